From an optimization exercise on the open Yosys and OpenROAD flow, aimed at small area, a short achievable clock period and few clock cycles; shortcuts taken in it are not production practice.
RTL that was checked went through simulation tests only; none was proved equivalent to the original.
The runs stand in the order in which they began. Some may have run side by side, so a run need not build on the results above it, and the first need not be the original design.
Not every run is shown, and edits may drop behaviour that the tests do not exercise.
The RTL of runs 5 and 6 was laid out without a check of its function.
The clock port is modelled as an ideal driver; clocking choices that lean on that would not hold on a real chip.
Power figures rest on the tool's default switching activity, not on a simulated workload.

$ cat run.sh
#!/bin/bash
# synth_recipe.tcl (not shown) runs the flow's synth.tcl, then flattens the netlist and writes it again
# the make line also repeats each setting of config.mk as NAME=value (left out here)
make -C /OpenROAD-flow-scripts/flow DESIGN_CONFIG=/design/flow/config.mk WORK_HOME=/design/flow/orfs CLKGATE_MAP_FILE= SYNTH_SCRIPT=/design/flow/synth_recipe.tcl finish
$ cat config.mk
export PLATFORM = sky130hd
export DESIGN_NAME = router_top
export DESIGN_NICKNAME = router_top
export VERILOG_FILES = /design/flow/design.v
export SDC_FILE = /design/flow/constraint.sdc
export NUM_CORES = 4
export LEC_CHECK = 0
export CAP_MARGIN = 20
export CORE_MARGIN = 2
export CORE_UTILIZATION = 40
export SLEW_MARGIN = 20
$ cat constraint.sdc
create_clock -name core_clock -period 5.0 [get_ports {clock}]
set_input_delay 1.0000 -clock core_clock [delete_from_list [all_inputs] [get_ports {clock}]]
set_output_delay 1.0000 -clock core_clock [all_outputs]
set_load 0.01 [all_outputs]
$ cat design.v
`timescale 1ns / 1ps
module fifo(
clk,rst,wr_en,sft_rst,lfd_state,rd_en,data_in,data_out,full,empty
    );
    input clk,rst,wr_en,rd_en,sft_rst,lfd_state;
    input [7:0]data_in;
    output reg full,empty;
    output reg [7:0]data_out;
    reg [4:0]rd_ptr,wr_ptr;
    reg [5:0]count;
    reg temp;
    reg [8:0]mem[15:0];
    reg [4:0] increment;
    integer i;
    always @(posedge clk)
    begin
    if(!rst)
    temp<=0;
    else
    temp<=lfd_state;
    end
    always @(posedge clk)
    begin
    if(!rst||sft_rst) begin
    wr_ptr<=0;
    rd_ptr<=0;end
    else begin
    if(wr_en&&!full)
    wr_ptr<=wr_ptr+1;
    if(rd_en&&!empty)
    rd_ptr<=rd_ptr+1;
    end
    end
    always @(posedge clk)
    begin
    if(!rst||sft_rst)increment<=0;
    else if(wr_en&&!full&&!(rd_en&&!empty))increment<=increment+1;
    else if(rd_en&&!empty&&!(wr_en&&!full))increment<=increment-1;
    else increment<=increment;
    end
    always@(increment)
    begin
    empty<=(increment==5'd0)?1'b1:1'b0;
    full<=(increment==5'd16)?1'b1:1'b0;
    end
    always @(posedge clk)
    begin
    if(!rst||sft_rst)
    for( i=0;i<16;i=i+1)
    mem[i]<=0;
    if(wr_en&&!full)
    begin
    mem[wr_ptr[3:0]][7:0]<=data_in;
    mem[wr_ptr[3:0]][8]<=temp;
    end
    end
    always@(posedge clk)
    begin
    if(!rst)
    data_out<=8'd0;
    else if(sft_rst)
    data_out<=8'd0;
    else if(rd_en &&!empty)
    data_out<=mem[rd_ptr[3:0]][7:0];
    else data_out<=data_out;
    end
    always @(posedge clk)
    begin
    if(rd_en&& !empty)
    begin
    if(mem[rd_ptr[3:0]][8])count<=mem[rd_ptr[3:0]][7:2]+1'b1;
    else if(count!=0)count<=count-1;
    end
    else
    count<=count;
    end
endmodule
`timescale 1ns / 1ps
module fsm(clk,rst,pkt_valid,busy,parity_done,data_in,soft_reset0,soft_reset1,soft_reset2,low_packet_valid,fifo_empty_0,fifo_empty_1,fifo_empty_2,
detect_addr,lfd_state,laf_state,full_state,write_enb_reg,rst_int_reg,ld_state,fifo_full   );
input clk,rst,pkt_valid,parity_done,soft_reset0,soft_reset1,soft_reset2,low_packet_valid,fifo_empty_0,fifo_empty_1,fifo_empty_2,fifo_full;
input [1:0]data_in;
output busy,detect_addr,lfd_state,laf_state,full_state,write_enb_reg,rst_int_reg,ld_state ;
reg [1:0]temp;
parameter decode_address=3'b000,load_first_data=3'b001,load_data=3'b010,fifo_full_state=3'b011,load_after_full=3'b100,
load_parity=3'b101,check_parity_error=3'b110,wait_till_empty=3'b111;
reg [2:0]p_s,n_s;
always @(posedge clk)
begin
if(!rst)
temp<=0;
else if(detect_addr)
temp<=data_in;
else
temp<=temp;
end
always @(posedge clk)
begin
if(!rst)
p_s<=decode_address;
else if((soft_reset0&&temp==0)||(soft_reset1&&temp==1)||(soft_reset2&&temp==2))
p_s<=decode_address;
else
p_s<=n_s;
end
always @(*)
begin
case(p_s)
decode_address:
begin
 if((pkt_valid&&(data_in[1:0]==0)&&fifo_empty_0)||(pkt_valid&&(data_in[1:0]==1)&&fifo_empty_1)||(pkt_valid&&(data_in[1:0]==2)&&fifo_empty_2))
 n_s<=load_first_data;
 else if((pkt_valid&&(data_in[1:0]==0)&&!fifo_empty_0)||(pkt_valid&&(data_in[1:0]==1)&&!fifo_empty_1)||(pkt_valid&&(data_in[1:0]==2)&&!fifo_empty_2))
 n_s<=wait_till_empty;
 else
 n_s<=decode_address;
end
load_first_data:
 n_s<=load_data;
load_data:
begin
if(fifo_full)
n_s<=fifo_full_state;
else if(!fifo_full&&!pkt_valid)
n_s<=load_parity;
else
n_s<=load_data;
end
fifo_full_state:
if(!fifo_full)
n_s<=load_after_full;
else
n_s<=fifo_full_state;
load_after_full:
begin
if(!parity_done&&!low_packet_valid)
n_s<=load_data;
else if(!parity_done&&low_packet_valid)
n_s<=load_parity;
else if(parity_done)
n_s<=decode_address;
else
n_s<=load_after_full;
end
load_parity:
if(!fifo_full)
n_s<=check_parity_error;
else
n_s<=load_parity;
check_parity_error:
if(!fifo_full)
n_s<=decode_address;
else 
n_s<=check_parity_error;
wait_till_empty:
begin
if((fifo_empty_0&&(temp==0))||(fifo_empty_1&&(temp==1))||(fifo_empty_2&&(temp==2)))
n_s<=load_first_data;
else
n_s<=wait_till_empty;
end
default :n_s<=decode_address;
endcase
end
assign busy=((p_s==load_first_data)||(p_s==fifo_full_state)||(p_s==load_after_full)||(p_s==load_parity)||(p_s==check_parity_error)
||(p_s==wait_till_empty))?1'b1:1'b0;
assign detect_addr=(p_s==decode_address)?1'b1:1'b0;
assign ld_state=(p_s==load_data)?1'b1:1'b0;
assign laf_state=(p_s==load_after_full)?1'b1:1'b0;
assign full_state=(p_s==fifo_full_state)?1'b1:1'b0;
assign write_enb_reg=((p_s==load_data)||(p_s==load_after_full)||(p_s==load_parity))?1'b1:1'b0;
assign rst_int_reg=(p_s==check_parity_error)?1'b1:1'b0;
assign lfd_state=(p_s==load_first_data)?1'b1:1'b0;
endmodule
`timescale 1ns / 1ps
module router_register( clk,rst,pkt_valid,data_in,fifo_full,rst_int_reg,detect_addr,ld_state,laf_state,full_state,lfd_state,parity_done,
low_packet_valid,err,dout);
input clk,rst,pkt_valid,fifo_full,detect_addr,rst_int_reg,ld_state,laf_state,full_state,lfd_state;
input [7:0] data_in;
output reg err;
output reg parity_done,low_packet_valid;
output reg [7:0] dout;
reg [7:0] hld_header,fifo_full_byte,internal_parity,pkt_parity;
always @(posedge clk)
begin
if(!rst ||rst_int_reg)
low_packet_valid<=0;
else if (!pkt_valid &&(ld_state))
low_packet_valid<=1;
else low_packet_valid<=low_packet_valid;
end
always @(posedge clk)
if(pkt_valid&&detect_addr)
hld_header<=data_in;
always@(posedge clk)
if(fifo_full &&ld_state)
fifo_full_byte<=data_in;
always@(posedge clk)
begin
if(!rst||detect_addr)
parity_done<=0;
else if(!pkt_valid &&!fifo_full&&ld_state)
parity_done<=1;
else if(low_packet_valid && laf_state&&!parity_done)
parity_done<=1;
else 
parity_done<=parity_done;
end
always @(posedge clk) begin
if(!rst)
dout<=8'd0;
else if(ld_state&&!fifo_full)
dout<=data_in;
else if(lfd_state)
dout<=hld_header;
else if(laf_state)
dout<=fifo_full_byte;
end
always @(posedge clk)
begin
if(!rst)
err<=0;
else if (parity_done)
begin
 if (internal_parity==pkt_parity)
err<=0;
else
err<=1;
end
else
err<=0;
end
always@(posedge clk)
begin
if(!rst)
pkt_parity<=8'd0;
else if(!pkt_valid && ld_state&& !fifo_full)
pkt_parity<=data_in;
else if(laf_state&&!parity_done&&low_packet_valid)
pkt_parity<=fifo_full_byte;
else
pkt_parity<=pkt_parity;
end
always @(posedge clk)
begin
if(!rst||detect_addr)
internal_parity<=0;
else if(lfd_state)
internal_parity<=internal_parity^hld_header;
else if(ld_state &&!full_state && pkt_valid)
internal_parity<=internal_parity^data_in;
else
internal_parity<=internal_parity;
end
endmodule
`timescale 1ns / 1ps
module router_synchronizer(input detect_addr,write_enb_reg,clock,resetn,read_enb_0,read_enb_1,read_enb_2, full_0,full_1,full_2,empty_0,empty_1,empty_2,
 input [1:0]data_in,
output vld_out_0,vld_out_1,vld_out_2,output reg fifo_full,soft_reset_0,soft_reset_1,soft_reset_2,output reg [2:0]write_en );
reg [4:0]count_0,count_1,count_2;
reg [1:0] temp;
 always@(posedge clock)
 begin
 if(!resetn)
 temp<=2'b00;
 else if(detect_addr)
 temp<=data_in;
 else
 temp<=temp;
 end
 always @(*)
 begin
 case(temp)
 2'b00:fifo_full=full_0;
 2'b01:fifo_full=full_1;
 2'b10:fifo_full=full_2;
 default:fifo_full=1'b0;
 endcase
 end
 always @(*)
 begin
 if(write_enb_reg)
 case(temp)
 2'b00:write_en=3'b001;
 2'b01:write_en=3'b010;
 2'b10:write_en=3'b100;
 default:write_en=0;
 endcase
 else
 write_en=0;
 end
 assign vld_out_0=(!empty_0)?1'b1:1'b0;
  assign vld_out_1=(!empty_1)?1'b1:1'b0;
   assign vld_out_2=(!empty_2)?1'b1:1'b0;
   always @(posedge clock)
      begin
      if(!resetn)
      begin
      soft_reset_0<=1'b0;
      count_0<=5'b0; end
      else if(vld_out_0&&!read_enb_0)begin
      if(count_0==5'b11110)begin
         soft_reset_0<=1'b1;
         count_0<=0;end
         else begin
      count_0<=count_0+1;
      soft_reset_0<=0;end
      end
      else begin
      count_0<=0;
      soft_reset_0<=0;end
      end
   always @(posedge clock)
      begin
      if(!resetn)
      begin
      soft_reset_1<=1'b0;
      count_1<=5'b0; end
      else if(vld_out_1&&!read_enb_1)begin
      if(count_1==5'b11110)begin
         soft_reset_1<=1'b1;
         count_1<=0;end
         else begin
      count_1<=count_1+1;
      soft_reset_1<=0;end
      end
      else begin
      count_1<=0;
      soft_reset_1<=0;end
      end
   always @(posedge clock)
      begin
      if(!resetn)
      begin
      soft_reset_2<=1'b0;
      count_2<=5'b0; end
      else if(vld_out_2&&!read_enb_2)begin
      if(count_2==5'b11110)begin
         soft_reset_2<=1'b1;
         count_2<=0;end
         else begin
      count_2<=count_2+1;
      soft_reset_2<=0;end
      end
      else begin
      count_2<=0;
      soft_reset_2<=0;end
      end
endmodule
`timescale 1ns / 1ps
module router_top(clock,resetn,pkt_valid,read_enb_0,read_enb_1,read_enb_2,data_in,
				    busy,err,vld_out_0,vld_out_1,vld_out_2,data_out_0,data_out_1,data_out_2);
  input [7:0]data_in;
  input pkt_valid,clock,resetn,read_enb_0,read_enb_1,read_enb_2;
  output [7:0]data_out_0,data_out_1,data_out_2;
  output vld_out_0,vld_out_1,vld_out_2,err,busy;
	wire soft_reset_0,full_0,empty_0,soft_reset_1,full_1,empty_1,soft_reset_2,full_2,empty_2,
         fifo_full,detect_add,ld_state,laf_state,full_state,lfd_state,rst_int_reg,
         parity_done,low_packet_valid,write_enb_reg;
	wire [2:0]write_enb;
	wire [7:0]d_in;
	 fifo fifo_0(
   clock,resetn,write_enb[0],soft_reset_0,lfd_state,read_enb_0,d_in,data_out_0,full_0,empty_0
       );
		 fifo fifo_1(
         clock,resetn,write_enb[1],soft_reset_1,lfd_state,read_enb_1,d_in,data_out_1,full_1,empty_1
             );		   
	 fifo fifo_2(
               clock,resetn,write_enb[2],soft_reset_2,lfd_state,read_enb_2,d_in,data_out_2,full_2,empty_2
                   );
    router_register register( clock,resetn,pkt_valid,data_in,fifo_full,rst_int_reg,detect_add,ld_state,laf_state,full_state,lfd_state,parity_done,
    low_packet_valid,err,d_in);			  
  router_synchronizer sync_block( detect_add,write_enb_reg,clock,resetn,read_enb_0,read_enb_1,read_enb_2, full_0,full_1,full_2,empty_0,empty_1,empty_2,    
    data_in[1:0],
  vld_out_0,vld_out_1,vld_out_2, fifo_full,soft_reset_0,soft_reset_1,soft_reset_2 ,write_enb );
  fsm fsm_1(clock,resetn,pkt_valid,busy,parity_done,data_in[1:0],soft_reset_0,soft_reset_1,soft_reset_2,low_packet_valid,empty_0,empty_1,empty_2,
    detect_add,lfd_state,laf_state,full_state,write_enb_reg,rst_int_reg,ld_state,fifo_full   );  
endmodule
==> results of run 1 <==
-- where the power goes --
group	internal [uW]	total (uW)	switching, uW	leakage (uW)
Combinational	1290	2820	1530	0.00365
Clock	2340	4040	1700	0.000876
Sequential	4970	5680	713	0.00504
-- layout make-up --
class	count	area, sq um	share of cell area (%)
clock buffer	72	1560	5.87
clock inverter	30	238	0.898
inverter	25	93.8	0.354
multi-input combinational	1077	8780	33.1
sequential	513	14300	54.0
tap	773	967	3.65
timing repair buffer	58	553	2.09
-- synth_stat cells, drive strengths merged, types with 15 or more instances --
cell and instances:
and2 388, xor2 41, nor2b 15, or2 49, clkbuf 83, inv 22, edfxtp 400, ha 33
a21oi 56, mux4 120, dfxtp 113, nand2 112, buf 29, nor3 21, nor2 108
-- layout by cell type (no fill, tap or decap), types with 13 or more instances in the layout --
| cell | Yosys | layout |
|---|---|---|
| xor2_1 | 41 | 41 |
| dfxtp_1 | 113 | 102 |
| ha_1 | 33 | 33 |
| nor2b_1 | 15 | 15 |
| or2_2 | 49 | 49 |
| nand2_1 | 100 | 100 |
| xnor2_1 | 13 | 13 |
| nor2_1 | 96 | 96 |
| clkdlybuf4s50_1 | 0 | 42 |
| clkbuf_16 | 0 | 59 |
| and2_1 | 388 | 388 |
| mux4_2 | 120 | 120 |
| edfxtp_1 | 400 | 400 |
| mux2i_1 | 13 | 13 |
| a21oi_1 | 56 | 56 |
| buf_4 | 6 | 15 |
| inv_1 | 22 | 22 |
| clkinv_2 | 0 | 14 |
-- registers in the layout, summed over array words and instances, names as in the netlist, 5 cells and up --
name and flops:
fifo_0.mem 128, fifo_1.mem 128, fifo_2.mem 128, fifo_0.data_out 8, fifo_1.data_out 8, fifo_2.data_out 8, register.dout 8, register.fifo_full_byte 8
register.hld_header 8, register.internal_parity 8, register.pkt_parity 8, fifo_0.increment 5, fifo_1.increment 5, fifo_2.increment 5, sync_block.count_0 5, sync_block.count_1 5
sync_block.count_2 5
-- critical path, delay by kind of cell --
family                     cells  cell delay, ps
and+or+nand+nor                4             930
buffers and inverters          3            1070
AOI/OAI and AO/OA              2             370
adders and majority gates      2             650
xor gates and xnor gates       1             140
-- metal layers --
metal	vias to the layer above	GRT usage (%)	wire, um
li1	6169	-	-
met1	6642	24.7	24100
met2	279	28.1	24200
met3	91	3.35	2620
met4	0	5.76	1570
met5	-	0	0
-- per-stage QoR --
stage	setup slack [ps]	hold WS (ps)	instance area, sq um	instances	power [uW]
6_report	1290	459	26500	2548	12500
5_1_grt	1010	481	26500	2548	13200
4_1_cts	1320	462	26500	2547	12700
3_5_place_dp	674	453	24700	2445	8610
3_3_place_gp	747	443	24700	2445	8550
2_1_floorplan	1960	430	23600	1727	7480
-- cell families (layout without fill, tap and decap cells) --
| logic type | after synthesis | after routing |
|---|---|---|
| buffers and inverters | 137 | 185 |
| AOI/OAI and AO/OA | 108 | 108 |
| DFF | 513 | 513 |
| xor gates and xnor gates | 54 | 54 |
| and+or+nand+nor | 746 | 746 |
| adders and majority gates | 36 | 36 |
| muxes | 133 | 133 |
-- worst max path at each step --
stage,from,cells past startpoint,end,slack [ps]
4_1_cts,read_enb_1,12,fifo_1.increment[4],1320
3_3_place_gp,read_enb_1,12,fifo_1.increment[4],750
2_1_floorplan,read_enb_2,11,fifo_2.increment[4],1960
5_1_grt,fifo_2.increment[0],14,fifo_2.increment[4],1010
3_5_place_dp,read_enb_1,12,fifo_1.increment[4],670
6_report,read_enb_1,12,fifo_1.increment[4],1290
==> results.rst, run 1 <==
.. list-table::
   :header-rows: 1

   * - Metric
     - Value
   * - Result of the run
     - no timing/DRC/antenna violations
   * - Hold Path Origin
     - fifo_0.data_out[3]
   * - Synth Net Count
     - between 1,500 and 2,000
   * - Kind of start point of the critical path
     - input pin
   * - Clock Skews
     - between 10 and 15 ps
   * - Average size of a mapped cell
     - 13.7 sq um
   * - Routed wire length per instance
     - between 20 and 25 um
   * - Unrepaired setup endpoints after global routing
     - no
   * - Leakage power
     - 0.00957 uW
   * - Die Span Y
     - between 200 and 250 um
   * - Crit path required time
     - approximately 5500 ps
   * - Post-Route Utilization
     - a little under half
   * - Later-pin clock latency in the skew report
     - 600 ps
   * - Worst-case register-to-register setup slack
     - ~1400 ps
   * - Fraction of final layout cells sized beyond drive strength 1
     - a little under a fifth
   * - Critical R2R Capture
     - fifo_2.increment[4]
   * - Fraction of the yosys area taken by sequential cells
     - between 60 and 70%
   * - Clock tree buffer depth
     - 3
   * - Mux contribution to synthesized area
     - about an eighth
   * - Power density relative to cell area
     - 474 mW/mm^2
   * - Series of cell instances along the critical path
     - clkdlybuf4s50_1 -> and2_1 -> clkinv_1 -> ha_1 -> inv_1 -> ha_1 -> nor2b_1 -> o21a_1 -> or3_1 -> a21oi_1 -> xnor2_1 -> nor2_1
   * - Quantity of hold-fixing buffers added after cts
     - 0
   * - Final critical-path share of the clock period
     - roughly 74%
   * - Commonest register cell after synthesis
     - edfxtp_1
   * - Antenna violations before repair
     - 0
   * - Post-Synthesis Cell Area
     - 0.0236 sq mm
   * - Count of unresolved DRC violations after routing
     - 0
   * - Setup TNS
     - 0 ps
   * - Reg clk slew, reported paths
     - about 60 ps
   * - N_diodes
     - 0
   * - Starting utilization of the core area
     - between 40% and 50%
   * - Element type at the critical path end
     - flop
   * - Width of the chip
     - 247 um
   * - Share of flip-flops with an asynchronous set or reset after synthesis
     - 0%
   * - 1st-pass router iterations
     - 5
   * - Area leader, netlist
     - edfxtp_1
   * - Number of H-tree levels
     - 2
   * - Synthesis-stage register bit count
     - 513
   * - Layout overhead on the synthesized area
     - 12.2%
   * - Number of flops mapped to enable cells by yosys
     - 400
   * - Logic depth of the worst register-to-register path
     - 14
   * - Global Route Usage Sum
     - ~18%
   * - Routed via count
     - between 10,000 and 15,000
   * - Number of library cell types mapped by synthesis
     - between 50 and 60
   * - Final count of negative-setup-slack endpoints
     - 0
   * - Routability cong.
     - a little under 0.8
   * - Clock Root Buffer
     - clkbuf_16
   * - Startpoint-to-endpoint class of the critical path
     - input pin to flop
   * - Vias in the first global route
     - about 13,000
   * - Post-Synthesis Cells
     - between 1,500 and 2,000
   * - # nets final
     - between 1,500 and 2,000
   * - Number of rows created at floorplan
     - between 80 and 90
   * - Number of ports placed on the die boundary
     - 43
   * - Overall die area
     - slightly above 0.06 sq mm
   * - YS warnings
     - 4
   * - Overflow after GRT
     - 0
   * - Cell type with the highest occurrence count on the critical path
     - ha_1
   * - Number of resized instances in the post-cts repair step
     - 0
   * - Biggest area contributors in the synthesized netlist
     - edfxtp_1, mux4_2, and2_1, dfxtp_1, ha_1
   * - # Max-Cap Violations
     - 0
   * - Number of buffers inserted during clock tree synthesis
     - 55
   * - Ratio of routed vias to standard cells
     - roughly 5.2
   * - Startpoint of the worst-slack reg-to-reg timing path
     - fifo_2.increment[0]
   * - Maximum fanout encountered on the critical timing path
     - 13
   * - Drt initial violations
     - 938
   * - Instance count along the most critical hold path
     - 2
   * - Hpwl dp
     - between 30 and 40 mm
   * - Relative slew slack
     - approximately two fifths
   * - Setup Buffers After CTS
     - 0
   * - Delay of the slowest critical-path stage
     - 490 ps
   * - Largest family of logic cells by synthesized area
     - simple AND/OR/NAND/NOR gates
   * - Simple-gate portion of the synthesized area
     - between 10% and 20%
   * - Arrival time at the worst endpoint
     - around 4200 ps
   * - Wire length of the first global-routing pass
     - around 82 mm
   * - FMAX
     - around 270 MHz
   * - Std-Cell Core Area
     - 0.0587 sq mm
   * - Synthesized-area fraction occupied by ao, oa, aoi and oai cells
     - approximately 3%
   * - Slew of the pin with the lowest slew margin
     - between 800 and 900 ps
   * - Slowest-stage cell, CP
     - clkdlybuf4s50_1
   * - Number of sinks handled by clock tree synthesis
     - 513
   * - Post-Synth Adder-Cell Area
     - about 2%
   * - Input/output buffers
     - 42
   * - Slew Viols, Final
     - 0
   * - Final-layout fill cell count
     - approximately 5,000
   * - Worst hold path class
     - flop to flop
   * - Final antenna-violating net count
     - 0
   * - CTS tree
     - built
   * - Proportion of netlist area held by the largest area contributor
     - between 50 and 60%
   * - Pin count of the biggest net entering global routing
     - 50
   * - Endpoint of the worst hold path
     - fifo_0.data_out[3]
   * - Total length of routed wires
     - 52.5 mm
   * - Shortest clock period the worst path allows after layout
     - roughly 3700 ps
   * - Post-Synth XOR/XNOR Area
     - between 2 and 2.5%
   * - Worst IR Drop VDD
     - roughly 0.3 mV
   * - Endpoints failing hold
     - 0
Testbench counts, summed over its fixed seeds: cycles 31,359.
==> run 2, diff against run 1 <==
==> design.v (replaced) <==
`timescale 1ns / 1ps
module fifo(
  input clk,
  input rst_n,
  input [7:0] din,
  input wr,
  input rd_enb,
  output vld,
  output full_next,
  output [7:0] dout
);
  reg c1, c2;           
  reg wp, rp;           
  reg [7:0] m0, m1;
  wire rd = rd_enb & c1;
  always @(posedge clk) begin
    if (!c2 && !wp) m0 <= din;
    if (!c2 && wp) m1 <= din;
  end
  always @(posedge clk)
    if (!rst_n) begin
      c1 <= 1'b0; c2 <= 1'b0; wp <= 1'b0; rp <= 1'b0;
    end else begin
      if (wr) wp <= ~wp;
      if (rd) rp <= ~rp;
      c1 <= wr | c2 | (c1 & ~rd);
      c2 <= ~rd & (c2 | (c1 & wr));
    end
  assign full_next = ~rd & (c2 | (c1 & wr));
  assign vld = c1;
  assign dout = rp ? m0 : m1;
endmodule
`timescale 1ns / 1ps
module router_top(clock,resetn,pkt_valid,read_enb_0,read_enb_1,read_enb_2,data_in,
                  busy,err,vld_out_0,vld_out_1,vld_out_2,data_out_0,data_out_1,data_out_2);
  input [7:0] data_in;
  input pkt_valid,clock,resetn,read_enb_0,read_enb_1,read_enb_2;
  output [7:0] data_out_0,data_out_1,data_out_2;
  output vld_out_0,vld_out_1,vld_out_2,err,busy;
  reg busy_q, in_pkt, pe, err_q;
  reg [1:0] addr;
  reg [7:0] par;
  wire take = ~busy_q & (in_pkt | pkt_valid);
  wire [1:0] tgt = in_pkt ? addr : data_in[1:0];
  wire [2:0] wr = {take & (tgt == 2'd2), take & (tgt == 2'd1), take & (tgt == 2'd0)};
  wire [2:0] full_next;
  wire in_pkt_next = take ? pkt_valid : in_pkt;
  fifo fifo_0(clock, resetn, data_in, wr[0], read_enb_0, vld_out_0, full_next[0], data_out_0);
  fifo fifo_1(clock, resetn, data_in, wr[1], read_enb_1, vld_out_1, full_next[1], data_out_1);
  fifo fifo_2(clock, resetn, data_in, wr[2], read_enb_2, vld_out_2, full_next[2], data_out_2);
  always @(posedge clock)
    if (!resetn) begin
      busy_q <= 1'b0; in_pkt <= 1'b0; pe <= 1'b0; err_q <= 1'b0;
    end else begin
      in_pkt <= in_pkt_next;
      busy_q <= in_pkt_next ? full_next[tgt] : |full_next;
      pe <= take & in_pkt & ~pkt_valid;         
      err_q <= pe & (|par);
    end
  always @(posedge clock) begin
    addr <= tgt;
    if (!in_pkt) par <= data_in;
    else if (!busy_q) par <= par ^ data_in;
  end
  assign busy = busy_q;
  assign err = err_q;
endmodule
==> results.rst, run 2 <==
.. list-table::
   :header-rows: 1

   * - Metric
     - Value
   * - Number of H-tree levels
     - 3
   * - Pin count of the biggest net entering global routing
     - 22
   * - Reg clk slew, reported paths
     - 70 ps
   * - Element type at the critical path end
     - primary output
   * - Post-layout power
     - ~1400 uW
   * - YS warnings
     - 2
   * - Setup Buffers After CTS
     - 0
   * - Crit path required time
     - ~4000 ps
   * - Count of unresolved DRC violations after routing
     - 0
   * - Later-pin clock latency in the skew report
     - between 300 and 400 ps
   * - Overflow after GRT
     - 0
   * - Routed wire length per instance
     - between 10 and 15 um
   * - Unrepaired setup endpoints after global routing
     - no
   * - FMAX
     - between 300 and 400 MHz
   * - N_diodes
     - 0
   * - Final critical-path share of the clock period
     - between 50% and 60%
   * - Commonest register cell after synthesis
     - edfxtp_1
   * - Post-Synthesis Cell Area
     - 0.00289 sq mm
   * - Number of buffers inserted during clock tree synthesis
     - 9
   * - Wire length of the first global-routing pass
     - between 7 and 8 mm
   * - Global Route Usage Sum
     - between 10% and 20%
   * - CTS tree
     - built
   * - Vias in the first global route
     - 1,614
   * - Final antenna-violating net count
     - 0
   * - Worst IR Drop VDD
     - ~0.17 mV
   * - Kind of start point of the critical path
     - flop
   * - Beginning of the critical path
     - fifo_0.rp
   * - Endpoints failing hold
     - 0
   * - Average size of a mapped cell
     - about 15 sq um
   * - Post-Synthesis Cells
     - ~190
   * - Clock tree buffer depth
     - 2
   * - Area leader, netlist
     - edfxtp_1
   * - Routed via count
     - 1,630
   * - Power density relative to cell area
     - between 300 and 400 mW/mm^2
   * - # nets final
     - 249
   * - Logic depth of the worst register-to-register path
     - 4
   * - Width of the chip
     - between 80 and 90 um
   * - Critical R2R Capture
     - busy_q
   * - Input/output buffers
     - 42
   * - Leakage power
     - about 0.0013 uW
   * - Ratio of routed vias to standard cells
     - approximately 4.8
   * - Startpoint of the worst-slack reg-to-reg timing path
     - in_pkt
   * - Number of rows created at floorplan
     - 31
   * - Number of library cell types mapped by synthesis
     - 36
   * - Starting utilization of the core area
     - approximately two fifths
   * - Fraction of final layout cells sized beyond drive strength 1
     - between 10% and 20%
   * - Biggest area contributors in the synthesized netlist
     - edfxtp_1, dfxtp_1, mux2_2, xnor2_1, nand2_1
   * - Std-Cell Core Area
     - 0.00714 sq mm
   * - WHS
     - about 420 ps
   * - Number of resized instances in the post-cts repair step
     - 0
   * - Fraction of the yosys area taken by sequential cells
     - ~71%
   * - Slew of the pin with the lowest slew margin
     - about 880 ps
   * - Clock Skews
     - ~5.3 ps
   * - Total length of routed wires
     - roughly 5.0 mm
   * - Setup TNS
     - 0 ps
   * - Slew Viols, Final
     - 0
   * - Most frequent cells in the layout
     - edfxtp_1, clkdlybuf4s50_1, mux2_2, dfxtp_1, nand2_1
   * - Drt initial violations
     - 73
   * - Antenna violations before repair
     - 0
   * - Routability cong.
     - just under 0.8
   * - Quantity of hold-fixing buffers added after cts
     - 0
   * - Number of sinks handled by clock tree synthesis
     - 74
   * - Startpoint-to-endpoint class of the critical path
     - flop to primary output
   * - Most common cell after layout, fill and taps aside
     - edfxtp_1
   * - Result of the run
     - no timing/DRC/antenna violations
   * - Top-count cell post-synth
     - edfxtp_1
   * - Number of flops mapped to enable cells by yosys
     - 56
   * - Proportion of netlist area held by the largest area contributor
     - slightly below 60%
   * - Relative slew slack
     - between 40 and 50%
   * - Synth Net Count
     - between 200 and 250
   * - 1st-pass router iterations
     - 4
   * - Worst-case register-to-register setup slack
     - just over 3000 ps
   * - Clock Root Buffer
     - clkbuf_8
   * - Shortest clock period the worst path allows after layout
     - between 2000 and 3000 ps
   * - Final count of negative-setup-slack endpoints
     - 0
   * - Leading post-synthesis cells by instance count
     - edfxtp_1, mux2_2, dfxtp_1
   * - Hpwl dp
     - between 3 and 4 mm
   * - Number of ports placed on the die boundary
     - 43
   * - Synthesis-stage register bit count
     - 74
   * - Overall die area
     - ~0.0079 sq mm
   * - Layout overhead on the synthesized area
     - 26.2%
   * - # Max-Cap Violations
     - 0
   * - Die Span Y
     - about 90 um
   * - Setup crit end
     - data_out_0[1]
   * - Maximum fanout encountered on the critical timing path
     - 9
   * - Share of flip-flops with an asynchronous set or reset after synthesis
     - 0%
   * - Arrival time at the worst endpoint
     - 1850 ps
   * - Worst hold path class
     - flop to flop
run 2: changes by cell type after synthesis, sizes merged, moves of 95 or more:
cell    before  now
and2       388    8
edfxtp     400   56
mux4       120    0
nor2       108    6
nand2      112   16
dfxtp      113   18
run 2: stage by stage:
step / area [sq um] / utilization, % / std cells / setup WS, ps
floorplan: 2890 / - / 189 / 2910
global placement: 3410 / 47.8 / 323 / 2070
detailed placement: 3410 / 47.8 / 323 / 2040
CTS: 3650 / 51.2 / 339 / 2100
global route: 3650 / 51.2 / 339 / 2050
finish: 3650 / 51.2 / 339 / 2150
run 2: worst max-delay path, cell delays in order, from the launching register on:
cell	delay, ps
dfxtp_1	620
mux2_2	410
clkdlybuf4s50_1	490
run 2: worst min-delay path by stage:
| stage | startpoint | depth (start not counted) | to |
|---|---|---|---|
| after floorplan | pe | 2 | err_q |
| after global placement | pe | 2 | err_q |
| after detailed placement | pe | 2 | err_q |
| after CTS | pe | 2 | err_q |
| after global routing | pe | 2 | err_q |
| final | pe | 2 | err_q |
run 2: report_power, final:
part	switching (uW)	total [uW]	leakage, uW	internal, uW
combinational	62.1	132	0.000461	70.3
sequential	22.0	738	0.000701	716
clock	208	550	0.000124	342
total	292	1420	0.00129	1130
run 2: layout make-up:
| cell class | count | area [sq um] |
|---|---|---|
| inverter | 2 | 7.51 |
| timing repair buffer | 42 | 420 |
| tap | 99 | 124 |
| clock buffer | 10 | 138 |
| clock inverter | 6 | 104 |
| multi-input combinational | 106 | 816 |
| sequential | 74 | 2040 |
| fill | 650 | 3490 |
run 2: cell families (layout without fill, tap and decap cells):
logic type | Yosys count | after routing | share of synthesized area (%)
flops | 74 | 74 | 70.6
simple gates | 50 | 50 | 9.21
mux | 25 | 25 | 9.68
compound gates | 17 | 17 | 5.06
xor+xnor | 14 | 14 | 4.24
buf+inv | 9 | 60 | 1.25
run 2: per-layer routing:
metal | wire, um | share of wire, % | GRT usage (%)
met1 | 2240 | 45 | 18.2
met2 | 2300 | 46 | 21.4
met3 | 311 | 6.2 | 3.51
met4 | 144 | 2.9 | 9.50
met5 | 0 | 0 | 0
Testbench counts for the RTL of run 2, summed over its fixed seeds: cycles 28,230.
==> run 3, diff against run 2 <==
--- a/config.mk
+++ b/config.mk
@@ -10,2 +10,3 @@
 export CORE_UTILIZATION = 40
+export SETUP_SLACK_MARGIN = 3.0
 export SLEW_MARGIN = 20
==> results.rst, run 3 <==
.. list-table::
   :header-rows: 1

   * - Metric
     - Value
   * - Result of the run
     - no timing/DRC/antenna violations
   * - Routability cong.
     - 0.798
   * - Beginning of the critical path
     - fifo_0.rp
   * - CTS tree
     - built
   * - Hold Path Origin
     - pe
   * - Number of ports placed on the die boundary
     - 43
   * - Clock Root Buffer
     - clkbuf_8
   * - Drt initial violations
     - 83
   * - Most frequent cells in the layout
     - edfxtp_1, buf_6, mux2_4, nand2_1
   * - Later-pin clock latency in the skew report
     - ~340 ps
   * - Setup TNS
     - 0 ps
   * - Clock tree buffer depth
     - 2
   * - Die Span Y
     - ~89 um
   * - Logic depth of the worst register-to-register path
     - 4
   * - Endpoint of the worst hold path
     - err_q
   * - Clock Skews
     - roughly 5.8 ps
   * - Worst IR Drop VDD
     - roughly 0.14 mV
   * - Vias in the first global route
     - approximately 1,700
   * - # Max-Cap Violations
     - 0
   * - Biggest area contributors in the synthesized netlist
     - edfxtp_1, dfxtp_1, mux2_2, xnor2_1, nand2_1
   * - # nets final
     - about 270
   * - Number of buffers inserted during clock tree synthesis
     - 9
   * - Global Route Usage Sum
     - 15.0%
   * - Number of flops mapped to enable cells by yosys
     - 56
   * - Worst hold path class
     - flop to flop
   * - Relative slew slack
     - 44.9%
   * - Quantity of hold-fixing buffers added after cts
     - 0
   * - Synth Net Count
     - slightly above 200
   * - Worst-case register-to-register setup slack
     - between 3000 and 4000 ps
   * - Number of rows created at floorplan
     - 31
   * - Number of library cell types mapped by synthesis
     - 36
   * - 1st-pass router iterations
     - 4
   * - Startpoint-to-endpoint class of the critical path
     - flop to primary output
   * - Instance count along the most critical hold path
     - 2
   * - Final antenna-violating net count
     - 0
   * - Synthesis-stage register bit count
     - 74
   * - Share of flip-flops with an asynchronous set or reset after synthesis
     - 0%
   * - Total length of routed wires
     - between 5 and 6 mm
   * - Number of sinks handled by clock tree synthesis
     - 74
   * - Antenna violations before repair
     - 0
   * - Global-route layer with the greatest usage
     - met2
   * - Starting utilization of the core area
     - about two fifths
   * - Fraction of met3 tracks used by global routing
     - ~4.8%
   * - Multi-input combinational cell area
     - around 920 sq um
   * - Arrival time at the worst endpoint
     - 1270 ps
   * - Proportion of netlist area held by the largest area contributor
     - about three fifths
   * - Pin count of the biggest net entering global routing
     - 22
   * - Power density relative to cell area
     - 341 mW/mm^2
   * - Std-Cell Core Area
     - ~0.007 sq mm
   * - Post-Synthesis Cell Area
     - between 0.002 and 0.003 sq mm
   * - Post-Route Utilization
     - ~55%
   * - YS warnings
     - 2
   * - Area used by sequential logic in the layout
     - around 0.0021 sq mm
   * - Maximum fanout encountered on the critical timing path
     - 5
   * - Top-count cell post-synth
     - edfxtp_1
   * - Hpwl dp
     - around 3.4 mm
   * - Leakage power
     - roughly 0.0015 uW
   * - Slew of the pin with the lowest slew margin
     - approximately 820 ps
   * - Wire length of the first global-routing pass
     - 8.48 mm
   * - Fraction of final layout cells sized beyond drive strength 1
     - a little under two fifths
   * - Shortest clock period the worst path allows after layout
     - about 2300 ps
   * - Width of the chip
     - between 80 and 90 um
   * - Overall die area
     - 0.00793 sq mm
   * - Routed via count
     - around 1,700
   * - Global-route track usage on met1
     - a little under a fifth
   * - Kind of start point of the critical path
     - flop
   * - Layout overhead on the synthesized area
     - 34.5%
   * - Fraction of the yosys area taken by sequential cells
     - between 70% and 80%
   * - FMAX
     - about 440 MHz
   * - Post-Synthesis Cells
     - approximately 190
   * - Leading post-synthesis cells by instance count
     - edfxtp_1, mux2_2, dfxtp_1
   * - Count of unresolved DRC violations after routing
     - 0
   * - Area leader, netlist
     - edfxtp_1
   * - Endpoints failing hold
     - 0
   * - Final count of negative-setup-slack endpoints
     - 0
   * - Unrepaired setup endpoints after global routing
     - yes
   * - Reg clk slew, reported paths
     - 70 ps
   * - Ratio of routed vias to standard cells
     - around 4.7
   * - Critical R2R Capture
     - busy_q
   * - Final critical-path share of the clock period
     - ~45%
   * - Startpoint of the worst-slack reg-to-reg timing path
     - in_pkt
   * - N_diodes
     - 0
   * - Most common cell after layout, fill and taps aside
     - edfxtp_1
   * - Commonest register cell after synthesis
     - edfxtp_1
   * - Overflow after GRT
     - 0
   * - Input/output buffers
     - 42
   * - Number of H-tree levels
     - 3
   * - M2 GR Usage
     - between 20% and 30%
   * - Routed wire length per instance
     - about 15 um
   * - Crit path required time
     - around 4000 ps
   * - Average size of a mapped cell
     - roughly 15 sq um
   * - Element type at the critical path end
     - primary output
   * - Slew Viols, Final
     - 0
   * - Final-layout fill cell count
     - between 600 and 700
-- run 3: cell types whose count changed in the layout (fill, tap and decap cells not counted), moves of 3 or more --
cell             before  now
mux2_2               24    0
clkdlybuf4s50_1      42    8
dfxtp_1              18   12
buf_4                 0   12
buf_12                0    3
dfxtp_4               0    3
clkbuf_1              0    3
dlygate4sd2_1         0    3
mux2_4                0   24
dfxtp_2               0    3
buf_6                 0   27
-- run 3: layout make-up --
cell class	instances	area share [%]
repair buffers	58	15.6
inverters	2	0.193
well taps	99	3.18
flip-flops and latches	74	52.8
clock inverters	4	1.09
multi-input cells	106	23.7
clock buffers	12	3.47
-- run 3: timing repair --
action / 4_1_cts / 5_1_grt
setup buffers: 11 / 5
resized for setup: 181 / 13
pin swaps: 0 / 5
endpoints found under the setup margin: 38 / 27
-- run 3: worst max-delay path by stage --
stage,endpoint,slack [ps]
final,data_out_0[1],2730
after global routing,data_out_0[1],2690
after CTS,data_out_0[1],2710
after detailed placement,busy_q,2030
after global placement,busy_q,2090
after floorplan,busy_q,2930
-- run 3: metal layers --
| layer | up-vias | share of wire (%) |
|---|---|---|
| met5 | - | 0 |
| met4 | 0 | 2.2 |
| met3 | 9 | 4.7 |
| met2 | 46 | 48 |
| met1 | 814 | 45 |
| li1 | 815 | - |
-- run 3: cells by family (layout without fill, tap and decap cells) --
group                     Yosys count  after routing  synth area share, %
xor gates and xnor gates           14             14                 4.24
DFF                                74             74                 70.6
muxes                              25             25                 9.68
buffers and inverters               9             76                 1.25
AOI/OAI and AO/OA                  17             17                 5.06
and+or+nand+nor                    50             50                 9.21
-- run 3: worst max-delay path, cell delays in order (launching register included) --
cell	delay (ps)
dfxtp_4	360
buf_12	140
mux2_4	310
buf_6	120
-- run 3: where the power goes --
group | leakage, uW | total (uW) | internal, uW | switching (uW)
Sequential | 0.000705 | 737 | 715 | 21.1
Clock | 0.0000894 | 429 | 227 | 202
Combinational | 0.000723 | 163 | 90.8 | 72.6
-- run 3: per-stage QoR --
| step | std cells | total power, uW | cell area, sq um | worst slack [ps] | hold slack, ps |
|---|---|---|---|---|---|
| 2_1_floorplan | 189 | 816 | 2890 | 2930 | 397 |
| 3_3_place_gp | 323 | 883 | 3410 | 2090 | 431 |
| 3_5_place_dp | 323 | 886 | 3410 | 2030 | 423 |
| 4_1_cts | 350 | 1340 | 3840 | 2710 | 439 |
| 5_1_grt | 355 | 1390 | 3890 | 2690 | 487 |
| 6_report | 355 | 1330 | 3890 | 2730 | 436 |
==> run 4, diff against run 3 <==
--- a/config.mk
+++ b/config.mk
@@ -9,3 +9,5 @@
 export CORE_MARGIN = 2
-export CORE_UTILIZATION = 40
+export CORE_UTILIZATION = 60
+export CTS_CLUSTER_DIAMETER = 100
+export CTS_CLUSTER_SIZE = 40
 export SETUP_SLACK_MARGIN = 3.0
==> results.rst, run 4 <==
.. list-table::
   :header-rows: 1

   * - Metric
     - Value
   * - Ratio of routed vias to standard cells
     - roughly 5.6
   * - Number of H-tree levels
     - 3
   * - Proportion of netlist area held by the largest area contributor
     - between 50% and 60%
   * - Delay of the slowest critical-path stage
     - 380 ps
   * - Number of library cell types mapped by synthesis
     - 36
   * - Fraction of the yosys area taken by sequential cells
     - 70.6%
   * - Std-Cell Core Area
     - ~0.0047 sq mm
   * - Commonest register cell after synthesis
     - edfxtp_1
   * - Vias in the first global route
     - ~1,800
   * - Fraction of final layout cells sized beyond drive strength 1
     - around two fifths
   * - Critical R2R Capture
     - busy_q
   * - Startpoint-to-endpoint class of the critical path
     - flop to primary output
   * - Leading post-synthesis cells by instance count
     - edfxtp_1, mux2_2, dfxtp_1
   * - # nets final
     - ~270
   * - Share of flip-flops with an asynchronous set or reset after synthesis
     - 0%
   * - Overall die area
     - around 0.0054 sq mm
   * - Post-Synthesis Cells
     - 189
   * - Slew Viols, Final
     - 0
   * - Slew of the pin with the lowest slew margin
     - 772 ps
   * - Series of cell instances along the critical path
     - buf_6 -> mux2_4 -> buf_6
   * - FMAX
     - approximately 440 MHz
   * - Routed wire length per instance
     - 18.9 um
   * - Number of flops mapped to enable cells by yosys
     - 56
   * - Final critical-path share of the clock period
     - 45.3%
   * - Most common cell after layout, fill and taps aside
     - edfxtp_1
   * - Worst hold path class
     - flop to flop
   * - Clock Skews
     - about 8.0 ps
   * - Routed via count
     - 1,760
   * - Clock Root Buffer
     - clkbuf_8
   * - Arrival time at the worst endpoint
     - roughly 1300 ps
   * - Post-Synthesis Cell Area
     - 0.00289 sq mm
   * - Pin count of the biggest net entering global routing
     - 22
   * - Clock tree buffer depth
     - 2
   * - Number of sinks handled by clock tree synthesis
     - 74
   * - Mux contribution to synthesized area
     - about a tenth
   * - Beginning of the critical path
     - fifo_0.rp
   * - Global Route Usage Sum
     - between 20% and 30%
   * - Synthesized-area fraction occupied by ao, oa, aoi and oai cells
     - under 10%
   * - 1st-pass router iterations
     - 4
   * - Cell type with the highest occurrence count on the critical path
     - buf_6
   * - Number of ports placed on the die boundary
     - 43
   * - Largest family of logic cells by synthesized area
     - multiplexers
   * - Kind of start point of the critical path
     - flop
   * - Layout overhead on the synthesized area
     - 37.4%
   * - Setup TNS
     - 0 ps
   * - Antenna violations before repair
     - 0
   * - Average size of a mapped cell
     - approximately 15 sq um
   * - # Max-Cap Violations
     - 0
   * - Top-count cell post-synth
     - edfxtp_1
   * - Starting utilization of the core area
     - 61.7%
   * - Slowest-stage cell, CP
     - dfxtp_4
   * - Worst IR Drop VDD
     - 0.273 mV
   * - Synth Net Count
     - 203
   * - Final-layout fill cell count
     - around 220
   * - Maximum fanout encountered on the critical timing path
     - 4
   * - Number of rows created at floorplan
     - 25
   * - Synthesis-stage register bit count
     - 74
   * - Overflow after GRT
     - 0
   * - N_diodes
     - 0
   * - Later-pin clock latency in the skew report
     - around 340 ps
   * - Reg clk slew, reported paths
     - 80 ps
   * - Result of the run
     - no timing/DRC/antenna violations
   * - Drt initial violations
     - between 100 and 150
   * - Most frequent cells in the layout
     - edfxtp_1, buf_6, mux2_4, nand2_1, buf_4
   * - Wire length of the first global-routing pass
     - slightly below 9 mm
   * - Shortest clock period the worst path allows after layout
     - around 2300 ps
   * - Instance count along the most critical hold path
     - 2
   * - Final count of negative-setup-slack endpoints
     - 0
   * - Crit path required time
     - 4000 ps
   * - Biggest area contributors in the synthesized netlist
     - edfxtp_1, dfxtp_1, mux2_2, xnor2_1, nand2_1
   * - Worst-case register-to-register setup slack
     - around 3300 ps
   * - Total length of routed wires
     - approximately 5.9 mm
   * - Endpoints failing hold
     - 0
   * - Count of unresolved DRC violations after routing
     - 0
   * - Die Span Y
     - about 73 um
   * - Width of the chip
     - ~73 um
   * - Routability cong.
     - around 0.77
   * - Relative slew slack
     - 48.4%
   * - Unrepaired setup endpoints after global routing
     - yes
   * - Element type at the critical path end
     - primary output
   * - Final antenna-violating net count
     - 0
   * - CTS tree
     - built
   * - Simple-gate portion of the synthesized area
     - ~9%
   * - YS warnings
     - 2
   * - Post-Route Utilization
     - about 85%
   * - Area leader, netlist
     - edfxtp_1
   * - Logic depth of the worst register-to-register path
     - 4
   * - Number of buffers inserted during clock tree synthesis
     - 9
   * - Post-Synth XOR/XNOR Area
     - between 4 and 5%
   * - Input/output buffers
     - 42
   * - Leakage power
     - around 0.0016 uW
   * - Post-Synth Adder-Cell Area
     - 0%
   * - Setup crit end
     - data_out_0[2]
   * - Hpwl dp
     - 3.51 mm
   * - Power density relative to cell area
     - roughly 370 mW/mm^2
   * - Startpoint of the worst-slack reg-to-reg timing path
     - in_pkt
run 4: cell counts after synthesis:
No cell type changed its count.
run 4: worst min-delay path by stage:
| stage | start | endpoint | slack (ps) |
|---|---|---|---|
| 3_5_place_dp | pe | err_q | 420 |
| 3_3_place_gp | pe | err_q | 420 |
| 5_1_grt | pe | err_q | 470 |
| 4_1_cts | pe | err_q | 430 |
| 2_1_floorplan | pe | err_q | 400 |
| 6_report | pe | err_q | 430 |
run 4: critical path, delay by kind of cell, from the launching register on:
family | cells | cell delay (ps)
buffers and inverters | 2 | 250
muxes | 1 | 300
DFF | 1 | 380
run 4: metrics by stage:
| step | std cells | hold slack (ps) | instance area, sq um | setup WS [ps] | power [uW] |
|---|---|---|---|---|---|
| 2_1_floorplan | 189 | 397 | 2890 | 2930 | 816 |
| 3_3_place_gp | 278 | 418 | 3350 | 2170 | 879 |
| 3_5_place_dp | 278 | 420 | 3350 | 2080 | 887 |
| 4_1_cts | 306 | 426 | 3880 | 2730 | 1460 |
| 5_1_grt | 314 | 470 | 3980 | 2700 | 1510 |
| 6_report | 314 | 428 | 3980 | 2740 | 1460 |
run 4: timing repair:
action | 4_1_cts | 5_1_grt
pin swaps | 3 | 7
gates resized for setup | 186 | 14
buffers inserted | 12 | 8
setup endpoints to repair | 38 | 28
hold buffers | 0 | 0
run 4: cells by family (layout without fill, tap and decap cells):
family | after synthesis | after routing
multiplexers | 25 | 25
XOR/XNOR | 14 | 14
buffers and inverters | 9 | 80
AO/OA/AOI/OAI | 17 | 17
AND/OR/NAND/NOR | 50 | 50
flip-flops | 74 | 74
run 4: layout make-up:
class	count	area, sq um	area share (%)
Tap cell	54	67.6	1.70
Sequential cell	74	2060	51.7
Clock inverter	4	70.1	1.76
Multi-Input combinational cell	106	935	23.5
Clock buffer	12	178	4.47
Inverter	2	7.51	0.189
Timing Repair Buffer	62	662	16.6
run 4: power by group:
group	total, uW	internal, uW	switching [uW]
combinational	172	95.4	76.4
sequential	740	716	24.3
clock	553	340	212
total	1460	1150	313
run 4: layer usage:
metal	global-route usage [%]	wire length [um]
met2	39.6	3080
met5	0	0
met3	3.98	252
met4	10.1	82
met1	29.2	2530
==> run 5, diff against run 4 <==
--- a/design.v
+++ b/design.v
@@ -8,12 +8,12 @@
   output vld,
-  output full_next,
+  output c1_q,
+  output c2_q,
   output [7:0] dout
 );
-  reg c1, c2;           
-  reg wp, rp;           
-  reg [7:0] m0, m1;
+  reg c1, c2, b;
+  reg [7:0] ra, rb;
   wire rd = rd_enb & c1;
   always @(posedge clk) begin
-    if (!c2 && !wp) m0 <= din;
-    if (!c2 && wp) m1 <= din;
+    if (b) ra <= rb;
+    if (!c2) rb <= din;
   end
@@ -21,12 +21,12 @@
     if (!rst_n) begin
-      c1 <= 1'b0; c2 <= 1'b0; wp <= 1'b0; rp <= 1'b0;
+      c1 <= 1'b0; c2 <= 1'b0; b <= 1'b0;
     end else begin
-      if (wr) wp <= ~wp;
-      if (rd) rp <= ~rp;
       c1 <= wr | c2 | (c1 & ~rd);
       c2 <= ~rd & (c2 | (c1 & wr));
+      b <= (wr & (~c1 | rd)) | (c2 & rd);
     end
-  assign full_next = ~rd & (c2 | (c1 & wr));
   assign vld = c1;
-  assign dout = rp ? m0 : m1;
+  assign c1_q = c1;
+  assign c2_q = c2;
+  assign dout = ra;
 endmodule
@@ -45,7 +45,20 @@
   wire [2:0] wr = {take & (tgt == 2'd2), take & (tgt == 2'd1), take & (tgt == 2'd0)};
-  wire [2:0] full_next;
-  wire in_pkt_next = take ? pkt_valid : in_pkt;
-  fifo fifo_0(clock, resetn, data_in, wr[0], read_enb_0, vld_out_0, full_next[0], data_out_0);
-  fifo fifo_1(clock, resetn, data_in, wr[1], read_enb_1, vld_out_1, full_next[1], data_out_1);
-  fifo fifo_2(clock, resetn, data_in, wr[2], read_enb_2, vld_out_2, full_next[2], data_out_2);
+  wire [2:0] c1, c2;
+  wire [2:0] rdq = {read_enb_2, read_enb_1, read_enb_0};
+  fifo fifo_0(clock, resetn, data_in, wr[0], read_enb_0, vld_out_0, c1[0], c2[0], data_out_0);
+  fifo fifo_1(clock, resetn, data_in, wr[1], read_enb_1, vld_out_1, c1[1], c2[1], data_out_1);
+  fifo fifo_2(clock, resetn, data_in, wr[2], read_enb_2, vld_out_2, c1[2], c2[2], data_out_2);
+  wire [2:0] p = c1 & ~rdq;
+  wire [2:0] q = c2 & ~rdq;
+  wire any_q = |q;
+  reg busy_n;
+  always @(*)
+    if (in_pkt) begin
+      if (busy_q) busy_n = q[addr];
+      else if (pkt_valid) busy_n = p[addr];
+      else busy_n = any_q | p[addr];
+    end else begin
+      if (!busy_q && pkt_valid) busy_n = p[data_in[1:0]];
+      else busy_n = any_q;
+    end
   always @(posedge clock)
@@ -54,4 +67,4 @@
     end else begin
-      in_pkt <= in_pkt_next;
-      busy_q <= in_pkt_next ? full_next[tgt] : |full_next;
+      in_pkt <= take ? pkt_valid : in_pkt;
+      busy_q <= busy_n;
       pe <= take & in_pkt & ~pkt_valid;         
--- a/config.mk
+++ b/config.mk
@@ -9,5 +9,3 @@
 export CORE_MARGIN = 2
-export CORE_UTILIZATION = 60
-export CTS_CLUSTER_DIAMETER = 100
-export CTS_CLUSTER_SIZE = 40
+export CORE_UTILIZATION = 40
 export SETUP_SLACK_MARGIN = 3.0
==> results.rst, run 5 <==
.. list-table::
   :header-rows: 1

   * - Metric
     - Value
   * - Result of the run
     - no timing/DRC/antenna violations
   * - Number of rows created at floorplan
     - 28
   * - Slowest-stage cell, CP
     - dfxtp_4
   * - Number of flops mapped to enable cells by yosys
     - 56
   * - YS warnings
     - 2
   * - Fraction of final layout cells sized beyond drive strength 1
     - 18.8%
   * - Internal Dissipation
     - around 1000 uW
   * - Unrepaired setup endpoints after global routing
     - yes
   * - Final critical-path share of the clock period
     - between 30% and 40%
   * - Clock Skews
     - just under 8 ps
   * - Delay of the slowest critical-path stage
     - 390 ps
   * - Largest delay share family, worst path
     - flip-flops
   * - Post-Route Utilization
     - a little under three fifths
   * - Overflow after GRT
     - 0
   * - Shortest clock period the worst path allows after layout
     - about 2000 ps
   * - Number of sinks handled by clock tree synthesis
     - 71
   * - Drt initial violations
     - slightly above 90
   * - Number of buffer and inverter stages on the critical path
     - 1
   * - Count of unresolved DRC violations after routing
     - 0
   * - Final non-filler cell total
     - 288
   * - Number of library cell types mapped by synthesis
     - 27
   * - Area used by sequential logic in the layout
     - between 0.0015 and 0.002 sq mm
   * - Hpwl dp
     - approximately 3.0 mm
   * - Average size of a mapped cell
     - between 15 and 20 sq um
   * - Fraction of the yosys area taken by sequential cells
     - about four fifths
   * - Starting utilization of the core area
     - around two fifths
   * - Multi-input combinational cell area
     - 546 sq um
   * - Switching power share of the total
     - 19.7%
   * - Wire length of the first global-routing pass
     - ~6.7 mm
   * - Reported net switching power
     - roughly 260 uW
   * - Series of cell instances along the critical path
     - dlygate4sd2_1
   * - Leakage power
     - between 0.001 and 0.0015 uW
   * - WHS
     - roughly 420 ps
   * - Crit path required time
     - roughly 4000 ps
   * - Slew of the pin with the lowest slew margin
     - around 630 ps
   * - # Max-Cap Violations
     - 0
   * - Routed via count
     - 1,404
   * - Ratio of routed vias to standard cells
     - 4.88
   * - Worst hold path class
     - flop to flop
   * - Number of H-tree levels
     - 3
   * - Startpoint-to-endpoint class of the critical path
     - flop to primary output
   * - Crit path setup slack, layout
     - ~3000 ps
   * - Slew Viols, Final
     - 0
   * - DP Cell Count
     - ~270
   * - Combinational share of power
     - under 10%
   * - Most common cell after layout, fill and taps aside
     - edfxtp_1
   * - Element type at the critical path end
     - primary output
   * - Number of buffers inserted during clock tree synthesis
     - 9
   * - N_diodes
     - 0
   * - Biggest area contributors in the synthesized netlist
     - edfxtp_1, dfxtp_1, xnor2_1, nand2_1, a21oi_1
   * - Leading post-synthesis cells by instance count
     - edfxtp_1, nand2_1, dfxtp_1
   * - Most frequent cells in the layout
     - edfxtp_1, clkdlybuf4s15_1, nand2_1, dfxtp_1
   * - Power density relative to cell area
     - slightly below 400 mW/mm^2
   * - Maximum fanout encountered on the critical timing path
     - 8
   * - Later-pin clock latency in the skew report
     - roughly 330 ps
   * - Clock tree buffer depth
     - 2
   * - Input/output buffers
     - 42
   * - Vias in the first global route
     - 1,389
   * - Arrival time at the worst endpoint
     - roughly 980 ps
   * - Routability cong.
     - around 0.91
   * - Endpoints failing hold
     - 0
   * - Final-layout fill cell count
     - between 400 and 500
   * - Layout overhead on the synthesized area
     - 31.6%
   * - Total length of routed wires
     - around 4.2 mm
   * - Worst slack after detailed placement
     - 2350 ps
   * - 1st-pass router iterations
     - 4
   * - Part of the power in the clock network
     - between 40% and 50%
   * - Overall die area
     - 0.00697 sq mm
   * - Commonest register cell after synthesis
     - edfxtp_1
   * - Final count of negative-setup-slack endpoints
     - 0
   * - # nets final
     - about 220
   * - Post-Synthesis Cells
     - about 160
   * - Proportion of netlist area held by the largest area contributor
     - between 60% and 70%
   * - Die Span Y
     - approximately 84 um
   * - Antenna violations before repair
     - 0
   * - FMAX
     - about 500 MHz
   * - Worst-case register-to-register setup slack
     - 3200 ps
   * - Setup TNS
     - 0 ps
   * - CTS tree
     - built
   * - Kind of start point of the critical path
     - flop
   * - Top-count cell post-synth
     - edfxtp_1
   * - Area leader, netlist
     - edfxtp_1
   * - Routed wire length per instance
     - 14.6 um
   * - Global Route Usage Sum
     - between 10% and 20%
   * - Pin count of the biggest net entering global routing
     - 17
   * - Synth Net Count
     - about 170
   * - Power share of the sequential group
     - between 50% and 60%
   * - Relative slew slack
     - 58.1%
   * - Share of flip-flops with an asynchronous set or reset after synthesis
     - 0%
   * - Number of ports placed on the die boundary
     - 43
   * - Worst IR Drop VDD
     - 0.231 mV
   * - Synthesis-stage register bit count
     - a little over 70
   * - Final antenna-violating net count
     - 0
   * - Post-Synthesis Cell Area
     - ~0.0025 sq mm
   * - Width of the chip
     - roughly 84 um
   * - Std-Cell Core Area
     - roughly 0.0060 sq mm
   * - Clock Root Buffer
     - clkbuf_8
   * - Reg clk slew, reported paths
     - about 60 ps
run 5: changes by cell type after synthesis, sizes merged, moves of 3 or more:
cell,delta
dfxtp,-3
nor3b,+3
inv,+3
a21oi,+5
mux2,-23
xor2,-3
and2,-8
xnor2,-3
run 5: logic make-up (layout without fill, tap and decap cells):
logic type	after synthesis	in the layout	synth area share [%]
flip-flops	71	71	78.4
buffers and inverters	9	67	1.63
AND/OR/NAND/NOR	42	42	9.80
XOR/XNOR	8	8	2.77
multiplexers	4	4	1.63
AO/OA/AOI/OAI	21	21	5.79
run 5: timing repair:
action	CTS	global route
pin swaps	0	3
setup buffers	0	5
gates resized for setup	48	29
endpoints found under the setup margin	39	27
hold buffers	0	0
run 5: path summary, 6_finish.rpt:
kind,start,endpoint,cells past startpoint
max reg2reg,in_pkt,fifo_2.b,5
min reg2reg,fifo_0.rb[6],fifo_0.ra[6],0
max,busy_q,busy,1
min,fifo_0.rb[6],fifo_0.ra[6],0
run 5: metrics by stage:
step	total power [uW]	instance area, sq um
after CTS	1300	3260
after global placement	778	3020
after global routing	1350	3330
final	1300	3330
after detailed placement	783	3020
after floorplan	741	2530
run 5: area by class of cell:
class,instances,share of cell area (%)
Clock buffer,9,3.72
Clock inverter,6,3.31
Inverter,5,0.564
Multi-Input combinational cell,75,16.4
Sequential cell,71,59.8
Tap cell,75,2.82
Timing Repair Buffer,47,13.4
run 5: layer usage:
layer | up-vias | GRT usage (%) | wire length (um)
li1 | 674 | - | -
met1 | 671 | 14.7 | 1710
met2 | 48 | 21.3 | 2190
met3 | 11 | 3.36 | 218
met4 | 0 | 7.04 | 88
met5 | - | 0 | 0
run 5: power groups by stage:
stage | Combinational, uW | Clock [uW] | Sequential, uW
finish | 80.7 | 524 | 695
CTS | 73.8 | 534 | 696
floorplan | 38.3 | 0 | 703
global route | 87.0 | 565 | 699
global placement | 73.0 | 0 | 705
detailed placement | 75.3 | 0 | 708
==> run 6, diff against run 5 <==
--- a/config.mk
+++ b/config.mk
@@ -10,3 +10,3 @@
 export CORE_UTILIZATION = 40
-export SETUP_SLACK_MARGIN = 3.0
+export SETUP_SLACK_MARGIN = 3.3
 export SLEW_MARGIN = 20
==> results.rst, run 6 <==
.. list-table::
   :header-rows: 1

   * - Metric
     - Value
   * - Drt initial violations
     - 84
   * - Maximum fanout encountered on the critical timing path
     - 1
   * - CTS tree
     - built
   * - Routed wire length per instance
     - about 15 um
   * - Number of library cell types mapped by synthesis
     - 27
   * - Std-Cell Core Area
     - about 0.0060 sq mm
   * - Average size of a mapped cell
     - between 15 and 20 sq um
   * - Crit path setup slack, layout
     - about 3100 ps
   * - Final count of negative-setup-slack endpoints
     - 0
   * - Setup TNS
     - 0 ps
   * - Final critical-path share of the clock period
     - a little under two fifths
   * - Worst IR Drop VDD
     - approximately 0.19 mV
   * - Most frequent cells in the layout
     - edfxtp_1, buf_2, nand2_1, dfxtp_1, buf_4
   * - Shortest clock period the worst path allows after layout
     - approximately 1900 ps
   * - Antenna violations before repair
     - 0
   * - Element type at the critical path end
     - primary output
   * - Vias in the first global route
     - between 1,000 and 1,500
   * - Largest delay share family, worst path
     - flip-flops
   * - Routability cong.
     - approximately 0.81
   * - Hpwl dp
     - 3.01 mm
   * - Layout overhead on the synthesized area
     - 29.7%
   * - Most common cell after layout, fill and taps aside
     - edfxtp_1
   * - Number of H-tree levels
     - 3
   * - Post-Synthesis Cells
     - about 160
   * - Series of cell instances along the critical path
     - buf_2
   * - Worst slack after detailed placement
     - about 2400 ps
   * - Count of unresolved DRC violations after routing
     - 0
   * - Synthesis-stage register bit count
     - 71
   * - Slew Viols, Final
     - 0
   * - Share of flip-flops with an asynchronous set or reset after synthesis
     - 0%
   * - Clock tree buffer depth
     - 2
   * - Clock Root Buffer
     - clkbuf_8
   * - Width of the chip
     - 83.5 um
   * - Beginning of the critical path
     - fifo_2.ra[1]
   * - FMAX
     - 539 MHz
   * - Endpoints failing hold
     - 0
   * - WHS
     - between 400 and 500 ps
   * - Post-Synthesis Cell Area
     - roughly 0.0025 sq mm
   * - Final-layout fill cell count
     - ~500
   * - Unrepaired setup endpoints after global routing
     - yes
   * - Starting utilization of the core area
     - around two fifths
   * - Clock Skews
     - 8.53 ps
   * - Number of rows created at floorplan
     - 28
   * - Crit path required time
     - ~4000 ps
   * - N_diodes
     - 0
   * - Worst hold path class
     - flop to flop
   * - Overall die area
     - between 0.006 and 0.007 sq mm
   * - Total length of routed wires
     - around 4.5 mm
   * - 1st-pass router iterations
     - 4
   * - Number of buffers inserted during clock tree synthesis
     - 9
   * - Input/output buffers
     - 42
   * - Die Span Y
     - 83.5 um
   * - Slew of the pin with the lowest slew margin
     - approximately 410 ps
   * - Leading post-synthesis cells by instance count
     - edfxtp_1, nand2_1, dfxtp_1
   * - Fraction of the yosys area taken by sequential cells
     - between 70 and 80%
   * - Number of flops mapped to enable cells by yosys
     - 56
   * - Number of ports placed on the die boundary
     - between 40 and 50
   * - Routed via count
     - 1,444
   * - Reg clk slew, reported paths
     - about 70 ps
   * - Slowest-stage cell, CP
     - edfxtp_1
   * - Ratio of routed vias to standard cells
     - approximately 5
   * - Global Route Usage Sum
     - about 14%
   * - # Max-Cap Violations
     - 0
   * - Overflow after GRT
     - 0
   * - Pin count of the biggest net entering global routing
     - 17
   * - Top-count cell post-synth
     - edfxtp_1
   * - Later-pin clock latency in the skew report
     - 330 ps
   * - Arrival time at the worst endpoint
     - about 860 ps
   * - Result of the run
     - no timing/DRC/antenna violations
   * - Final antenna-violating net count
     - 0
   * - Area leader, netlist
     - edfxtp_1
   * - Biggest area contributors in the synthesized netlist
     - edfxtp_1, dfxtp_1, xnor2_1, nand2_1, a21oi_1
   * - # nets final
     - 229
   * - Fraction of final layout cells sized beyond drive strength 1
     - between 30% and 40%
   * - Delay of the slowest critical-path stage
     - roughly 380 ps
   * - Number of sinks handled by clock tree synthesis
     - slightly above 70
   * - Leakage power
     - ~0.0012 uW
   * - Startpoint of the worst-slack reg-to-reg timing path
     - in_pkt
   * - Kind of start point of the critical path
     - flop
   * - Power density relative to cell area
     - between 300 and 400 mW/mm^2
   * - Startpoint-to-endpoint class of the critical path
     - flop to primary output
   * - Hold Path Origin
     - fifo_2.rb[6]
   * - Wire length of the first global-routing pass
     - 7.50 mm
   * - Commonest register cell after synthesis
     - edfxtp_1
   * - Proportion of netlist area held by the largest area contributor
     - about 67%
   * - Relative slew slack
     - approximately 73%
   * - Number of buffer and inverter stages on the critical path
     - 1
   * - Synth Net Count
     - 169
   * - YS warnings
     - 2
## run 6: cell counts after synthesis
Identical to the previous run, type by type.
## run 6: logic make-up (layout without fill, tap and decap cells)
| kind of cell | after synthesis | in the layout | synth area share (%) |
|---|---|---|---|
| AND/OR/NAND/NOR | 42 | 42 | 9.80 |
| XOR/XNOR | 8 | 8 | 2.77 |
| AO/OA/AOI/OAI | 21 | 21 | 5.79 |
| multiplexers | 4 | 4 | 1.63 |
| buffers and inverters | 9 | 74 | 1.63 |
| flip-flops | 71 | 71 | 78.4 |
## run 6: area by class of cell
type | count | area (sq um) | area share, %
clock buffer | 9 | 124 | 3.78
clock inverter | 7 | 87.6 | 2.67
inverter | 5 | 18.8 | 0.572
multi-input combinational | 75 | 583 | 17.8
sequential | 71 | 1990 | 60.7
tap | 75 | 93.8 | 2.86
timing repair buffer | 53 | 383 | 11.7
## run 6: metal layers
layer | GRT usage (%) | share of wire (%) | vias up
met5 | 0 | 0 | -
met4 | 4.40 | 1.3 | 0
li1 | - | - | 692
met1 | 17.2 | 43 | 708
met3 | 6.03 | 6.4 | 6
met2 | 22.9 | 49 | 38
## run 6: worst paths after layout
path                   endpoint  slack (ps)  depth (start not counted)
setup / recovery  data_out_2[1]        3140                          1
hold / removal     fifo_2.ra[6]         420                          0
setup reg to reg       fifo_0.b        3390                          6
hold reg to reg    fifo_2.ra[6]         420                          0
## run 6: repair_timing
action | in CTS | in global routing
hold buffers | 0 | 0
endpoints found under the setup margin | 44 | 39
buffers inserted | 8 | 3
pin swaps | 7 | 8
resized for setup | 161 | 16
## run 6: per-stage QoR
| stage | std cells | utilization (%) | power, uW | area [sq um] |
|---|---|---|---|---|
| 6_report | 295 | 54.4 | 1260 | 3280 |
| 5_1_grt | 295 | 54.4 | 1310 | 3280 |
| 4_1_cts | 292 | 53.8 | 1270 | 3240 |
| 3_5_place_dp | 268 | 50.4 | 786 | 3040 |
| 3_3_place_gp | 268 | 50.4 | 783 | 3040 |
| 2_1_floorplan | 155 | - | 744 | 2540 |
## run 6: power breakdown
part           internal [uW]  switching (uW)  leakage (uW)
Clock                    276             199      0.000102
Combinational           48.2            43.7      0.000418
Sequential               673            20.7      0.000681
Total                    998             263       0.00120
==> run 7, diff against run 6 <==
==> design.v (replaced) <==
`timescale 1ns / 1ps
module fifo(
  input clk,
  input rst_n,
  input [7:0] r,
  input own,            
  input vld_next,
  input rd_enb,
  output a_q,           
  output vld,
  output [7:0] dout
);
  reg a, v;
  reg [7:0] ra;
  wire rd = rd_enb & v;
  always @(posedge clk)
    if (own & ~a) ra <= r;
  always @(posedge clk)
    if (!rst_n) begin
      a <= 1'b0; v <= 1'b0;
    end else begin
      a <= v & ~rd_enb;
      v <= vld_next;
    end
  assign a_q = a;
  assign vld = v;
  assign dout = ra;
endmodule
`timescale 1ns / 1ps
module router_top(clock,resetn,pkt_valid,read_enb_0,read_enb_1,read_enb_2,data_in,
                  busy,err,vld_out_0,vld_out_1,vld_out_2,data_out_0,data_out_1,data_out_2);
  input [7:0] data_in;
  input pkt_valid,clock,resetn,read_enb_0,read_enb_1,read_enb_2;
  output [7:0] data_out_0,data_out_1,data_out_2;
  output vld_out_0,vld_out_1,vld_out_2,err,busy;
  reg busy_q, in_pkt, pe, err_q, rv;
  reg [1:0] addr;       
  reg [7:0] r, par;
  wire [2:0] a, vld;
  wire [2:0] rdq = {read_enb_2, read_enb_1, read_enb_0};
  wire [2:0] own = {rv & (addr == 2'd2), rv & (addr == 2'd1), rv & (addr == 2'd0)};
  wire a_o = a[addr];                       
  wire stuck = rv & a_o;
  wire take = ~busy_q & (in_pkt | pkt_valid);
  wire [1:0] tgt = in_pkt ? addr : data_in[1:0];
  wire [2:0] hit = {tgt == 2'd2, tgt == 2'd1, tgt == 2'd0};
  wire [2:0] keep = vld & ~rdq;             
  wire [2:0] vld_next = keep | (take ? hit : (own & a));
  fifo fifo_0(clock, resetn, r, own[0], vld_next[0], read_enb_0, a[0], vld_out_0, data_out_0);
  fifo fifo_1(clock, resetn, r, own[1], vld_next[1], read_enb_1, a[1], vld_out_1, data_out_1);
  fifo fifo_2(clock, resetn, r, own[2], vld_next[2], read_enb_2, a[2], vld_out_2, data_out_2);
  assign vld = {vld_out_2, vld_out_1, vld_out_0};
  always @(posedge clock)
    if (!resetn) begin
      busy_q <= 1'b0; in_pkt <= 1'b0; pe <= 1'b0; err_q <= 1'b0; rv <= 1'b0;
    end else begin
      in_pkt <= take ? pkt_valid : in_pkt;
      rv <= take | stuck;
      busy_q <= take ? keep[tgt] : (stuck & ~rdq[addr]);
      pe <= take & in_pkt & ~pkt_valid;         
      err_q <= pe & (|par);
    end
  always @(posedge clock) begin
    if (take) addr <= tgt;
    if (!stuck) r <= data_in;
    if (!in_pkt) par <= data_in;
    else if (!busy_q) par <= par ^ data_in;
  end
  assign busy = busy_q;
  assign err = err_q;
endmodule
==> results.rst, run 7 <==
.. list-table::
   :header-rows: 1

   * - Metric
     - Value
   * - Overflow after GRT
     - 0
   * - Worst hold path class
     - flop to flop
   * - Number of sinks handled by clock tree synthesis
     - 53
   * - Number of rows created at floorplan
     - 25
   * - # nets final
     - roughly 190
   * - Number of flops mapped to enable cells by yosys
     - 42
   * - Endpoints failing hold
     - 0
   * - Layout overhead on the synthesized area
     - 29.9%
   * - Setup TNS
     - 0 ps
   * - Most frequent cells in the layout
     - edfxtp_1, buf_2, nand2_1, buf_4
   * - Total length of routed wires
     - 3.58 mm
   * - Number of H-tree levels
     - 2
   * - Delay of the slowest critical-path stage
     - about 390 ps
   * - Clock tree buffer depth
     - 2
   * - 1st-pass router iterations
     - 4
   * - Post-layout instance area
     - between 0.002 and 0.003 sq mm
   * - Share of flip-flops with an asynchronous set or reset after synthesis
     - 0%
   * - Post-Synthesis Cell Area
     - between 0.0015 and 0.002 sq mm
   * - Worst IR Drop VDD
     - between 0.1 and 0.15 mV
   * - Maximum fanout encountered on the critical timing path
     - 1
   * - Quantity of hold-fixing buffers added after cts
     - 0
   * - Post-Synthesis Cells
     - between 100 and 150
   * - Final antenna-violating net count
     - 0
   * - Synth Net Count
     - roughly 140
   * - Kind of start point of the critical path
     - flop
   * - Final critical-path share of the clock period
     - between 30% and 40%
   * - Startpoint of the worst-slack reg-to-reg timing path
     - addr[0]
   * - Later-pin clock latency in the skew report
     - between 300 and 400 ps
   * - Element type at the critical path end
     - primary output
   * - Crit path setup slack, layout
     - between 3000 and 4000 ps
   * - Leading post-synthesis cells by instance count
     - edfxtp_1, dfxtp_1, nand2_1
   * - Result of the run
     - no timing/DRC/antenna violations
   * - M2 GR Usage
     - a little over a fifth
   * - Leakage power
     - approximately 0.00095 uW
   * - Routability cong.
     - a little under 0.9
   * - Critical R2R Capture
     - r[2]
   * - Power density relative to cell area
     - roughly 330 mW/mm^2
   * - Routed via count
     - around 1,200
   * - Reg clk slew, reported paths
     - around 100 ps
   * - CTS tree
     - built
   * - Vias in the first global route
     - about 1,100
   * - Commonest register cell after synthesis
     - edfxtp_1
   * - Final-layout fill cell count
     - about 400
   * - Number of ports placed on the die boundary
     - 43
   * - Largest delay share family, worst path
     - flip-flops
   * - Top-count cell post-synth
     - edfxtp_1
   * - Startpoint-to-endpoint class of the critical path
     - flop to primary output
   * - Area used by sequential logic in the layout
     - between 0.001 and 0.0015 sq mm
   * - Unrepaired setup endpoints after global routing
     - yes
   * - Arrival time at the worst endpoint
     - 850 ps
   * - Die Span Y
     - between 70 and 80 um
   * - Slew Viols, Final
     - 0
   * - YS warnings
     - 2
   * - Std-Cell Core Area
     - 0.00472 sq mm
   * - Endpoint of the worst hold path
     - err_q
   * - Relative slew slack
     - slightly below 60%
   * - Series of cell instances along the critical path
     - buf_2
   * - Wire length of the first global-routing pass
     - 5.64 mm
   * - Slew of the pin with the lowest slew margin
     - roughly 610 ps
   * - Average size of a mapped cell
     - 15.8 sq um
   * - Synthesis-stage register bit count
     - 53
   * - Area of placed instances
     - 0.00247 sq mm
   * - Hold Path Origin
     - pe
   * - Global-route track usage on met1
     - 18.8%
   * - Ratio of routed vias to standard cells
     - approximately 4.7
   * - Most common cell after layout, fill and taps aside
     - edfxtp_1
   * - Clock Root Buffer
     - clkbuf_8
   * - Count of unresolved DRC violations after routing
     - 0
   * - Pin count of the biggest net entering global routing
     - 19
   * - Clock Skews
     - 10.1 ps
   * - Hpwl dp
     - 2.53 mm
   * - Slowest-stage cell, CP
     - edfxtp_1
   * - Number of buffer and inverter stages on the critical path
     - 1
   * - Area leader, netlist
     - edfxtp_1
   * - Proportion of netlist area held by the largest area contributor
     - ~64%
   * - N_diodes
     - 0
   * - Routed wire length per instance
     - between 10 and 15 um
   * - Overall die area
     - approximately 0.0055 sq mm
   * - Fraction of met3 tracks used by global routing
     - 4.88%
   * - Drt initial violations
     - 69
   * - Shortest clock period the worst path allows after layout
     - around 1900 ps
   * - Multi-input combinational cell area
     - 509 sq um
   * - Biggest area contributors in the synthesized netlist
     - edfxtp_1, dfxtp_1, xnor2_1, nand2_1, a21oi_1
   * - Fraction of final layout cells sized beyond drive strength 1
     - around two fifths
   * - Final count of negative-setup-slack endpoints
     - 0
   * - Fraction of the yosys area taken by sequential cells
     - 75.5%
   * - Global Route Usage Sum
     - approximately 14%
   * - Instance count along the most critical hold path
     - 2
   * - Worst slack after detailed placement
     - approximately 2600 ps
   * - # Max-Cap Violations
     - 0
   * - Global-route layer with the greatest usage
     - met2
   * - Input/output buffers
     - 42
   * - FMAX
     - ~540 MHz
   * - Antenna violations before repair
     - 0
   * - Crit path required time
     - 4000 ps
   * - Number of buffers inserted during clock tree synthesis
     - 5
   * - Starting utilization of the core area
     - between 40 and 50%
   * - Width of the chip
     - around 74 um
   * - Worst-case register-to-register setup slack
     - between 3000 and 4000 ps
   * - WHS
     - about 420 ps
   * - Logic depth of the worst register-to-register path
     - 3
   * - Number of library cell types mapped by synthesis
     - 31
## run 7: routing by layer
layer / part of all wire [%] / up-vias
li1: - / 572
met1: 46 / 546
met2: 45 / 38
met3: 6.5 / 7
met4: 2.1 / 0
met5: 0 / -
## run 7: layout make-up
class                   count  share of cell area [%]
flip-flops and latches     53                    58.4
clock inverters             3                   0.982
clock buffers               5                    2.70
multi-input cells          64                    20.0
inverters                   5                   0.736
repair buffers             51                    13.9
well taps                  67                    3.29
## run 7: through the flow
step	std cells	utilization [%]	power, uW
after floorplan	124	-	555
after global placement	231	52.2	591
after detailed placement	231	52.2	593
after CTS	245	53.3	838
after global routing	248	54.0	869
final	248	54.0	834
## run 7: repair_timing
item / 4_1_cts / 5_1_grt
pin swaps: 3 / 0
setup endpoints to repair: 62 / 48
resized for setup: 143 / 8
setup buffers: 6 / 3
hold endpoints to repair: 0 / 0
## run 7: cells by family after synthesis
family	after synthesis	synth area share (%)
compound gates	14	6.00
xor+xnor	8	3.57
buf+inv	7	1.40
flops	53	75.5
mux	4	2.10
simple gates	38	11.4
## run 7: worst max path at each step
stage / startpoint / end / slack, ps / depth (start not counted)
after floorplan: data_in[0] / busy_q / 3150 / 5
after global placement: data_in[0] / busy_q / 2560 / 6
after detailed placement: data_in[0] / busy_q / 2560 / 6
after CTS: fifo_1.ra[4] / data_out_1[4] / 3130 / 1
after global routing: fifo_1.ra[4] / data_out_1[4] / 3100 / 1
final: fifo_1.ra[6] / data_out_1[6] / 3150 / 1
## run 7: power by group
| group | switching, uW | total, uW | internal (uW) |
|---|---|---|---|
| clock network | 146 | 248 | 101 |
| logic | 33.2 | 69.5 | 36.4 |
| registers | 16.3 | 517 | 500 |
Testbench counts for the RTL of run 7, summed over its fixed seeds: cycles 28,230.
==> run 8, diff against run 7 <==
--- a/config.mk
+++ b/config.mk
@@ -10,3 +10,3 @@
 export CORE_UTILIZATION = 40
-export SETUP_SLACK_MARGIN = 3.3
+export SETUP_SLACK_MARGIN = 3.5
 export SLEW_MARGIN = 20
==> results.rst, run 8 <==
.. list-table::
   :header-rows: 1

   * - Metric
     - Value
   * - Result of the run
     - no timing/DRC/antenna violations
   * - Number of ports placed on the die boundary
     - 43
   * - Proportion of netlist area held by the largest area contributor
     - 64.3%
   * - Leakage power
     - around 0.0010 uW
   * - Input/output buffers
     - 42
   * - Area leader, netlist
     - edfxtp_1
   * - Global Route Usage Sum
     - 15.3%
   * - Final count of negative-setup-slack endpoints
     - 0
   * - Unrepaired setup endpoints after global routing
     - yes
   * - Arrival time at the worst endpoint
     - between 800 and 900 ps
   * - Final antenna-violating net count
     - 0
   * - Post-Synthesis Cells
     - about 120
   * - Hold Path Origin
     - pe
   * - Slowest-stage cell, CP
     - edfxtp_1
   * - Number of flops mapped to enable cells by yosys
     - 42
   * - Power density relative to cell area
     - between 300 and 400 mW/mm^2
   * - Commonest register cell after synthesis
     - edfxtp_1
   * - Area of placed instances
     - 0.00249 sq mm
   * - Shortest clock period the worst path allows after layout
     - 1840 ps
   * - Post-Synthesis Cell Area
     - approximately 0.0020 sq mm
   * - # nets final
     - between 200 and 250
   * - Most common cell after layout, fill and taps aside
     - edfxtp_1
   * - Slew Viols, Final
     - 0
   * - Hpwl dp
     - 2.53 mm
   * - Final critical-path share of the clock period
     - a little under two fifths
   * - Std-Cell Core Area
     - around 0.0047 sq mm
   * - Startpoint of the worst-slack reg-to-reg timing path
     - addr[1]
   * - Overall die area
     - between 0.005 and 0.006 sq mm
   * - Starting utilization of the core area
     - 41.5%
   * - Count of unresolved DRC violations after routing
     - 0
   * - Post-Synth XOR/XNOR Area
     - under 10%
   * - Wire length of the first global-routing pass
     - ~6 mm
   * - Maximum fanout encountered on the critical timing path
     - 1
   * - Simple-gate portion of the synthesized area
     - between 10% and 20%
   * - Routed via count
     - 1,253
   * - Mux contribution to synthesized area
     - 2.10%
   * - Clock Skews
     - between 5 and 6 ps
   * - Largest delay share family, worst path
     - flip-flops
   * - Die Span Y
     - between 70 and 80 um
   * - Leading post-synthesis cells by instance count
     - edfxtp_1, dfxtp_1, nand2_1
   * - Routability cong.
     - about 0.88
   * - Startpoint-to-endpoint class of the critical path
     - flop to primary output
   * - Fraction of final layout cells sized beyond drive strength 1
     - a little under half
   * - Layout overhead on the synthesized area
     - 39.3%
   * - Beginning of the critical path
     - fifo_0.ra[7]
   * - CTS tree
     - built
   * - Synthesis-stage register bit count
     - between 50 and 60
   * - Worst hold path class
     - flop to flop
   * - Final non-filler cell total
     - 260
   * - Drt initial violations
     - 42
   * - Kind of start point of the critical path
     - flop
   * - Biggest area contributors in the synthesized netlist
     - edfxtp_1, dfxtp_1, xnor2_1, nand2_1, a21oi_1
   * - Number of H-tree levels
     - 2
   * - Relative slew slack
     - 70.5%
   * - Setup TNS
     - 0 ps
   * - Synthesized-area fraction occupied by ao, oa, aoi and oai cells
     - under 10%
   * - Later-pin clock latency in the skew report
     - ~310 ps
   * - N_diodes
     - 0
   * - Pin count of the biggest net entering global routing
     - 19
   * - Quantity of hold-fixing buffers added after cts
     - 0
   * - FMAX
     - 542 MHz
   * - Crit path required time
     - approximately 4000 ps
   * - Endpoints failing hold
     - 0
   * - Antenna violations before repair
     - 0
   * - Number of sinks handled by clock tree synthesis
     - 53
   * - Element type at the critical path end
     - primary output
   * - Reg clk slew, reported paths
     - 100 ps
   * - Post-layout instance area
     - 0.00273 sq mm
   * - Clock tree buffer depth
     - 2
   * - Total length of routed wires
     - 4.04 mm
   * - Number of buffers inserted during clock tree synthesis
     - 5
   * - Post-Synth Adder-Cell Area
     - 0%
   * - Number of library cell types mapped by synthesis
     - 31
   * - DP Cell Count
     - 231
   * - Slew of the pin with the lowest slew margin
     - between 400 and 500 ps
   * - YS warnings
     - 2
   * - Share of flip-flops with an asynchronous set or reset after synthesis
     - 0%
   * - Delay of the slowest critical-path stage
     - between 300 and 400 ps
   * - Number of buffer and inverter stages on the critical path
     - 1
   * - Worst-case register-to-register setup slack
     - 3330 ps
   * - Most frequent cells in the layout
     - edfxtp_1, buf_2, buf_4, nand2_1, buf_6
   * - Worst IR Drop VDD
     - approximately 0.13 mV
   * - Overflow after GRT
     - 0
   * - 1st-pass router iterations
     - 4
   * - Clock Root Buffer
     - clkbuf_8
   * - Largest family of logic cells by synthesized area
     - simple AND/OR/NAND/NOR gates
   * - Series of cell instances along the critical path
     - buf_2
   * - Vias in the first global route
     - 1,227
   * - Ratio of routed vias to standard cells
     - 4.82
   * - Width of the chip
     - roughly 74 um
   * - Average size of a mapped cell
     - 15.8 sq um
   * - Post-Route Utilization
     - a little under 60%
   * - Number of rows created at floorplan
     - 25
   * - Fraction of the yosys area taken by sequential cells
     - 75.5%
   * - Synth Net Count
     - ~140
   * - Top-count cell post-synth
     - edfxtp_1
   * - Routed wire length per instance
     - around 16 um
   * - # Max-Cap Violations
     - 0
run 8: cell counts after synthesis:
No cell type changed its count.
run 8: cell type report:
| class | instances | area, sq um |
|---|---|---|
| fillers | 390 | 1990 |
| flip-flops and latches | 53 | 1490 |
| multi-input cells | 64 | 569 |
| repair buffers | 63 | 474 |
| well taps | 67 | 83.8 |
| clock buffers | 5 | 68.8 |
| clock inverters | 3 | 25.0 |
| inverters | 5 | 21.3 |
run 8: logic make-up after synthesis:
family,Yosys count
compound gates,14
xor+xnor,8
buf+inv,7
flops,53
mux,4
simple gates,38
run 8: what timing repair did:
action,CTS,global route
buffers inserted,14,7
gates resized for setup,161,22
endpoints found under the setup margin,85,51
hold endpoints to repair,0,0
pin swaps,10,6
gates cloned,0,0
run 8: final timing paths:
check,to,cells after the start
worst max-delay path,data_out_0[7],1
worst min register to register,err_q,2
worst max register to register,r[7],3
worst min-delay path,err_q,2
run 8: per-layer routing:
metal  vias to the layer above  track usage (%)  wire, um
met1                       602             20.5      1870
met4                         0             7.07        76
met3                         8             3.12       215
met5                         -                0         0
li1                        597                -         -
met2                        46             24.0      1880
run 8: stage by stage:
stage	total power (uW)	hold slack, ps	setup slack (ps)
finish	860	425	3160
global route	884	486	3110
CTS	846	433	3140
detailed placement	595	415	2480
global placement	593	421	2530
floorplan	557	397	3200
run 8: report_power, final:
group	total [uW]	internal [uW]	switching, uW
sequential	516	500	16.0
combinational	88.4	47.1	41.3
clock	255	102	153
==> run 9, diff against run 8 <==
==> design.v (replaced) <==
`timescale 1ns / 1ps
module fifo(
  input clk,
  input rst_n,
  input [7:0] r,
  input load,
  input vld_next,
  output vld,
  output [7:0] dout
);
  reg v;
  reg [7:0] ra;
  always @(posedge clk)
    if (load) ra <= r;
  always @(posedge clk)
    if (!rst_n) v <= 1'b0;
    else v <= vld_next;
  assign vld = v;
  assign dout = ra;
endmodule
`timescale 1ns / 1ps
module router_top(clock,resetn,pkt_valid,read_enb_0,read_enb_1,read_enb_2,data_in,
                  busy,err,vld_out_0,vld_out_1,vld_out_2,data_out_0,data_out_1,data_out_2);
  input [7:0] data_in;
  input pkt_valid,clock,resetn,read_enb_0,read_enb_1,read_enb_2;
  output [7:0] data_out_0,data_out_1,data_out_2;
  output vld_out_0,vld_out_1,vld_out_2,err,busy;
  reg busy_q, in_pkt, err_q, rv;
  reg [1:0] addr;       
  reg [7:0] r, par;
  wire [2:0] vld = {vld_out_2, vld_out_1, vld_out_0};
  wire [2:0] rdq = {read_enb_2, read_enb_1, read_enb_0};
  wire take = ~busy_q & (in_pkt | pkt_valid);
  wire [1:0] tgt = in_pkt ? addr : data_in[1:0];
  wire [1:0] addr_n = take ? tgt : addr;
  wire [2:0] hit = {addr_n == 2'd2, addr_n == 2'd1, addr_n == 2'd0};
  wire [2:0] at = {addr == 2'd2, addr == 2'd1, addr == 2'd0};
  wire [2:0] keep = vld & ~rdq;             
  wire [2:0] load = {3{rv & ~busy_q}} & at;
  wire [2:0] vld_next = keep | ({3{take | busy_q}} & hit);
  fifo fifo_0(clock, resetn, r, load[0], vld_next[0], vld_out_0, data_out_0);
  fifo fifo_1(clock, resetn, r, load[1], vld_next[1], vld_out_1, data_out_1);
  fifo fifo_2(clock, resetn, r, load[2], vld_next[2], vld_out_2, data_out_2);
  always @(posedge clock)
    if (!resetn) begin
      busy_q <= 1'b0; in_pkt <= 1'b0; err_q <= 1'b0; rv <= 1'b0;
    end else begin
      in_pkt <= take ? pkt_valid : in_pkt;
      rv <= take | busy_q;
      busy_q <= (take | busy_q) & keep[addr_n];
      err_q <= take & in_pkt & ~pkt_valid & (|(par ^ data_in));
    end
  always @(posedge clock) begin
    addr <= addr_n;
    if (!busy_q) r <= data_in;
    if (!in_pkt) par <= data_in;
    else if (!busy_q) par <= par ^ data_in;
  end
  assign busy = busy_q;
  assign err = err_q;
endmodule
==> results.rst, run 9 <==
.. list-table::
   :header-rows: 1

   * - Metric
     - Value
   * - Result of the run
     - no timing/DRC/antenna violations
   * - Routed via count
     - 1,010
   * - Element type at the critical path end
     - primary output
   * - Std-Cell Core Area
     - ~0.0044 sq mm
   * - Number of library cell types mapped by synthesis
     - 28
   * - Kind of start point of the critical path
     - flop
   * - Count of unresolved DRC violations after routing
     - 0
   * - Average size of a mapped cell
     - 17.0 sq um
   * - Worst IR Drop VDD
     - between 0.2 and 0.25 mV
   * - Slew of the pin with the lowest slew margin
     - between 400 and 500 ps
   * - Post-layout power
     - ~850 uW
   * - Fraction of the yosys area taken by sequential cells
     - 76.0%
   * - Post-Synthesis Cell Area
     - about 0.0018 sq mm
   * - Final count of negative-setup-slack endpoints
     - 0
   * - 1st-pass router iterations
     - 4
   * - YS warnings
     - 2
   * - # nets final
     - ~180
   * - Leading post-synthesis cells by instance count
     - edfxtp_1, nand2_1, dfxtp_1
   * - Post-Synthesis Cells
     - about 110
   * - Hpwl dp
     - approximately 2.1 mm
   * - Overall die area
     - just over 0.005 sq mm
   * - Most frequent cells in the layout
     - edfxtp_1, buf_2, nand2_1, buf_4
   * - Number of buffers inserted during clock tree synthesis
     - 5
   * - Clock Skews
     - roughly 8.6 ps
   * - Delay of the slowest critical-path stage
     - between 300 and 400 ps
   * - Share of flip-flops with an asynchronous set or reset after synthesis
     - 0%
   * - Clock tree buffer depth
     - 2
   * - Drt initial violations
     - 80
   * - Series of cell instances along the critical path
     - buf_2
   * - # Max-Cap Violations
     - 0
   * - Wire length of the first global-routing pass
     - just under 5 mm
   * - Proportion of netlist area held by the largest area contributor
     - 66.1%
   * - Number of ports placed on the die boundary
     - 43
   * - Post-layout instance area
     - between 0.002 and 0.0025 sq mm
   * - Largest delay share family, worst path
     - flip-flops
   * - Worst hold path class
     - flop to flop
   * - Biggest area contributors in the synthesized netlist
     - edfxtp_1, dfxtp_1, xnor2_1, xor2_1, nand2_1
   * - Ratio of routed vias to standard cells
     - ~4.7
   * - Relative slew slack
     - about two thirds
   * - Leakage power
     - around 0.00093 uW
   * - Slowest-stage cell, CP
     - edfxtp_1
   * - Maximum fanout encountered on the critical timing path
     - 1
   * - Clock Root Buffer
     - clkbuf_8
   * - Input/output buffers
     - 42
   * - Endpoints failing hold
     - 0
   * - Top-count cell post-synth
     - edfxtp_1
   * - Crit path setup slack, layout
     - between 3000 and 4000 ps
   * - Final-layout fill cell count
     - about 360
   * - FMAX
     - ~550 MHz
   * - Antenna violations before repair
     - 0
   * - Number of H-tree levels
     - 2
   * - Quantity of hold-fixing buffers added after cts
     - 0
   * - Area leader, netlist
     - edfxtp_1
   * - Internal Dissipation
     - ~670 uW
   * - Crit path required time
     - ~4000 ps
   * - Final critical-path share of the clock period
     - between 30% and 40%
   * - Power share of the sequential group
     - just under 60%
   * - Routed wire length per instance
     - about 15 um
   * - Most common cell after layout, fill and taps aside
     - edfxtp_1
   * - Number of rows created at floorplan
     - 24
   * - Global Route Usage Sum
     - 12.6%
   * - Starting utilization of the core area
     - a little over two fifths
   * - Die Span Y
     - slightly above 70 um
   * - Pin count of the biggest net entering global routing
     - 15
   * - Part of the power in the clock network
     - 31.2%
   * - Power density relative to cell area
     - 348 mW/mm^2
   * - Width of the chip
     - approximately 70 um
   * - Reported net switching power
     - ~180 uW
   * - Reg clk slew, reported paths
     - around 80 ps
   * - Combinational share of power
     - a little over a tenth
   * - Synthesis-stage register bit count
     - just under 50
   * - Number of buffer and inverter stages on the critical path
     - 1
   * - Total length of routed wires
     - between 3 and 4 mm
   * - Layout overhead on the synthesized area
     - 33.8%
   * - Vias in the first global route
     - about 960
   * - Number of sinks handled by clock tree synthesis
     - about 50
   * - Routability cong.
     - 0.751
   * - Arrival time at the worst endpoint
     - a little over 800 ps
   * - Synth Net Count
     - around 120
   * - Startpoint-to-endpoint class of the critical path
     - flop to primary output
   * - Final antenna-violating net count
     - 0
   * - CTS tree
     - built
   * - Commonest register cell after synthesis
     - edfxtp_1
   * - Shortest clock period the worst path allows after layout
     - between 1500 and 2000 ps
   * - Number of flops mapped to enable cells by yosys
     - 40
   * - Switching power share of the total
     - a little over a fifth
   * - Setup TNS
     - 0 ps
   * - Overflow after GRT
     - 0
   * - Slew Viols, Final
     - 0
   * - Fraction of final layout cells sized beyond drive strength 1
     - between 40% and 50%
   * - Later-pin clock latency in the skew report
     - between 200 and 300 ps
   * - N_diodes
     - 0
   * - Area of placed instances
     - between 0.002 and 0.0025 sq mm
   * - Worst slack after detailed placement
     - about 2500 ps
   * - Unrepaired setup endpoints after global routing
     - yes
[run 9: cell count changes in the layout (fill, tap and decap cells not counted), sizes merged, moves of 3 or more]
cell         previous run  this run
buf                    53        48
inv                     7         2
xor2                    0         8
a21oi                   8         2
dlygate4sd2             7         2
nor2                    5         0
nor3b                   4         1
[run 9: final timing paths]
kind | startpoint | end | slack (ps) | depth (start not counted)
setup / recovery | fifo_2.ra[5] | data_out_2[5] | 3190 | 1
hold / removal | r[4] | fifo_1.ra[4] | 480 | 0
setup reg to reg | in_pkt | fifo_2.v | 3530 | 4
hold reg to reg | r[4] | fifo_1.ra[4] | 480 | 0
[run 9: what timing repair did]
item,4_1_cts,5_1_grt
setup endpoints to repair,56,44
cloned,0,0
pin swaps,6,5
setup buffers,4,6
gates resized for setup,171,21
[run 9: cells by family after synthesis]
family | Yosys count | share of synthesized area (%)
compound gates | 10 | 4.20
flops | 49 | 76.0
mux | 3 | 1.72
buf+inv | 5 | 1.51
simple gates | 24 | 8.82
xor+xnor | 16 | 7.71
[run 9: power groups by stage]
stage               Clock (uW)  Combinational, uW  Sequential, uW
floorplan                    0               37.2             497
global placement             0               79.9             495
detailed placement           0               80.8             497
CTS                        273               78.4             488
global route               289                101             493
finish                     264               92.9             489
[run 9: layout make-up]
| type | count | area (sq um) | share of cell area, % |
|---|---|---|---|
| multi-input cells | 53 | 473 | 19.5 |
| flip-flops and latches | 49 | 1390 | 57.1 |
| inverters | 2 | 7.51 | 0.309 |
| well taps | 52 | 65.1 | 2.68 |
| repair buffers | 52 | 390 | 16.1 |
| clock inverters | 2 | 33.8 | 1.39 |
| clock buffers | 6 | 72.6 | 2.99 |
[run 9: routing by layer]
metal	vias up	wire, um	global-route usage [%]
met1	470	1380	16.8
met3	3	217	4.92
li1	505	-	-
met2	32	1520	19.4
met4	0	27	3.14
met5	-	0	0
[run 9: through the flow]
step	utilization [%]	hold slack, ps	instances
3_3_place_gp	52.6	445	198
3_5_place_dp	52.6	461	198
6_report	55.8	476	216
5_1_grt	55.8	497	216
4_1_cts	53.0	479	210
2_1_floorplan	-	440	107
Testbench counts for the RTL of run 9, summed over its fixed seeds: cycles 28,229.
==> run 10, diff against run 9 <==
--- a/config.mk
+++ b/config.mk
@@ -10,3 +10,3 @@
 export CORE_UTILIZATION = 40
-export SETUP_SLACK_MARGIN = 3.5
+export SETUP_SLACK_MARGIN = 3.2
 export SLEW_MARGIN = 20
==> results.rst, run 10 <==
.. list-table::
   :header-rows: 1

   * - Metric
     - Value
   * - Element type at the critical path end
     - primary output
   * - Wire length of the first global-routing pass
     - 4.80 mm
   * - Startpoint-to-endpoint class of the critical path
     - flop to primary output
   * - M2 GR Usage
     - between 10% and 20%
   * - Power density relative to cell area
     - 347 mW/mm^2
   * - Most common cell after layout, fill and taps aside
     - edfxtp_1
   * - Number of rows created at floorplan
     - 24
   * - Relative slew slack
     - a little under three fifths
   * - Leakage power
     - roughly 0.00086 uW
   * - DP Cell Count
     - around 200
   * - Biggest area contributors in the synthesized netlist
     - edfxtp_1, dfxtp_1, xnor2_1, xor2_1, nand2_1
   * - Clock Skews
     - ~3.8 ps
   * - Number of H-tree levels
     - 2
   * - Final critical-path share of the clock period
     - 36.4%
   * - Pin count of the biggest net entering global routing
     - 16
   * - Number of flops mapped to enable cells by yosys
     - 40
   * - Unrepaired setup endpoints after global routing
     - yes
   * - Shortest clock period the worst path allows after layout
     - between 1500 and 2000 ps
   * - Delay of the slowest critical-path stage
     - around 380 ps
   * - Input/output buffers
     - 42
   * - Part of the power in the clock network
     - ~29%
   * - Top-count cell post-synth
     - edfxtp_1
   * - Std-Cell Core Area
     - between 0.004 and 0.005 sq mm
   * - Total length of routed wires
     - between 3 and 4 mm
   * - Number of library cell types mapped by synthesis
     - 28
   * - Number of buffer and inverter stages on the critical path
     - 1
   * - Hpwl dp
     - about 2.1 mm
   * - Layout overhead on the synthesized area
     - 24.7%
   * - Routability cong.
     - 0.732
   * - Setup TNS
     - 0 ps
   * - Clock Root Buffer
     - clkbuf_8
   * - Area leader, netlist
     - edfxtp_1
   * - Result of the run
     - no timing/DRC/antenna violations
   * - Internal Dissipation
     - about 610 uW
   * - Synthesis-stage register bit count
     - between 40 and 50
   * - YS warnings
     - 2
   * - FMAX
     - roughly 550 MHz
   * - Commonest register cell after synthesis
     - edfxtp_1
   * - Starting utilization of the core area
     - 41.7%
   * - Number of sinks handled by clock tree synthesis
     - 49
   * - Kind of start point of the critical path
     - flop
   * - Final count of negative-setup-slack endpoints
     - 0
   * - Overall die area
     - a little over 0.005 sq mm
   * - Share of flip-flops with an asynchronous set or reset after synthesis
     - 0%
   * - Most frequent cells in the layout
     - edfxtp_1, buf_2, nand2_1, xnor2_1, xor2_1
   * - Later-pin clock latency in the skew report
     - approximately 290 ps
   * - Vias in the first global route
     - about 950
   * - Quantity of hold-fixing buffers added after cts
     - 0
   * - Synth Net Count
     - about 120
   * - Global-route layer with the greatest usage
     - met2
   * - Largest delay share family, worst path
     - flip-flops
   * - # nets final
     - 169
   * - Fraction of met3 tracks used by global routing
     - roughly 4.2%
   * - Final-layout fill cell count
     - ~370
   * - Ratio of routed vias to standard cells
     - ~4.8
   * - Final antenna-violating net count
     - 0
   * - Drt initial violations
     - between 90 and 100
   * - Slew Viols, Final
     - 0
   * - Arrival time at the worst endpoint
     - 820 ps
   * - Slew of the pin with the lowest slew margin
     - 656 ps
   * - Fraction of the yosys area taken by sequential cells
     - approximately 76%
   * - Count of unresolved DRC violations after routing
     - 0
   * - Number of ports placed on the die boundary
     - 43
   * - Endpoints failing hold
     - 0
   * - Switching power share of the total
     - between 20% and 30%
   * - Proportion of netlist area held by the largest area contributor
     - 66.1%
   * - Overflow after GRT
     - 0
   * - Combinational share of power
     - around a tenth
   * - Antenna violations before repair
     - 0
   * - Slowest-stage cell, CP
     - edfxtp_1
   * - Number of buffers inserted during clock tree synthesis
     - 5
   * - 1st-pass router iterations
     - 4
   * - CTS tree
     - built
   * - Worst hold path class
     - flop to flop
   * - Routed wire length per instance
     - 14.6 um
   * - Final non-filler cell total
     - 208
   * - # Max-Cap Violations
     - 0
   * - Clock tree buffer depth
     - 2
   * - Global Route Usage Sum
     - about an eighth
   * - Post-Synthesis Cells
     - about 110
   * - Die Span Y
     - a little over 70 um
   * - Worst IR Drop VDD
     - between 0.15 and 0.2 mV
   * - Power share of the sequential group
     - just over 60%
   * - Series of cell instances along the critical path
     - buf_2
   * - Fraction of final layout cells sized beyond drive strength 1
     - between 30% and 40%
   * - N_diodes
     - 0
   * - Reported net switching power
     - 181 uW
   * - Maximum fanout encountered on the critical timing path
     - 1
   * - Global-route track usage on met1
     - 16.1%
   * - Leading post-synthesis cells by instance count
     - edfxtp_1, nand2_1, dfxtp_1
   * - Width of the chip
     - around 70 um
   * - Post-Synthesis Cell Area
     - approximately 0.0018 sq mm
   * - Reg clk slew, reported paths
     - 90 ps
   * - Average size of a mapped cell
     - approximately 17 sq um
   * - Crit path required time
     - approximately 4000 ps
   * - Routed via count
     - slightly below 1,000
[run 10: cell count changes in the layout (fill, tap and decap cells not counted), sizes merged]
cell | previous run | this run
clkinvlp | 0 | 2
bufinv | 1 | 0
clkinv | 1 | 0
buf | 48 | 31
clkdlybuf4s50 | 2 | 3
dlymetal6s2s | 0 | 2
dlygate4sd2 | 2 | 6
clkbuf | 6 | 8
[run 10: final cells by class]
class                      count  area, sq um  area share (%)
sequential                    49         1390            61.3
multi-input combinational     53          433            19.1
timing repair buffer          44          284            12.5
clock buffer                   6         72.6            3.20
tap                           52         65.1            2.87
clock inverter                 2         15.0           0.663
inverter                       2         7.51           0.331
[run 10: cell families (layout without fill, tap and decap cells)]
group | Yosys count | in the layout | synth area share [%]
AO/OA/AOI/OAI | 10 | 10 | 4.20
XOR/XNOR | 16 | 16 | 7.71
buffers and inverters | 5 | 54 | 1.51
flip-flops | 49 | 49 | 76.0
multiplexers | 3 | 3 | 1.72
AND/OR/NAND/NOR | 24 | 24 | 8.82
[run 10: through the flow]
| stage | hold slack (ps) | power, uW | setup slack (ps) | cell area, sq um | utilization (%) |
|---|---|---|---|---|---|
| floorplan | 440 | 534 | 3180 | 1820 | - |
| global placement | 445 | 575 | 2560 | 2290 | 52.6 |
| detailed placement | 466 | 578 | 2480 | 2290 | 52.6 |
| CTS | 484 | 794 | 3120 | 2260 | 52.0 |
| global route | 494 | 823 | 3130 | 2270 | 52.0 |
| finish | 481 | 787 | 3180 | 2270 | 52.0 |
[run 10: power by group through the flow]
| stage | registers, uW | clock network [uW] | logic (uW) |
|---|---|---|---|
| 3_5_place_dp | 497 | 0 | 81.0 |
| 4_1_cts | 487 | 233 | 73.9 |
| 2_1_floorplan | 497 | 0 | 37.2 |
| 6_report | 488 | 226 | 73.5 |
| 3_3_place_gp | 495 | 0 | 79.8 |
| 5_1_grt | 492 | 251 | 80.4 |
[run 10: metal layers]
metal  wire, um  part of all wire [%]  vias up
li1           -                     -      487
met2       1430                    47       30
met3        191                   6.3        2
met1       1400                    46      470
met4         18                  0.59        0
met5          0                     0        -
[run 10: final timing paths]
kind           startpoint             to  slack [ps]  cells past startpoint
max          fifo_1.ra[6]  data_out_1[6]        3180                      1
min reg2reg          r[4]   fifo_1.ra[4]         480                      0
max reg2reg        busy_q   fifo_0.ra[3]        3500                      2
min                  r[4]   fifo_1.ra[4]         480                      0
[run 10: what timing repair did]
item,4_1_cts,5_1_grt
buffers inserted,2,0
setup endpoints to repair,36,39
resized for setup,132,7
pin swaps,1,2
hold endpoints to repair,0,0
==> run 11, diff against run 10 <==
--- a/design.v
+++ b/design.v
@@ -27,3 +27,3 @@
   output vld_out_0,vld_out_1,vld_out_2,err,busy;
-  reg busy_q, in_pkt, err_q, rv;
+  reg busy_q, in_pkt, pe, err_q, rv;
   reg [1:0] addr;       
@@ -45,3 +45,3 @@
     if (!resetn) begin
-      busy_q <= 1'b0; in_pkt <= 1'b0; err_q <= 1'b0; rv <= 1'b0;
+      busy_q <= 1'b0; in_pkt <= 1'b0; pe <= 1'b0; err_q <= 1'b0; rv <= 1'b0;
     end else begin
@@ -50,3 +50,4 @@
       busy_q <= (take | busy_q) & keep[addr_n];
-      err_q <= take & in_pkt & ~pkt_valid & (|(par ^ data_in));
+      pe <= take & in_pkt & ~pkt_valid;         
+      err_q <= pe & (|par);                      
     end
==> flow/run.sh (new file) <==
#!/bin/bash
# The standard layout (standard.sh) with two ORFS settings changed:
# ports are buffered with buf_1 cells (repair sizes them up where timing
# needs it) and CTS inserts no dummy loads. The make output goes to
# flow_make.log; ORFS keeps each step's log under orfs/logs/.
set -euo pipefail
bash standard.sh \
  "BUFFER_PORTS_ARGS=-buffer_cell sky130_fd_sc_hd__buf_1" \
  "CTS_ARGS=-sink_clustering_enable -repair_clock_nets -dont_use_dummy_load" \
  finish > flow_make.log 2>&1
==> standard.sh (new file) <==
#!/bin/bash
# synth_recipe.tcl (not shown) runs the flow's synth.tcl, then flattens the netlist and writes it again
# the make line also repeats each setting of config.mk as NAME=value (left out here)
make -C /OpenROAD-flow-scripts/flow DESIGN_CONFIG=/design/flow/config.mk WORK_HOME=/design/flow/orfs CLKGATE_MAP_FILE= SYNTH_SCRIPT=/design/flow/synth_recipe.tcl "${@:-finish}"
removed: run.sh
==> results.rst, run 11 <==
.. list-table::
   :header-rows: 1

   * - Metric
     - Value
   * - Crit path required time
     - about 4000 ps
   * - Endpoints failing hold
     - 0
   * - Largest delay share family, worst path
     - flip-flops
   * - Worst IR Drop VDD
     - roughly 0.13 mV
   * - Die Span Y
     - just over 70 um
   * - Worst hold path class
     - flop to flop
   * - Later-pin clock latency in the skew report
     - ~300 ps
   * - Share of flip-flops with an asynchronous set or reset after synthesis
     - 0%
   * - Count of unresolved DRC violations after routing
     - 0
   * - Setup TNS
     - 0 ps
   * - YS warnings
     - 2
   * - Biggest area contributors in the synthesized netlist
     - edfxtp_1, dfxtp_1, xnor2_1, nand2_1, nor4b_1
   * - Final antenna-violating net count
     - 0
   * - Element type at the critical path end
     - primary output
   * - Layout overhead on the synthesized area
     - 20.5%
   * - Area leader, netlist
     - edfxtp_1
   * - Most frequent cells in the layout
     - edfxtp_1, clkbuf_2, buf_1, nand2_1, xnor2_1
   * - FMAX
     - between 500 and 600 MHz
   * - Final critical-path share of the clock period
     - a little over a third
   * - Std-Cell Core Area
     - 0.00432 sq mm
   * - Leakage power
     - around 0.00076 uW
   * - Quantity of hold-fixing buffers added after cts
     - 0
   * - Width of the chip
     - 70.9 um
   * - WHS
     - 408 ps
   * - N_diodes
     - 0
   * - Slew of the pin with the lowest slew margin
     - roughly 630 ps
   * - Number of buffer and inverter stages on the critical path
     - 1
   * - Global Route Usage Sum
     - roughly an eighth
   * - Kind of start point of the critical path
     - flop
   * - Number of ports placed on the die boundary
     - 43
   * - Proportion of netlist area held by the largest area contributor
     - approximately two thirds
   * - Total length of routed wires
     - roughly 3.0 mm
   * - Overall die area
     - approximately 0.0050 sq mm
   * - Clock Skews
     - around 12 ps
   * - Hpwl dp
     - between 2 and 2.5 mm
   * - Series of cell instances along the critical path
     - buf_1
   * - Overflow after GRT
     - 0
   * - Startpoint-to-endpoint class of the critical path
     - flop to primary output
   * - Number of flops mapped to enable cells by yosys
     - 40
   * - Routed via count
     - just over 1,000
   * - Ratio of routed vias to standard cells
     - between 4 and 5
   * - Wire length of the first global-routing pass
     - 5.01 mm
   * - # Max-Cap Violations
     - 0
   * - Slew Viols, Final
     - 0
   * - Reg clk slew, reported paths
     - ~80 ps
   * - DP Cell Count
     - 203
   * - Arrival time at the worst endpoint
     - around 800 ps
   * - Number of rows created at floorplan
     - 24
   * - Shortest clock period the worst path allows after layout
     - between 1500 and 2000 ps
   * - Leading post-synthesis cells by instance count
     - edfxtp_1, nand2_1, dfxtp_1
   * - # nets final
     - between 150 and 200
   * - Number of library cell types mapped by synthesis
     - 27
   * - Post-Synthesis Cells
     - 111
   * - Unrepaired setup endpoints after global routing
     - yes
   * - Fraction of final layout cells sized beyond drive strength 1
     - 28.0%
   * - Maximum fanout encountered on the critical timing path
     - 1
   * - Fraction of the yosys area taken by sequential cells
     - between 70% and 80%
   * - Synth Net Count
     - 125
   * - CTS tree
     - built
   * - Relative slew slack
     - just under 60%
   * - Starting utilization of the core area
     - about two fifths
   * - Antenna violations before repair
     - 0
   * - Clock Root Buffer
     - clkbuf_8
   * - Power density relative to cell area
     - approximately 350 mW/mm^2
   * - Most common cell after layout, fill and taps aside
     - edfxtp_1
   * - Commonest register cell after synthesis
     - edfxtp_1
   * - Vias in the first global route
     - approximately 1,000
   * - Slowest-stage cell, CP
     - edfxtp_1
   * - Post-layout power
     - about 760 uW
   * - Final count of negative-setup-slack endpoints
     - 0
   * - Number of H-tree levels
     - 2
   * - Top-count cell post-synth
     - edfxtp_1
   * - Delay of the slowest critical-path stage
     - about 380 ps
   * - Routability cong.
     - between 0.8 and 0.9
   * - Result of the run
     - no timing/DRC/antenna violations
   * - 1st-pass router iterations
     - 4
   * - Clock tree buffer depth
     - 2
   * - Number of buffers inserted during clock tree synthesis
     - 5
   * - Final non-filler cell total
     - between 200 and 250
   * - Routed wire length per instance
     - ~14 um
   * - Pin count of the biggest net entering global routing
     - 16
   * - Average size of a mapped cell
     - roughly 16 sq um
   * - Drt initial violations
     - 70
   * - Post-Synthesis Cell Area
     - 0.00179 sq mm
   * - Synthesis-stage register bit count
     - 50
   * - Number of sinks handled by clock tree synthesis
     - 50
   * - Input/output buffers
     - 42
## run 11: through the flow
step           instance area [sq um]  setup slack (ps)  utilization, %
2_1_floorplan                   1800              3140               -
3_3_place_gp                    2020              2900            46.6
3_5_place_dp                    2020              2860            46.6
4_1_cts                         2100              3110            48.6
5_1_grt                         2150              3140            49.8
6_report                        2150              3180            49.8
## run 11: cell families after synthesis
kind of cell    synth area share (%)
simple gates                    10.6
xor+xnor                        3.92
buf+inv                         1.68
compound gates                  4.83
flops                           78.4
mux                            0.630
## run 11: worst min-delay path, delay by kind of cell, from the launching register on
| family | cells | cell delay [ps] |
|---|---|---|
| and+or+nand+nor | 1 | 50 |
| AOI/OAI and AO/OA | 1 | 40 |
| DFF | 1 | 300 |
## run 11: power by group
part	total, uW	leakage (uW)	switching, uW	internal [uW]
logic	57.7	0.000251	32.6	25.1
clock network	207	0.0000359	117	90.4
registers	496	0.000472	18.1	478
total	761	0.000759	167	593
## run 11: path summary, 6_finish.rpt
kind           startpoint             to  slack, ps  depth (start not counted)
max          fifo_0.ra[1]  data_out_0[1]       3180                          1
min                    pe          err_q        410                          2
max reg2reg        busy_q   fifo_1.ra[7]       3360                          3
min reg2reg            pe          err_q        410                          2
## run 11: timing repair
item	CTS	global route
endpoints found under the hold margin	0	0
gates resized for setup	6	26
endpoints found under the setup margin	27	31
setup buffers	0	1
## run 11: area by class of cell
type / instances / area [sq um]
tap: 52 / 65.1
inverter: 4 / 15.0
multi-input combinational: 55 / 394
sequential: 50 / 1410
clock buffer: 5 / 68.8
timing repair buffer: 43 / 204
fill: 394 / 2170
## run 11: routing by layer
layer | vias up | GRT usage [%] | wire (um)
met2 | 34 | 20.8 | 1400
li1 | 504 | - | -
met1 | 493 | 16.0 | 1380
met4 | 0 | 6.08 | 54
met5 | - | 0 | 0
met3 | 5 | 4.99 | 194
Testbench counts for the RTL of run 11, summed over its fixed seeds: cycles 28,230.
==> run 12, diff against run 11 <==
==> run.sh (new file) <==
#!/bin/bash
# synth_recipe.tcl (not shown) runs the flow's synth.tcl, then flattens the netlist and writes it again
# the make line also repeats each setting of config.mk as NAME=value (left out here)
make -C /OpenROAD-flow-scripts/flow DESIGN_CONFIG=/design/flow/config.mk WORK_HOME=/design/flow/orfs CLKGATE_MAP_FILE= SYNTH_SCRIPT=/design/flow/synth_recipe.tcl finish
removed: flow/run.sh
removed: standard.sh
==> results.rst, run 12 <==
.. list-table::
   :header-rows: 1

   * - Metric
     - Value
   * - Synth Net Count
     - 125
   * - Number of rows created at floorplan
     - 24
   * - Setup TNS
     - 0 ps
   * - M2 GR Usage
     - 21.0%
   * - Global-route track usage on met1
     - 17.4%
   * - Number of flops mapped to enable cells by yosys
     - 40
   * - # Max-Cap Violations
     - 0
   * - Number of ports placed on the die boundary
     - 43
   * - Combinational share of power
     - 8.1%
   * - Element type at the critical path end
     - primary output
   * - Final-layout fill cell count
     - between 300 and 400
   * - Result of the run
     - no timing/DRC/antenna violations
   * - Reported net switching power
     - about 170 uW
   * - Post-Synthesis Cells
     - about 110
   * - Hpwl dp
     - around 2.2 mm
   * - Later-pin clock latency in the skew report
     - roughly 300 ps
   * - Wire length of the first global-routing pass
     - between 5 and 6 mm
   * - Number of buffers inserted during clock tree synthesis
     - 5
   * - Clock Root Buffer
     - clkbuf_8
   * - Internal Dissipation
     - between 600 and 700 uW
   * - Slew Viols, Final
     - 0
   * - Routed wire length per instance
     - roughly 15 um
   * - Routed via count
     - 1,069
   * - Commonest register cell after synthesis
     - edfxtp_1
   * - Number of library cell types mapped by synthesis
     - 27
   * - Relative slew slack
     - between 50% and 60%
   * - Total length of routed wires
     - a little over 3 mm
   * - Biggest area contributors in the synthesized netlist
     - edfxtp_1, dfxtp_1, xnor2_1, nand2_1, nor4b_1
   * - Overflow after GRT
     - 0
   * - Part of the power in the clock network
     - about a third
   * - Clock Skews
     - about 10 ps
   * - Global Route Usage Sum
     - between 10% and 20%
   * - Shortest clock period the worst path allows after layout
     - approximately 1800 ps
   * - Most frequent cells in the layout
     - edfxtp_1, buf_2, nand2_1, clkdlybuf4s50_1, xnor2_1
   * - Crit path required time
     - 4000 ps
   * - Global-route layer with the greatest usage
     - met2
   * - Final critical-path share of the clock period
     - 36.5%
   * - Average size of a mapped cell
     - roughly 16 sq um
   * - Maximum fanout encountered on the critical timing path
     - 1
   * - Leading post-synthesis cells by instance count
     - edfxtp_1, nand2_1, dfxtp_1
   * - Number of buffer and inverter stages on the critical path
     - 1
   * - Synthesis-stage register bit count
     - 50
   * - 1st-pass router iterations
     - 4
   * - Worst hold path class
     - flop to flop
   * - Most common cell after layout, fill and taps aside
     - edfxtp_1
   * - Kind of start point of the critical path
     - flop
   * - Post-Synthesis Cell Area
     - approximately 0.0018 sq mm
   * - Final count of negative-setup-slack endpoints
     - 0
   * - Share of flip-flops with an asynchronous set or reset after synthesis
     - 0%
   * - Fraction of met3 tracks used by global routing
     - under 10%
   * - FMAX
     - approximately 550 MHz
   * - Endpoints failing hold
     - 0
   * - Final antenna-violating net count
     - 0
   * - Proportion of netlist area held by the largest area contributor
     - approximately two thirds
   * - Largest delay share family, worst path
     - flip-flops
   * - DP Cell Count
     - around 200
   * - Count of unresolved DRC violations after routing
     - 0
   * - Power density relative to cell area
     - approximately 360 mW/mm^2
   * - Number of H-tree levels
     - 2
   * - Vias in the first global route
     - roughly 1,100
   * - Std-Cell Core Area
     - 0.00432 sq mm
   * - Startpoint-to-endpoint class of the critical path
     - flop to primary output
   * - Clock tree buffer depth
     - 2
   * - Ratio of routed vias to standard cells
     - ~5.0
   * - Switching power share of the total
     - 20.8%
   * - Final non-filler cell total
     - 213
   * - Starting utilization of the core area
     - about two fifths
   * - # nets final
     - roughly 170
   * - Worst IR Drop VDD
     - about 0.16 mV
   * - Routability cong.
     - roughly 0.75
   * - Die Span Y
     - 70.9 um
   * - Quantity of hold-fixing buffers added after cts
     - 0
   * - Slew of the pin with the lowest slew margin
     - ~630 ps
   * - Slowest-stage cell, CP
     - edfxtp_1
   * - Number of sinks handled by clock tree synthesis
     - 50
   * - Overall die area
     - 0.00502 sq mm
   * - Area leader, netlist
     - edfxtp_1
   * - Fraction of the yosys area taken by sequential cells
     - 78.4%
   * - Drt initial violations
     - roughly 110
   * - Power share of the sequential group
     - roughly 60%
   * - Fraction of final layout cells sized beyond drive strength 1
     - between 30 and 40%
   * - Series of cell instances along the critical path
     - buf_2
   * - Antenna violations before repair
     - 0
   * - Unrepaired setup endpoints after global routing
     - yes
   * - Delay of the slowest critical-path stage
     - ~380 ps
   * - Layout overhead on the synthesized area
     - 28.2%
   * - Arrival time at the worst endpoint
     - roughly 820 ps
   * - Top-count cell post-synth
     - edfxtp_1
   * - Leakage power
     - approximately 0.00084 uW
   * - N_diodes
     - 0
   * - Width of the chip
     - slightly above 70 um
   * - CTS tree
     - built
   * - Pin count of the biggest net entering global routing
     - 16
   * - YS warnings
     - 2
   * - Input/output buffers
     - 42
   * - Reg clk slew, reported paths
     - around 90 ps
==> run 12: cell counts after synthesis <==
Identical to the previous run, type by type.
==> run 12: per-layer routing <==
metal | routed length (um) | vias up
met5 | 0 | -
met4 | 39 | 0
met3 | 213 | 6
met2 | 1530 | 37
met1 | 1330 | 518
li1 | - | 508
==> run 12: repair_timing <==
| item | in CTS | in global routing |
|---|---|---|
| buffers inserted | 2 | 0 |
| endpoints found under the setup margin | 39 | 36 |
| pin swaps | 0 | 0 |
| endpoints found under the hold margin | 0 | 0 |
| resized for setup | 132 | 6 |
==> run 12: final cells by class <==
cell class                      instances  area [sq um]  share of cell area [%]
Tap cell                               52          65.1                    2.84
Timing Repair Buffer                   44           284                    12.4
Inverter                                4          15.0                   0.655
Multi-Input combinational cell         55           413                    18.0
Clock inverter                          2          33.8                    1.47
Sequential cell                        50          1410                    61.5
Clock buffer                            6          72.6                    3.17
==> run 12: power by group through the flow <==
stage | clock [uW] | sequential [uW] | combinational [uW]
floorplan | 0 | 504 | 29.0
global placement | 0 | 503 | 71.3
global route | 298 | 499 | 73.5
CTS | 277 | 494 | 66.1
finish | 267 | 496 | 67.3
detailed placement | 0 | 504 | 71.9
==> run 12: kinds of logic (layout without fill, tap and decap cells) <==
kind of cell              Yosys count  in the layout  share of synthesized area (%)
muxes                               1              1                          0.630
and+or+nand+nor                    34             34                           10.6
AOI/OAI and AO/OA                  12             12                           4.83
xor gates and xnor gates            8              8                           3.92
DFF                                50             50                           78.4
buffers and inverters               6             56                           1.68
==> run 12: worst paths after layout <==
path	cells past startpoint	end	startpoint	slack, ps
hold / removal	2	err_q	pe	430
setup reg to reg	3	fifo_1.ra[2]	busy_q	3370
setup / recovery	1	data_out_0[4]	fifo_0.ra[4]	3180
hold reg to reg	2	err_q	pe	430
==> run 12: stage by stage <==
step	total power [uW]	hold slack, ps	worst slack, ps	instance area [sq um]	util [%]
global placement	575	413	2530	2280	52.7
floorplan	533	397	3140	1800	-
CTS	837	434	3160	2270	52.5
global route	871	466	3120	2290	53.0
finish	830	430	3180	2290	53.0
detailed placement	576	416	2510	2280	52.7
==> run 13, diff against run 12 <==
--- a/design.v
+++ b/design.v
@@ -32,10 +32,12 @@
   wire [2:0] rdq = {read_enb_2, read_enb_1, read_enb_0};
+  wire [2:0] keep = vld & ~rdq;             
+  wire [2:0] at = {addr[1], ~addr[1] & addr[0], ~addr[1] & ~addr[0]};
+  wire [2:0] ad = {data_in[1], ~data_in[1] & data_in[0], ~data_in[1] & ~data_in[0]};
+  wire sel = busy_q | in_pkt;
+  wire hdr = ~sel & pkt_valid;              
   wire take = ~busy_q & (in_pkt | pkt_valid);
-  wire [1:0] tgt = in_pkt ? addr : data_in[1:0];
-  wire [1:0] addr_n = take ? tgt : addr;
-  wire [2:0] hit = {addr_n == 2'd2, addr_n == 2'd1, addr_n == 2'd0};
-  wire [2:0] at = {addr == 2'd2, addr == 2'd1, addr == 2'd0};
-  wire [2:0] keep = vld & ~rdq;             
+  wire ka = addr[1] ? keep[2] : (addr[0] ? keep[1] : keep[0]);
+  wire kd = data_in[1] ? keep[2] : (data_in[0] ? keep[1] : keep[0]);
   wire [2:0] load = {3{rv & ~busy_q}} & at;
-  wire [2:0] vld_next = keep | ({3{take | busy_q}} & hit);
+  wire [2:0] vld_next = keep | ({3{sel}} & at) | ({3{hdr}} & ad);
   fifo fifo_0(clock, resetn, r, load[0], vld_next[0], vld_out_0, data_out_0);
@@ -49,3 +51,3 @@
       rv <= take | busy_q;
-      busy_q <= (take | busy_q) & keep[addr_n];
+      busy_q <= sel ? ka : (pkt_valid & kd);
       pe <= take & in_pkt & ~pkt_valid;         
@@ -54,3 +56,3 @@
   always @(posedge clock) begin
-    addr <= addr_n;
+    if (hdr) addr <= data_in[1:0];
     if (!busy_q) r <= data_in;
==> flow/run.sh (new file) <==
#!/bin/bash
# The standard layout (standard.sh) with these ORFS settings changed:
# - ports are buffered with buf_1 cells (repair sizes them up where timing
#   needs it);
# - before CTS, flow/pre_cts.tcl builds a one-level clock tree: the
#   registers are split by position into three groups, each driven by one
#   clkbuf_8 fed straight from the clock port (CTS then finds the clock
#   already buffered and adds nothing);
# - CTS inserts no dummy loads.
# The make output goes to flow_make.log; ORFS keeps each step's log under
# orfs/logs/.
set -euo pipefail
export CLK_GROUPS=3
export CLK_BUF=sky130_fd_sc_hd__clkbuf_8
bash standard.sh \
  "BUFFER_PORTS_ARGS=-buffer_cell sky130_fd_sc_hd__buf_1" \
  "PRE_CTS_TCL=$PWD/flow/pre_cts.tcl" \
  "CTS_ARGS=-sink_clustering_enable -repair_clock_nets -dont_use_dummy_load" \
  finish > flow_make.log 2>&1
==> flow/pre_cts.tcl (new file) <==
# Clock tree of one level: the registers are split by position into
# CLK_GROUPS groups and each group's clock pins are driven by one clkbuf_16
# placed at the group's centre, straight from the clock port. Every register
# thus sees the same single buffer stage.
set ngroups 3
set bufcell sky130_fd_sc_hd__clkbuf_16
if {[info exists ::env(CLK_BUF)]} { set bufcell $::env(CLK_BUF) }
if {[info exists ::env(CLK_GROUPS)]} { set ngroups $::env(CLK_GROUPS) }
set block [ord::get_db_block]
set dbu [$block getDbUnitsPerMicron]
set regs {}
foreach inst [$block getInsts] {
  set m [[$inst getMaster] getName]
  if {[string match "sky130_fd_sc_hd__*df*" $m]} {
    set bb [$inst getBBox]
    set x [expr {([$bb xMin] + [$bb xMax]) / 2.0 / $dbu}]
    set y [expr {([$bb yMin] + [$bb yMax]) / 2.0 / $dbu}]
    lappend regs [list $x $y [$inst getName]]
  }
}
# split by angle around the centre so the groups are compact sectors
set cx 0.0; set cy 0.0
foreach r $regs { set cx [expr {$cx + [lindex $r 0]}]; set cy [expr {$cy + [lindex $r 1]}] }
set n [llength $regs]
set cx [expr {$cx / $n}]; set cy [expr {$cy / $n}]
set keyed {}
foreach r $regs {
  lappend keyed [list [expr {atan2([lindex $r 1] - $cy, [lindex $r 0] - $cx)}] {*}$r]
}
set keyed [lsort -real -index 0 $keyed]
for {set g 0} {$g < $ngroups} {incr g} {
  set lo [expr {$g * $n / $ngroups}]
  set hi [expr {($g + 1) * $n / $ngroups - 1}]
  set pins {}
  set gx 0.0; set gy 0.0
  foreach r [lrange $keyed $lo $hi] {
    lappend pins [get_pins "[lindex $r 3]/CLK"]
    set gx [expr {$gx + [lindex $r 1]}]; set gy [expr {$gy + [lindex $r 2]}]
  }
  set k [llength $pins]
  set gx [expr {$gx / $k}]; set gy [expr {$gy / $k}]
  puts "clock buffer $g at $gx $gy for $k registers"
  insert_buffer -buffer_cell $bufcell -net clock -load_pins $pins \
    -location [list $gx $gy] -buffer_name clkbuf_g$g -net_name clk_g$g
}
==> standard.sh (new file) <==
#!/bin/bash
# synth_recipe.tcl (not shown) runs the flow's synth.tcl, then flattens the netlist and writes it again
# the make line also repeats each setting of config.mk as NAME=value (left out here)
make -C /OpenROAD-flow-scripts/flow DESIGN_CONFIG=/design/flow/config.mk WORK_HOME=/design/flow/orfs CLKGATE_MAP_FILE= SYNTH_SCRIPT=/design/flow/synth_recipe.tcl "${@:-finish}"
removed: run.sh
==> results.rst, run 13 <==
.. list-table::
   :header-rows: 1

   * - Metric
     - Value
   * - Power density relative to cell area
     - approximately 330 mW/mm^2
   * - Startpoint-to-endpoint class of the critical path
     - input pin to flop
   * - Clock Skews
     - 9.62 ps
   * - Shortest clock period the worst path allows after layout
     - 1790 ps
   * - Wire length of the first global-routing pass
     - 4.80 mm
   * - Routability cong.
     - 0.773
   * - Antenna violations before repair
     - 0
   * - Multi-input combinational cell area
     - roughly 380 sq um
   * - Drt initial violations
     - 57
   * - Leading post-synthesis cells by instance count
     - edfxtp_1, nand2_1, dfxtp_1, xnor2_1, nand2b_1
   * - DP Cell Count
     - between 150 and 200
   * - Slew Viols, Final
     - 0
   * - Post-Synthesis Cells
     - 104
   * - Post-Route Utilization
     - between 40% and 50%
   * - Reg clk slew, reported paths
     - 100 ps
   * - Overall die area
     - 0.00497 sq mm
   * - Synth Net Count
     - 118
   * - Unrepaired setup endpoints after global routing
     - yes
   * - Input/output buffers
     - between 40 and 50
   * - Starting utilization of the core area
     - 41.2%
   * - Proportion of netlist area held by the largest area contributor
     - between 70% and 80%
   * - Setup TNS
     - 0 ps
   * - Hpwl dp
     - about 2.1 mm
   * - N_diodes
     - 0
   * - Post-Synthesis Cell Area
     - around 0.0018 sq mm
   * - Power share of the sequential group
     - between 70% and 80%
   * - Number of ports placed on the die boundary
     - 43
   * - Die Span Y
     - 70.5 um
   * - Combinational share of power
     - just over 6%
   * - Result of the run
     - no timing/DRC/antenna violations
   * - Global Route Usage Sum
     - a little under an eighth
   * - Fraction of the yosys area taken by sequential cells
     - between 80% and 90%
   * - 1st-pass router iterations
     - 4
   * - Share of flip-flops with an asynchronous set or reset after synthesis
     - 0%
   * - Setup Buffers After CTS
     - 0
   * - Synthesis-stage register bit count
     - 50
   * - Ratio of routed vias to standard cells
     - 4.95
   * - Area of placed instances
     - about 0.002 sq mm
   * - Post-layout instance area
     - 0.00208 sq mm
   * - Area leader, netlist
     - edfxtp_1
   * - Number of flops mapped to enable cells by yosys
     - 42
   * - Final antenna-violating net count
     - 0
   * - Relative slew slack
     - 58.6%
   * - Kind of start point of the critical path
     - input pin
   * - Overflow after GRT
     - 0
   * - Routed wire length per instance
     - 14.8 um
   * - # Max-Cap Violations
     - 0
   * - Commonest register cell after synthesis
     - edfxtp_1
   * - Vias in the first global route
     - approximately 950
   * - YS warnings
     - 2
   * - Final count of negative-setup-slack endpoints
     - 0
   * - Top-count cell post-synth
     - edfxtp_1
   * - FMAX
     - roughly 560 MHz
   * - Crit path required time
     - 5100 ps
   * - Biggest area contributors in the synthesized netlist
     - edfxtp_1, dfxtp_1, xnor2_1, nand2_1, nor4b_1
   * - Layout overhead on the synthesized area
     - 17.7%
   * - Final-layout fill cell count
     - 375
   * - Worst IR Drop VDD
     - about 0.12 mV
   * - Final non-filler cell total
     - 200
   * - Post-layout power
     - 686 uW
   * - Most common cell after layout, fill and taps aside
     - edfxtp_1
   * - Endpoints failing hold
     - 0
   * - Average size of a mapped cell
     - roughly 17 sq um
   * - Routed via count
     - 990
   * - Pin count of the biggest net entering global routing
     - 18
   * - Leakage power
     - 0.000660 uW
   * - Number of library cell types mapped by synthesis
     - 26
   * - Part of the power in the clock network
     - 22.3%
   * - Total length of routed wires
     - between 2 and 3 mm
   * - Std-Cell Core Area
     - roughly 0.0043 sq mm
   * - Slew of the pin with the lowest slew margin
     - just over 600 ps
   * - Width of the chip
     - 70.5 um
   * - Later-pin clock latency in the skew report
     - roughly 160 ps
   * - Count of unresolved DRC violations after routing
     - 0
   * - Arrival time at the worst endpoint
     - around 1900 ps
   * - Quantity of hold-fixing buffers added after cts
     - 0
   * - Maximum fanout encountered on the critical timing path
     - 2
   * - Reported net switching power
     - approximately 140 uW
   * - Element type at the critical path end
     - flop
   * - Most frequent cells in the layout
     - edfxtp_1, buf_1, nand2_1, xnor2_1, dfxtp_1
   * - Internal Dissipation
     - roughly 550 uW
   * - Final critical-path share of the clock period
     - between 30% and 40%
   * - Worst hold path class
     - flop to flop
   * - Area used by sequential logic in the layout
     - approximately 0.0014 sq mm
   * - # nets final
     - ~160
   * - Fraction of final layout cells sized beyond drive strength 1
     - about 9%
   * - Number of rows created at floorplan
     - 24
   * - Switching power share of the total
     - about a fifth
==> run 13: changes by cell type in the layout (fill, tap and decap cells not counted), sizes merged, moves of 3 or more <==
cell and change:
nor2 -3, a31oi +3, clkdlybuf4s50 -9, buf +9
o21ai -3
==> run 13: layer usage <==
metal	GRT usage, %	part of all wire, %
met2	20.2	50
met3	0.855	4.7
met4	1.89	2.6
met5	0	0
met1	15.9	43
==> run 13: cells by family after synthesis <==
logic type / share of synthesized area (%)
AO/OA/AOI/OAI: 3.75
XOR/XNOR: 3.96
flip-flops: 80.3
AND/OR/NAND/NOR: 10.5
buffers and inverters: 0.918
multiplexers: 0.565
==> run 13: metrics by stage <==
| step | worst slack [ps] | hold slack (ps) |
|---|---|---|
| detailed placement | 2970 | 439 |
| global placement | 3020 | 449 |
| CTS | 3030 | 445 |
| global route | 3180 | 469 |
| finish | 3210 | 450 |
| floorplan | 3110 | 397 |
==> run 13: final timing paths <==
check	startpoint	slack, ps	depth (start not counted)	endpoint
max	read_enb_0	3210	4	busy_q
min	pe	450	2	err_q
max reg2reg	in_pkt	3500	3	fifo_1.v
min reg2reg	pe	450	2	err_q
==> run 13: final cells by class, without the clock buffers <==
type	count	area share, %
sequential	50	68.4
tap	52	3.12
inverter	2	0.360
timing repair buffer	43	8.04
multi-input combinational	50	18.1
==> run 13: power groups by stage <==
stage	clock network, uW	registers [uW]	logic (uW)
floorplan	0	499	21.6
global placement	0	498	40.0
detailed placement	0	500	40.5
CTS	114	501	42.3
global route	171	493	47.2
finish	153	491	42.7
==> run 13: repair_timing <==
action,CTS,global route
gates resized for setup,4,5
pin swaps,3,1
endpoints found under the setup margin,11,2
==> run 13: worst max-delay path, cell delays in order <==
cell and delay [ps]:
buf_1 80, or3b_4 380, a2111oi_4 290, a311o_1 140
Testbench counts for the RTL of run 13, summed over its fixed seeds: cycles 28,230.
==> run 14, diff against run 13 <==
==> run.sh (new file) <==
#!/bin/bash
# synth_recipe.tcl (not shown) runs the flow's synth.tcl, then flattens the netlist and writes it again
# the make line also repeats each setting of config.mk as NAME=value (left out here)
make -C /OpenROAD-flow-scripts/flow DESIGN_CONFIG=/design/flow/config.mk WORK_HOME=/design/flow/orfs CLKGATE_MAP_FILE= SYNTH_SCRIPT=/design/flow/synth_recipe.tcl finish
removed: flow/run.sh
removed: flow/pre_cts.tcl
removed: standard.sh
==> results.rst, run 14 <==
.. list-table::
   :header-rows: 1

   * - Metric
     - Value
   * - Result of the run
     - no timing/DRC/antenna violations
   * - Overflow after GRT
     - 0
   * - Area leader, netlist
     - edfxtp_1
   * - Width of the chip
     - 70.5 um
   * - Fraction of the yosys area taken by sequential cells
     - about four fifths
   * - Number of buffer and inverter stages on the critical path
     - 1
   * - Most common cell after layout, fill and taps aside
     - edfxtp_1
   * - CTS tree
     - built
   * - Final antenna-violating net count
     - 0
   * - Startpoint-to-endpoint class of the critical path
     - flop to primary output
   * - Reg clk slew, reported paths
     - 90 ps
   * - N_diodes
     - 0
   * - Antenna violations before repair
     - 0
   * - Shortest clock period the worst path allows after layout
     - roughly 1800 ps
   * - Area used by sequential logic in the layout
     - roughly 0.0014 sq mm
   * - Synth Net Count
     - approximately 120
   * - Relative slew slack
     - a little under three fifths
   * - Clock Skews
     - 5.82 ps
   * - Routability cong.
     - between 0.7 and 0.8
   * - Post-layout instance area
     - ~0.0023 sq mm
   * - Number of H-tree levels
     - 2
   * - Number of library cell types mapped by synthesis
     - 26
   * - Synthesis-stage register bit count
     - 50
   * - Layout overhead on the synthesized area
     - 29.3%
   * - # nets final
     - ~170
   * - Number of sinks handled by clock tree synthesis
     - 50
   * - Worst IR Drop VDD
     - 0.238 mV
   * - Routed via count
     - between 900 and 1,000
   * - Number of flops mapped to enable cells by yosys
     - 42
   * - Slowest-stage cell, CP
     - edfxtp_1
   * - Maximum fanout encountered on the critical timing path
     - 1
   * - Vias in the first global route
     - about 970
   * - Number of ports placed on the die boundary
     - between 40 and 50
   * - Most frequent cells in the layout
     - edfxtp_1, buf_2, nand2_1, xnor2_1, clkdlybuf4s50_1
   * - Kind of start point of the critical path
     - flop
   * - Hpwl dp
     - about 2.1 mm
   * - Std-Cell Core Area
     - approximately 0.0043 sq mm
   * - Total length of routed wires
     - roughly 3 mm
   * - Clock Root Buffer
     - clkbuf_8
   * - Final-layout fill cell count
     - approximately 370
   * - Element type at the critical path end
     - primary output
   * - Proportion of netlist area held by the largest area contributor
     - just over 70%
   * - Routed wire length per instance
     - between 10 and 15 um
   * - Arrival time at the worst endpoint
     - 850 ps
   * - Die Span Y
     - ~71 um
   * - Count of unresolved DRC violations after routing
     - 0
   * - Leakage power
     - about 0.00084 uW
   * - Crit path setup slack, layout
     - approximately 3200 ps
   * - Endpoints failing hold
     - 0
   * - Leading post-synthesis cells by instance count
     - edfxtp_1, nand2_1, dfxtp_1, xnor2_1, nand2b_1
   * - Starting utilization of the core area
     - about two fifths
   * - Post-Synthesis Cells
     - about 100
   * - Fraction of final layout cells sized beyond drive strength 1
     - about a third
   * - Unrepaired setup endpoints after global routing
     - yes
   * - Largest delay share family, worst path
     - flip-flops
   * - # Max-Cap Violations
     - 0
   * - YS warnings
     - 2
   * - Area of placed instances
     - roughly 0.0023 sq mm
   * - Ratio of routed vias to standard cells
     - approximately 4.8
   * - Number of rows created at floorplan
     - 24
   * - Worst hold path class
     - flop to flop
   * - Worst slack after detailed placement
     - between 2000 and 3000 ps
   * - Final count of negative-setup-slack endpoints
     - 0
   * - Crit path required time
     - ~4000 ps
   * - Series of cell instances along the critical path
     - buf_2
   * - Power density relative to cell area
     - about 360 mW/mm^2
   * - Later-pin clock latency in the skew report
     - around 300 ps
   * - Quantity of hold-fixing buffers added after cts
     - 0
   * - Clock tree buffer depth
     - 2
   * - Number of buffers inserted during clock tree synthesis
     - 5
   * - Slew of the pin with the lowest slew margin
     - 659 ps
   * - Slew Viols, Final
     - 0
   * - Drt initial violations
     - 88
   * - 1st-pass router iterations
     - 4
   * - Multi-input combinational cell area
     - 363 sq um
   * - Average size of a mapped cell
     - 17.0 sq um
   * - Share of flip-flops with an asynchronous set or reset after synthesis
     - 0%
   * - Global Route Usage Sum
     - between 10% and 20%
   * - Commonest register cell after synthesis
     - edfxtp_1
   * - Post-Synthesis Cell Area
     - around 0.0018 sq mm
   * - Biggest area contributors in the synthesized netlist
     - edfxtp_1, dfxtp_1, xnor2_1, nand2_1, nor4b_1
   * - Overall die area
     - about 0.0050 sq mm
   * - Setup TNS
     - 0 ps
   * - Pin count of the biggest net entering global routing
     - 17
   * - Top-count cell post-synth
     - edfxtp_1
   * - Final critical-path share of the clock period
     - a little under two fifths
   * - Input/output buffers
     - 42
   * - Delay of the slowest critical-path stage
     - about 400 ps
   * - Wire length of the first global-routing pass
     - 5.04 mm
   * - FMAX
     - around 540 MHz
## run 14: cell counts after synthesis
No cell type changed its count.
## run 14: what timing repair did
action / in CTS / in global routing
endpoints found under the setup margin: 40 / 27
resized for setup: 130 / 3
cloned: 0 / 0
pin swaps: 3 / 0
buffers inserted: 2 / 1
## run 14: final timing paths
check | start | end | slack (ps) | cells after the start
hold reg to reg | pe | err_q | 450 | 2
hold / removal | pe | err_q | 450 | 2
setup / recovery | fifo_2.ra[3] | data_out_2[3] | 3150 | 1
setup reg to reg | busy_q | fifo_0.ra[6] | 3470 | 2
## run 14: routing by layer
metal | track usage (%) | up-vias | wire length, um
met1 | 17.5 | 457 | 1390
met2 | 20.5 | 30 | 1470
met5 | 0 | - | 0
li1 | - | 501 | -
met3 | 4.84 | 5 | 155
met4 | 6.29 | 0 | 65
## run 14: worst register-to-register path, stage by stage, from the launching register on
cell	delay [ps]
dfxtp_4	350
buf_4	180
nor4b_4	640
## run 14: cell type report
type / count / area share (%)
inverter: 2 / 0.328
timing repair buffer: 46 / 13.6
sequential: 50 / 62.4
clock inverter: 3 / 1.91
clock buffer: 5 / 3.01
multi-input combinational: 50 / 15.9
tap: 52 / 2.84
## run 14: power breakdown
group	total (uW)	switching, uW	internal [uW]
clock	281	131	150
sequential	490	13.6	476
combinational	52.3	25.4	26.9
total	823	170	653
## run 14: cells by family after synthesis
group | count (synthesis) | share of synthesized area, %
AO/OA/AOI/OAI | 9 | 3.75
buffers and inverters | 4 | 0.918
flip-flops | 50 | 80.3
multiplexers | 1 | 0.565
AND/OR/NAND/NOR | 32 | 10.5
XOR/XNOR | 8 | 3.96
## run 14: stage by stage
stage / utilization, % / cells / hold slack, ps / total power (uW)
after CTS: 53.0 / 207 / 460 / 832
final: 53.3 / 208 / 451 / 823
after global placement: 52.7 / 197 / 442 / 555
after floorplan: - / 104 / 397 / 520
after global routing: 53.3 / 208 / 477 / 860
after detailed placement: 52.7 / 197 / 439 / 556

==> afterwards: timing with drivers on the ports <==
The flow's constraints put no driver on any port. The routed layouts listed below were extracted and timed again, unchanged, in two steps.
Step 1 (the two cells are an assumption about what drives the block):
set clk [get_ports {clock}]
set_driving_cell -lib_cell sky130_fd_sc_hd__clkbuf_16 $clk
set_driving_cell -lib_cell sky130_fd_sc_hd__buf_2 [delete_from_list [all_inputs] $clk]
Step 2 moves the port delays by t, midway between the first and last clock arrival at a register: inputs arrive t later, outputs are due t later. That takes back most of the time a late clock gives input paths.
Slacks: no drivers / after step 1 / after step 2; pairs: no drivers / after step 1.
run | t (ns) | setup WS [ns] | slew at the worst register clock pin (ns) | cell pins on the clock port's net
run 1 | 0.653 | 1.292 / 1.328 / 0.675 | 0.07 / 0.07 | 1
run 2 | 0.365 | 2.148 / 2.117 / 2.041 | 0.08 / 0.08 | 1
run 3 | 0.363 | 2.729 / 2.702 / 2.673 | 0.07 / 0.07 | 1
run 4 | 0.358 | 2.735 / 2.708 / 2.640 | 0.08 / 0.08 | 1
run 5 | 0.350 | 3.018 / 2.992 / 2.685 | 0.07 / 0.07 | 1
run 6 | 0.349 | 3.144 / 3.121 / 2.840 | 0.08 / 0.08 | 1
run 7 | 0.335 | 3.146 / 3.120 / 3.008 | 0.10 / 0.10 | 1
run 8 | 0.336 | 3.157 / 3.129 / 3.002 | 0.10 / 0.10 | 1
run 9 | 0.311 | 3.191 / 3.168 / 2.960 | 0.08 / 0.08 | 1
run 10 | 0.318 | 3.182 / 3.156 / 2.958 | 0.09 / 0.09 | 1
run 11 | 0.316 | 3.185 / 3.159 / 2.941 | 0.08 / 0.08 | 1
run 12 | 0.314 | 3.177 / 3.155 / 2.923 | 0.09 / 0.09 | 1
run 13 | 0.200 | 3.213 / 3.175 / 3.036 | 0.10 / 0.10 | 3
run 14 | 0.324 | 3.150 / 3.124 / 2.915 | 0.09 / 0.09 | 1
After both steps every run listed still meets setup and hold. For run 1, which loses most, drivers alone change the setup slack by +0.036 ns; drivers and shift together by -0.617 ns.
